This is an optimization exercise on Yosys and OpenROAD, whose aim is small area, not a production implementation. In this exercise RTL edits were held to simulation tests only and were not proved equivalent to the original. Order is by start time. A run may have started before the one above it ended, and the first run may already hold edits. The series may have gaps, and a smaller design here may also do less where the tests do not look. The flow treats the clock pin as an ideal source, which a real chip does not have. No activity file was given, so power comes from the tool's default toggle rates.

===== config.mk =====
export PLATFORM = sky130hd
export DESIGN_NAME = ram32
export DESIGN_NICKNAME = ram32
export VERILOG_FILES = /design/flow/design.v
export SDC_FILE = /design/flow/constraint.sdc
export NUM_CORES = 8
export LEC_CHECK = 0
export CAP_MARGIN = 20
export CORE_MARGIN = 2
export CORE_UTILIZATION = 30
export SLEW_MARGIN = 20

===== constraint.sdc =====
create_clock -name core_clock -period 4.0 [get_ports {clk}]
set_input_delay 0.8000 -clock core_clock [delete_from_list [all_inputs] [get_ports {clk}]]
set_output_delay 0.8000 -clock core_clock [all_outputs]
set_load 0.01 [all_outputs]

===== design.v =====
module ram32(
    input clk,
    input rst,                      
    input [4:0] addr_a, addr_b,
    input [31:0] data_in_a, data_in_b,
    input we_a, we_b,               
    input re_a, re_b,               
    output reg [31:0] data_out_a, data_out_b
);
    reg [31:0] mem [0:31];
    always @(posedge clk or posedge rst) begin
        if (rst) begin
            data_out_a <= 32'd0;
            data_out_b <= 32'd0;
        end 
        else begin
            if (we_a)
                mem[addr_a] <= data_in_a;         
            else if (re_a)
                data_out_a <= mem[addr_a];        
            if(!re_a)
                data_out_a <= 32'b0;              
            if (we_b)
                mem[addr_b] <= data_in_b;         
            else if (re_b)
                data_out_b <= mem[addr_b];        
            if(!re_b)
                data_out_b <= 32'b0;
        end
    end
endmodule

===== run.sh =====
#!/bin/bash
# synth_recipe.tcl (not shown) runs the flow's synth.tcl, then flattens the netlist and writes it again
# the make line also repeats each setting of config.mk as NAME=value (left out here)
make -C /OpenROAD-flow-scripts/flow DESIGN_CONFIG=/design/flow/config.mk WORK_HOME=/design/flow/orfs CLKGATE_MAP_FILE= SYNTH_SCRIPT=/design/flow/synth_recipe.tcl finish

==> key figures, run 1 <==
STA
  • Slew of the pin with the lowest slew margin: 1.33 ns
  • RSZ-0062 raised after global routing: no
  • Slew Limit Fails: 0
  • Hold_ws: 0.498 ns
  • Setup Skew: 0.0326 ns
  • Setup TNS: 0 ns
  • Final Hold Viols: 0
  • Peak Freq: 290 MHz
  • Tcrit/Tclk final: 86.1%
  • Minimum clock period: 3.44 ns
  • Setup violations, final: 0
  • Slew margin rel.: 10.5%

Detailed routing
  • Drt initial violations: 15100
  • DR WL met3: 74500 µm
  • Routed WL per cell: 49.1 µm
  • WL met2: 204000 µm
  • Routed Antenna Nets: 0
  • Routed met1 length: 184000 µm
  • DR top layer: met5
  • Drt first pass iters: 9
  • Total Wirelength: 509000 µm
  • # DRC: 0
  • Post-DR vias/cell: 6.99
  • Total vias in the final route: 72400

Critical path
  • CP Class: in2reg
  • Worst setup EP type: flip-flop
  • R2R depth: 6
  • R2r endpoint: data_out_b[14]$_DFFE_PP0P_
  • Reg2reg start: mem[6][14]$_DFFE_PN_
  • R2r setup slk: 1.30 ns
  • Worst Path Required: 4.71 ns
  • Critical path arrival: 4.16 ns
  • Worst setup startpoint: addr_b[2]
  • Startpoint types: input pin
  • Crit-path max FO: 21

CTS
  • CTS Buf Count: 142
  • CTS root buf: clkbuf_16
  • CTS tree: yes
  • Clk slew on worst S/H paths: 0.06 ns
  • Post-cts hold buffer count: 0
  • Post-CTS Setup Bufs: 0
  • Num Clock Sinks: 1088
  • CTS max path bufs: 3
  • Worst skew pair latency: 0.85 ns
  • Post-cts resize count: 0
  • Total number of H-tree levels: 4

Synthesis
  • Top-area cell type share of the netlist area: 44.6%
  • FFs w/ async S/R, synth: 5.88%
  • Syn Area/Cell: 9.80 µm²
  • Yosys reg bits: 1088
  • Post-synth EDFFs: 1024
  • Post-synth top flop: edfxtp_1
  • Synth Instances: 7032
  • Cell type with the largest total area after synthesis: edfxtp_1
  • Main area contributors after synthesis: edfxtp_1 (45%), mux2i_1 (15%), a22oi_1 (7.4%)
  • Cell area after synthesis: 68900 µm²
  • Synth unique cells: 77
  • Synth warn: 2
  • Sequential area share after synthesis: 46.9%

Worst hold path
  • Min-Delay Path Class: reg2reg
  • Hold path startpoint: data_out_b[6]$_DFFE_PP0P_
  • Hold path endpoint: data_out_b[6]$_DFFE_PP0P_
  • Worst Hold Path Cells: 2

Placement
  • Gpl congestion: 1.05
  • Placed Area: 78000 µm²
  • Detailed-placement wirelength estimate: 328000 µm
  • IO Port Bufs: 143

Global route
  • Initial antenna violation count: 67
  • GR Util All Layers: 41.7%
  • Vias in the first global route: 64000
  • Largest net degree at the start of global routing: 69
  • Remaining Overflow, GRT: 0
  • First-pass GRT wire length: 652000 µm

Die
  • Starting density of the core: 30.2%
  • Die W: 483 µm
  • I/O pin count: 144
  • Die area: 234000 µm²
  • DIE HEIGHT: 483 µm
  • Std cell rows: 175
  • Core area: 228000 µm²

Finish
  • Layout cells sized above 1: 14.3%
  • Post-route cell area: 83000 µm²
  • Area grow syn2layout: 20.4%
  • Final #Nets: 7255
  • Most common cell after layout, fill and taps aside: mux2i_1
  • Most frequent cells in the layout: mux2i_1 (1065), edfxtp_1 (1024), nand2_1 (699)

Status
  • Status: finished clean

Pwr
  • Pwr Total: 32600 µW
  • VDD IR-drop max: 477 µV
  • Pleak: 0.0340 µW
  • Power Density: 393 nW/µm²

Job
  • Max cap viols: 0
per-stage QoR:
step	setup slack (ns)	utilization [%]	std cells
after floorplan	-13.51	-	7032
after global placement	-0.195	34.2	10000
after detailed placement	-0.193	34.2	10000
after CTS	0.697	36.4	10300
after global routing	0.567	36.4	10300
final	0.555	36.4	10400
critical path, cell delays in order:
cell and delay, ns:
buf_2 0.47, buf_4 0.35, nor3b_2 0.15, buf_4 0.26, buf_4 0.25, and3_1 0.22
a2111oi_0 0.72, nand3_1 0.17, nor4_1 0.60, o21ai_1 0.15
power breakdown:
group	switching, µW	internal (µW)	leakage, µW	total (µW)
registers	1000	13400	0.0109	14400
logic	2910	1340	0.0207	4250
clock network	5860	8080	0.00239	13900
cell families (layout without fill, tap and decap cells):
kind of cell           Yosys count  in the layout  share of synthesized area (%)
AO/OA/AOI/OAI                 2105           2105                           18.9
buffers and inverters          768           1028                           4.94
flip-flops                    1088           1088                           46.9
multiplexers                  1073           1073                           15.6
other                            0             58                              0
AND/OR/NAND/NOR               1998           1998                           13.6
cell usage after synthesis (all sizes together), types with 6 or more instances:
library cell	instances
a2111oi	63
a211oi	13
a21oi	532
a221oi	27
a222oi	6
a22o	25
a22oi	675
a2bb2oi	9
a31oi	8
a32oi	23
and3	196
and3b	8
buf	276
clkbuf	479
dfrtp	64
edfxtp	1024
inv	13
mux2	7
mux2i	1065
nand2	733
nand2b	13
nand3	108
nand3b	15
nand4	145
nor2	591
nor2b	18
nor3	59
nor3b	11
nor4	55
o211ai	11
o21ai	677
or2	7
or3	11
or3b	8
how the worst max path moves through the flow:
stage / endpoint / slack (ns) / cells after the start
after global routing: data_out_b[4]$_DFFE_PP0P_ / 0.57 / 10
final: data_out_b[4]$_DFFE_PP0P_ / 0.56 / 10
after detailed placement: data_out_b[4]$_DFFE_PP0P_ / -0.19 / 10
after global placement: data_out_b[4]$_DFFE_PP0P_ / -0.19 / 10
after floorplan: mem[0][0]$_DFFE_PN_ / -13.51 / 1
after CTS: data_out_b[4]$_DFFE_PP0P_ / 0.70 / 10
layer usage:
metal	up-vias	track usage [%]
met5	-	0
met4	28	31.4
met3	2189	16.6
met2	7465	57.9
met1	35600	51.6
li1	27100	-
state kept, by name (all words and copies together), names as in the netlist:
| name | count |
|---|---|
| mem | 1024 |
| data_out_a | 32 |
| data_out_b | 32 |
final cells by class:
cell class | count | area [µm²]
inverters | 13 | 52.6
clock inverters | 75 | 915
well taps | 3009 | 3760
multi-input cells | 5176 | 34100
clock buffers | 186 | 3950
fillers | 22700 | 145000
diodes | 58 | 145
flip-flops and latches | 1088 | 32400
repair buffers | 754 | 7690
==> run 2, diff against run 1 <==
==> design.v (replaced) <==
module ram32_word(
    input clk,
    input sel_a, sel_b, keep,
    input [31:0] da, db,
    output reg [31:0] s
);
    always @(posedge clk)
        s <= ~(({32{sel_a}} & da) | ({32{sel_b}} & db) | ({32{keep}} & s));
endmodule
module ram32_aoi3(
    input a0, b0, a1, b1, a2, b2,
    output y
);
    assign y = ~((a0 & b0) | (a1 & b1) | (a2 & b2));
endmodule
module ram32_rdbit(
    input [31:0] sel,
    input [31:0] col,
    input hold, cur, flip,
    output d
);
    wire [10:0] y;
    genvar k;
    generate
        for (k = 0; k < 10; k = k + 1) begin : g_aoi
            ram32_aoi3 u_aoi(.a0(sel[3*k]), .b0(col[3*k]), .a1(sel[3*k+1]), .b1(col[3*k+1]),
                             .a2(sel[3*k+2]), .b2(col[3*k+2]), .y(y[k]));
        end
    endgenerate
    ram32_aoi3 u_aoi_last(.a0(sel[30]), .b0(col[30]), .a1(sel[31]), .b1(col[31]),
                          .a2(hold), .b2(cur), .y(y[10]));
    assign d = ~(&y) ^ flip;
endmodule
module ram32(
    input clk,
    input rst,
    input [4:0] addr_a, addr_b,
    input [31:0] data_in_a, data_in_b,
    input we_a, we_b,
    input re_a, re_b,
    output reg [31:0] data_out_a, data_out_b
);
    reg p;
    always @(posedge clk)
        p <= ~p;
    wire wa = we_a & ~rst;
    wire wb = we_b & ~rst;
    wire [31:0] hit_a = 32'd1 << addr_a;
    wire [31:0] hit_b = 32'd1 << addr_b;
    wire [31:0] sel_b  = {32{wb}} & hit_b;
    wire [31:0] sel_a  = {32{wa}} & hit_a & ~sel_b;
    wire [31:0] keep   = ~(({32{wa}} & hit_a) | sel_b);
    wire [31:0] da = data_in_a ^ {32{p}};
    wire [31:0] db = data_in_b ^ {32{p}};
    wire rdy_a = re_a & ~we_a;
    wire rdy_b = re_b & ~we_b;
    wire [31:0] rd_a = {32{rdy_a}} & hit_a;
    wire [31:0] rd_b = {32{rdy_b}} & hit_b;
    wire hold_a = re_a & we_a;
    wire hold_b = re_b & we_b;
    wire flip_a = rdy_a & p;
    wire flip_b = rdy_b & p;
    wire [31:0] s [0:31];
    genvar w, j;
    generate
        for (w = 0; w < 32; w = w + 1) begin : g_word
            ram32_word u_word(.clk(clk), .sel_a(sel_a[w]), .sel_b(sel_b[w]), .keep(keep[w]),
                              .da(da), .db(db), .s(s[w]));
        end
    endgenerate
    wire [31:0] nxt_a, nxt_b;
    generate
        for (j = 0; j < 32; j = j + 1) begin : g_col
            wire [31:0] col;
            for (w = 0; w < 32; w = w + 1) begin : g_w
                assign col[w] = s[w][j];
            end
            ram32_rdbit u_ra(.sel(rd_a), .col(col), .hold(hold_a), .cur(data_out_a[j]),
                             .flip(flip_a), .d(nxt_a[j]));
            ram32_rdbit u_rb(.sel(rd_b), .col(col), .hold(hold_b), .cur(data_out_b[j]),
                             .flip(flip_b), .d(nxt_b[j]));
        end
    endgenerate
    always @(posedge clk or posedge rst) begin
        if (rst) begin
            data_out_a <= 32'd0;
            data_out_b <= 32'd0;
        end else begin
            data_out_a <= nxt_a;
            data_out_b <= nxt_b;
        end
    end
endmodule
--- a/config.mk
+++ b/config.mk
@@ -9,3 +9,5 @@
 export CORE_MARGIN = 2
 export CORE_UTILIZATION = 30
 export SLEW_MARGIN = 20
+export SYNTH_HIERARCHICAL = 1
+export SYNTH_MINIMUM_KEEP_SIZE = 0
==> run 2 against run 1 <==
  * Count of clock-buffer cells in the layout shrank 33
  * Clock skew shrank 0.0031 ns
  * First-iteration DRC count grew 45%
  * Non-clock buffer count shrank 239
  * Synthesized cell count shrank 47%
  * Critical path type unchanged
  * Largest cell class unchanged
  * Largest power group unchanged
==> key figures, run 2 <==
STA
  • Setup TNS: 0 ns (unchanged)
  • Tcrit/Tclk final: 95.8% (was 86.1%)
  • Slew Limit Fails: 0 (unchanged)
  • Minimum clock period: 3.83 ns (was 3.44 ns)
  • Final Hold Viols: 0 (unchanged)
  • Hold_ws: 0.469 ns (was 0.498 ns)
  • Slew margin rel.: 13.8% (was 10.5%)
  • Slew of the pin with the lowest slew margin: 1.29 ns (was 1.33 ns)
  • RSZ-0062 raised after global routing: no (unchanged)
  • Peak Freq: 261 MHz (was 290 MHz)
  • Setup Skew: 0.0295 ns (was 0.0326 ns)
  • Setup violations, final: 0 (unchanged)

CTS
  • Clk slew on worst S/H paths: 0.06 ns (about the same)
  • Worst skew pair latency: 0.73 ns (was 0.85 ns)
  • CTS tree: yes (unchanged)
  • Post-cts resize count: 0 (unchanged)
  • CTS root buf: clkbuf_16 (unchanged)
  • Post-CTS Setup Bufs: 0 (unchanged)
  • Total number of H-tree levels: 3 (was 4)
  • Num Clock Sinks: 1089 (was 1088)
  • CTS max path bufs: 3 (unchanged)
  • Post-cts hold buffer count: 0 (unchanged)
  • CTS Buf Count: 113 (was 142)

Synthesis
  • XOR/XNOR Fraction of Synth Area: 2.41% (was 0%)
  • Synth Instances: 3762 (was 7032)
  • Synth warn: 8 (was 2)
  • Synth Area in Simple Gates: 6.48% (was 13.6%)
  • Post-synth EDFFs: 0 (was 1024)
  • Post-synth top flop: dfxtp_1 (was edfxtp_1)
  • Cell type with the largest total area after synthesis: dfxtp_1 (was edfxtp_1)
  • Mux share of post-synthesis cell area: 0% (was 15.6%)
  • Top-area cell type share of the netlist area: 44.1% (was 44.6%)
  • FFs w/ async S/R, synth: 5.88% (about the same)
  • Synth unique cells: 38 (was 77)
  • Synth Area in Adders: 0% (unchanged)
  • Most frequent cell after synthesis: a222oi_1 (was mux2i_1)
  • Main area contributors after synthesis: dfxtp_1 (44%), a222oi_1 (37%), buf_6 (4.7%) (was edfxtp_1 (45%), mux2i_1 (15%), a22oi_1 (7.4%))
  • Most frequent cells after synthesis: a222oi_1 (1728), dfxtp_1 (1025), buf_6 (194), nand4_1 (129), buf_2 (117) (was mux2i_1 (1065), edfxtp_1 (1024), nand2_1 (725), a22oi_1 (675), o21ai_0 (605))
  • Synth Area in Compound Gates: 37.5% (was 18.9%)
  • Cell area after synthesis: 46500 µm² (was 68900 µm²)
  • Yosys reg bits: 1089 (was 1088)
  • Sequential area share after synthesis: 47.5% (was 46.9%)
  • Largest family of logic cells by synthesized area: compound AO/OA/AOI/OAI gates (unchanged)
  • Syn Area/Cell: 12.4 µm² (was 9.80 µm²)

Placement
  • Gpl congestion: 0.977 (was 1.05)
  • Placed Cells: 5994 (was 10000)
  • IO Port Bufs: 143 (unchanged)
  • Detailed-placement wirelength estimate: 161000 µm (was 328000 µm)

Detailed routing
  • Drt initial violations: 21800 (was 15100)
  • # DRC: 0 (unchanged)
  • Routed Antenna Nets: 0 (unchanged)
  • Routed WL per cell: 42.0 µm (was 49.1 µm)
  • Drt first pass iters: 21 (was 9)
  • Total vias in the final route: 51800 (was 72400)
  • Post-DR vias/cell: 8.33 (was 6.99)
  • Total Wirelength: 261000 µm (was 509000 µm)

Pwr
  • Pleak: 0.0210 µW (was 0.0340 µW)
  • VDD IR-drop max: 371 µV (was 477 µV)
  • Power Density: 564 nW/µm² (was 393 nW/µm²)

Finish
  • Filler cells: 14700 (was 22700)
  • Layout cells sized above 1: 20.8% (was 14.3%)
  • Final #Nets: 4151 (was 7255)
  • Number of non-filler instances in the completed layout: 6217 (was 10400)
  • Top Registers: g_word.u_word.s: 1024 flops, data_out_a: 32 flops, data_out_b: 32 flops (was mem: 1024 flops, data_out_a: 32 flops, data_out_b: 32 flops)
  • Most frequent cells in the layout: a222oi_1 (1728), dfxtp_1 (1024), buf_4 (323) (was mux2i_1 (1065), edfxtp_1 (1024), nand2_1 (699))
  • Max reg flops: 1024 (unchanged)
  • Biggest register: g_word.u_word.s (was mem)
  • Area grow syn2layout: 22.5% (was 20.4%)
  • Most common cell after layout, fill and taps aside: a222oi_1 (was mux2i_1)

Die
  • Die area: 158000 µm² (was 234000 µm²)
  • Std cell rows: 144 (was 175)
  • I/O pin count: 144 (unchanged)
  • Starting density of the core: 30.2% (about the same)
  • Die W: 398 µm (was 483 µm)
  • Core area: 154000 µm² (was 228000 µm²)
  • DIE HEIGHT: 398 µm (was 483 µm)

Critical path
  • Worst setup EP type: flip-flop (unchanged)
  • Startpoint types: input pin (unchanged)
  • Worst stage delay on the critical path: 1.01 ns (was 0.72 ns)
  • WP buf/inv: 3 (was 4)
  • Critical-path top delay cell: nor2_4 (was a2111oi_0)
  • Crit-path max FO: 26 (was 21)
  • Worst path cell trace: clkdlybuf4s50_1 -> and3b_1 -> nand2_1 -> nor2_4 -> buf_4 -> a222oi_1 -> nand4_1 -> buf_4 -> nor3_2 -> xnor2_1 (was buf_2 -> buf_4 -> nor3b_2 -> buf_4 -> buf_4 -> and3_1 -> a2111oi_0 -> nand3_1 -> nor4_1 -> o21ai_1)
  • CP Class: in2reg (unchanged)
  • Critical path arrival: 4.42 ns (was 4.16 ns)
  • Cell mode on critical path: buf_4 (unchanged)
  • Top Family by Delay on Critical Path: simple AND/OR/NAND/NOR gates (was buffers and inverters)
  • Worst Path Required: 4.58 ns (was 4.71 ns)

Status
  • Status: finished clean (unchanged)

Global route
  • Initial antenna violation count: 22 (was 67)
  • GR Util All Layers: 31.1% (was 41.7%)
  • Largest net degree at the start of global routing: 37 (was 69)
  • Remaining Overflow, GRT: 0 (unchanged)
  • First-pass GRT wire length: 363000 µm (was 652000 µm)
  • Vias in the first global route: 48200 (was 64000)

Worst hold path
  • Min-Delay Path Class: reg2reg (unchanged)

Job
  • Max cap viols: 0 (unchanged)
==> run 2: power breakdown <==
group / internal (µW) / total (µW) / switching [µW] / leakage (µW)
Sequential: 13900 / 16600 / 2750 / 0.00962
Combinational: 2020 / 4050 / 2030 / 0.00942
Clock: 6700 / 11500 / 4770 / 0.00196
Total: 22600 / 32200 / 9560 / 0.0210
==> run 2: layout make-up <==
type / instances / area, µm² / area share, %
Inverter: 3 / 12.5 / 0.0219
Timing Repair Buffer: 515 / 4880 / 8.56
Multi-Input combinational cell: 2349 / 23500 / 41.2
Tap cell: 2044 / 2560 / 4.48
Antenna cell: 7 / 17.5 / 0.0307
Clock buffer: 153 / 3200 / 5.61
Sequential cell: 1089 / 22100 / 38.8
Clock inverter: 57 / 761 / 1.33
==> run 2: final timing paths <==
| kind | startpoint | endpoint | slack, ns | cells past startpoint |
|---|---|---|---|---|
| min | g_word[7].u_word.s[1]$_DFF_P_ | g_word[7].u_word.s[1]$_DFF_P_ | 0.47 | 1 |
| max reg2reg | p$_DFF_P_ | g_word[17].u_word.s[10]$_DFF_P_ | 1.46 | 3 |
| min in group asynchronous | rst | data_out_b[25]$_DFF_PP0_ | 1.05 | 2 |
| min reg2reg | g_word[7].u_word.s[1]$_DFF_P_ | g_word[7].u_word.s[1]$_DFF_P_ | 0.47 | 1 |
| max | re_a | data_out_a[29]$_DFF_PP0_ | 0.17 | 10 |
| max in group asynchronous | rst | data_out_b[5]$_DFF_PP0_ | 2.05 | 3 |
==> run 2: logic make-up (layout without fill, tap and decap cells) <==
group                  after synthesis  count (layout)
AO/OA/AOI/OAI                     1760            1760
XOR/XNOR                           128             128
buffers and inverters              324             728
flip-flops                        1089            1089
other                                0               7
AND/OR/NAND/NOR                    461             461
==> run 2: Yosys stat by module (local to each module, per instance) <==
module	cells inside	flip-flops and latches	cell area, µm²	copies in the design
ram32_rdbit	5	0	36.3	64
ram32_aoi3	1	0	10.0	704
ram32	402	65	3780	1
ram32_word	73	32	1040	32
==> run 2: through the flow <==
| step | util [%] | power [µW] | area [µm²] | setup slack [ns] |
|---|---|---|---|---|
| after global routing | 37.0 | 33000 | 57000 | 0.228 |
| after detailed placement | 34.3 | 20500 | 52900 | -0.182 |
| after CTS | 36.9 | 31700 | 56900 | 0.541 |
| after global placement | 34.3 | 20300 | 52800 | -0.194 |
| final | 37.0 | 32200 | 57000 | 0.166 |
| after floorplan | - | 18200 | 46500 | 0.0379 |
==> run 2: metal layers <==
metal  global-route usage [%]  vias to the layer above  part of all wire (%)
met5                    0.121                        -                 0.082
li1                         -                    19200                     -
met4                     17.0                       28                   7.3
met2                     44.2                     6049                    40
met1                     37.9                    25100                    33
met3                     15.4                     1432                    20
==> run 3, diff against run 2 <==
--- a/design.v
+++ b/design.v
@@ -31,6 +31,17 @@
                           .a2(hold), .b2(cur), .y(y[10]));
     assign d = ~(&y) ^ flip;
 endmodule
+module ram32_wdec(
+    input alo, ahi, blo, bhi, rlo_a, rhi_a, rlo_b, rhi_b,
+    output sel_a, sel_b, keep, rd_a, rd_b
+);
+    wire hit_a = alo & ahi;
+    assign sel_b = blo & bhi;
+    assign sel_a = hit_a & ~sel_b;
+    assign keep  = ~(hit_a | sel_b);
+    assign rd_a  = rlo_a & rhi_a;
+    assign rd_b  = rlo_b & rhi_b;
+endmodule
 module ram32(
     input clk,
     input rst,
@@ -45,17 +56,19 @@
         p <= ~p;
     wire wa = we_a & ~rst;
     wire wb = we_b & ~rst;
-    wire [31:0] hit_a = 32'd1 << addr_a;
-    wire [31:0] hit_b = 32'd1 << addr_b;
-    wire [31:0] sel_b  = {32{wb}} & hit_b;
-    wire [31:0] sel_a  = {32{wa}} & hit_a & ~sel_b;
-    wire [31:0] keep   = ~(({32{wa}} & hit_a) | sel_b);
+    wire rdy_a = re_a & ~we_a;
+    wire rdy_b = re_b & ~we_b;
+    wire [3:0] lo_a = 4'd1 << addr_a[1:0];
+    wire [3:0] lo_b = 4'd1 << addr_b[1:0];
+    wire [7:0] hi_a = 8'd1 << addr_a[4:2];
+    wire [7:0] hi_b = 8'd1 << addr_b[4:2];
+    wire [7:0] whi_a = {8{wa}} & hi_a;
+    wire [7:0] whi_b = {8{wb}} & hi_b;
+    wire [7:0] rhi_a = {8{rdy_a}} & hi_a;
+    wire [7:0] rhi_b = {8{rdy_b}} & hi_b;
+    wire [31:0] sel_a, sel_b, keep, rd_a, rd_b;
     wire [31:0] da = data_in_a ^ {32{p}};
     wire [31:0] db = data_in_b ^ {32{p}};
-    wire rdy_a = re_a & ~we_a;
-    wire rdy_b = re_b & ~we_b;
-    wire [31:0] rd_a = {32{rdy_a}} & hit_a;
-    wire [31:0] rd_b = {32{rdy_b}} & hit_b;
     wire hold_a = re_a & we_a;
     wire hold_b = re_b & we_b;
     wire flip_a = rdy_a & p;
@@ -64,6 +77,9 @@
     genvar w, j;
     generate
         for (w = 0; w < 32; w = w + 1) begin : g_word
+            ram32_wdec u_dec(.alo(lo_a[w%4]), .ahi(whi_a[w/4]), .blo(lo_b[w%4]), .bhi(whi_b[w/4]),
+                             .rlo_a(lo_a[w%4]), .rhi_a(rhi_a[w/4]), .rlo_b(lo_b[w%4]), .rhi_b(rhi_b[w/4]),
+                             .sel_a(sel_a[w]), .sel_b(sel_b[w]), .keep(keep[w]), .rd_a(rd_a[w]), .rd_b(rd_b[w]));
             ram32_word u_word(.clk(clk), .sel_a(sel_a[w]), .sel_b(sel_b[w]), .keep(keep[w]),
                               .da(da), .db(db), .s(s[w]));
         end
==> flow/run.sh (new file) <==
#!/bin/bash
# Own layout flow: the standard ORFS flow (standard.sh) with these
# changes, all through ORFS's own variables:
#  - the synthesis netlist's buffers are removed at floorplan, and global
#    placement is not timing-driven, so high-fanout nets are not buffered
#    early, while cells are still spread out;
#  - ports are buffered with the smallest buffer cell;
#  - before repair_design, flow/presize.tcl gives each high-fanout net just
#    enough drive (a stronger driver or one buffer, whichever is smaller);
#  - clock tree synthesis without dummy loads;
#  - after CTS, flow/downsize.tcl shrinks logic cells that synthesis sized
#    for more load than they drive, then repairs slew, capacitance and setup.
# make's output goes to make_finish.log; each ORFS step keeps its own log
# under orfs/logs/.
set -euo pipefail
W=$(cd "$(dirname "$0")/.." && pwd)
cd "$W"
bash standard.sh \
  REMOVE_ABC_BUFFERS=1 \
  GPL_TIMING_DRIVEN=0 \
  "BUFFER_PORTS_ARGS=-buffer_cell sky130_fd_sc_hd__buf_1" \
  PRE_RESIZE_TCL="$W/flow/presize.tcl" \
  "CTS_ARGS=-sink_clustering_enable -repair_clock_nets -sink_clustering_size 25 -sink_clustering_max_diameter 100 -dont_use_dummy_load" \
  POST_CTS_TCL="$W/flow/downsize.tcl" \
  finish > "$W/make_finish.log" 2>&1
==> flow/downsize.tcl (new file) <==
# Runs after CTS (POST_CTS_TCL). Swaps each logic cell that drives only a
# few loads for the smallest cell of the same function that keeps the slew on
# its output net under a target and the worst setup slack above a margin:
# synthesis sized some of them for loads they do not have in the layout.
# Buffers and the drivers of high-fanout nets keep the sizes the placement
# step gave them. A repair of slew, capacitance and setup follows.
set_propagated_clock [all_clocks]
estimate_parasitics -placement
estimate_parasitics -placement

proc my_ds_area {m} { return [expr {[$m getWidth] * [$m getHeight] / 1e6}] }

proc my_ds_net_slew {net} {
  set w 0
  foreach it [$net getITerms] {
    set pin [get_pins [[$it getInst] getName]/[[$it getMTerm] getName]]
    foreach p {slew_max_rise slew_max_fall} {
      set s [get_property $pin $p]
      if {$s > $w} { set w $s }
    }
  }
  return $w
}

proc my_downsize {target min_slack maxfo} {
  set db [ord::get_db]
  set block [ord::get_db_block]
  set saved 0.0
  set n 0
  set insts {}
  foreach inst [$block getInsts] {
    set m [$inst getMaster]
    if {[$m getType] ne "CORE"} continue
    if {[$inst isDoNotTouch]} continue
    if {![regexp {^(sky130_fd_sc_hd__[a-z0-9]+)_(\d+)$} [$m getName] -> base sz]} continue
    if {[regexp {^sky130_fd_sc_hd__(df|sdf|edf|clk|dly|conb|tap|fill|decap|diode|buf|inv)} $base]} continue
    lappend insts [list $inst $base $m]
  }
  foreach e $insts {
    lassign $e inst base m0
    set out ""
    foreach it [$inst getITerms] {
      if {[$it isOutputSignal] && [$it getNet] ne "NULL"} { set out [$it getNet] }
    }
    if {$out eq "" || [$out getSigType] ne "SIGNAL"} continue
    if {[llength [$out getITerms]] > $maxfo + 1} continue
    set a0 [my_ds_area $m0]
    set cands {}
    foreach s {0 1 2 3 4 6 8 12 16} {
      set m [$db findMaster ${base}_$s]
      if {$m ne "NULL" && [my_ds_area $m] < $a0} { lappend cands [list [my_ds_area $m] $m] }
    }
    set done 0
    foreach c [lsort -real -index 0 $cands] {
      set m [lindex $c 1]
      replace_cell [$inst getName] [$m getName]
      if {[my_ds_net_slew $out] <= $target && [sta::worst_slack_cmd max] >= $min_slack} {
        set saved [expr {$saved + $a0 - [lindex $c 0]}]
        incr n
        set done 1
        break
      }
    }
    if {!$done} { replace_cell [$inst getName] [$m0 getName] }
  }
  puts "my_downsize: $n cells smaller, [format %.1f $saved] um2 less"
}

set my_ds_wns [sta::worst_slack_cmd max]
puts "my_downsize: worst slack before [format %.3f [expr {$my_ds_wns * 1e9}]] ns"
my_downsize 1.0 [expr {min(0.2e-9, $my_ds_wns)}] 4
estimate_parasitics -placement
puts "my_downsize: worst slack after [format %.3f [expr {[sta::worst_slack_cmd max] * 1e9}]] ns"
repair_design -slew_margin 20 -cap_margin 20
repair_timing -setup -setup_margin 0.1
detailed_placement
check_placement
estimate_parasitics -placement
puts "my_downsize: worst slack after repair [format %.3f [expr {[sta::worst_slack_cmd max] * 1e9}]] ns"
==> flow/presize.tcl (new file) <==
# Runs before ORFS's repair_design (PRE_RESIZE_TCL). For each net with many
# loads, gives it enough drive at the least added cell area: either a
# stronger cell of the driver's own function, or one buffer after the
# driver. The repair that follows then finds little to do, and may use only
# small buffers.
estimate_parasitics -placement

proc my_area_of {m} { return [expr {[$m getWidth] * [$m getHeight] / 1e6}] }

# worst slew over a net's pins
proc my_net_slew {net} {
  set w 0
  foreach it [$net getITerms] {
    set pin [get_pins [[$it getInst] getName]/[[$it getMTerm] getName]]
    foreach p {slew_max_rise slew_max_fall} {
      set s [get_property $pin $p]
      if {$s > $w} { set w $s }
    }
  }
  return $w
}

proc my_driver {net} {
  foreach it [$net getITerms] { if {[$it isOutputSignal]} { return $it } }
  return ""
}

proc my_family {base} {
  set db [ord::get_db]
  set cands {}
  foreach s {0 1 2 3 4 6 8 12 16} {
    set m [$db findMaster ${base}_$s]
    if {$m ne "NULL"} { lappend cands [list [my_area_of $m] $m] }
  }
  return [lsort -real -index 0 $cands]
}

proc my_drive_hf {minfo target} {
  set db [ord::get_db]
  set block [ord::get_db_block]
  set bufs {}
  foreach b {buf_2 buf_4 buf_6 buf_8} {
    set m [$db findMaster sky130_fd_sc_hd__$b]
    lappend bufs [list [my_area_of $m] $m]
  }
  set nets {}
  foreach net [$block getNets] {
    if {[$net getSigType] ne "SIGNAL"} continue
    if {[llength [$net getITerms]] < $minfo} continue
    lappend nets $net
  }
  set nres 0
  set nbuf 0
  foreach net $nets {
    set drv [my_driver $net]
    if {$drv eq ""} continue
    set inst [$drv getInst]
    set m0 [$inst getMaster]
    if {![regexp {^(sky130_fd_sc_hd__[a-z0-9]+)_(\d+)$} [$m0 getName] -> base sz]} continue
    if {[regexp {^sky130_fd_sc_hd__(df|sdf|edf|buf|clk|inv)} $base]} continue
    if {[my_net_slew $net] <= $target} continue
    set a0 [my_area_of $m0]
    # option 1: the same function, stronger
    set best_cost 1e9
    set best_m ""
    foreach c [my_family $base] {
      set m [lindex $c 1]
      set cost [expr {[lindex $c 0] - $a0}]
      if {$cost >= $best_cost} break
      replace_cell [$inst getName] [$m getName]
      if {[my_net_slew $net] <= $target} { set best_cost $cost; set best_m $m; break }
    }
    replace_cell [$inst getName] [$m0 getName]
    estimate_parasitics -placement
    # option 2: one buffer after the driver, at the middle of the loads
    set x 0; set y 0; set n 0
    foreach it [$net getITerms] {
      if {$it eq $drv} continue
      set bb [[$it getInst] getBBox]
      set x [expr {$x + [$bb xMin]}]; set y [expr {$y + [$bb yMin]}]; incr n
    }
    set dbu [$block getDbUnitsPerMicron]
    set loc [list [expr {$x / $n / double($dbu)}] [expr {$y / $n / double($dbu)}]]
    set bobj [insert_buffer -buffer_cell [[lindex [lindex $bufs 0] 1] getName] -net [get_nets [$net getName]] -location $loc]
    set binst [$block findInst [get_full_name $bobj]]
    set bnet ""
    foreach it [$binst getITerms] { if {[$it isOutputSignal]} { set bnet [$it getNet] } }
    set bbest ""
    foreach c $bufs {
      if {[lindex $c 0] >= $best_cost} break
      replace_cell [$binst getName] [[lindex $c 1] getName]
      if {[my_net_slew $bnet] <= $target && [my_net_slew $net] <= $target} { set bbest [lindex $c 1]; break }
    }
    if {$bbest ne ""} {
      replace_cell [$binst getName] [$bbest getName]
      incr nbuf
    } else {
      remove_buffers $bobj
      if {$best_m ne ""} { replace_cell [$inst getName] [$best_m getName]; incr nres }
    }
  }
  puts "my_drive_hf: [llength $nets] nets, resized $nres drivers, buffered $nbuf nets"
}

my_drive_hf 8 1.0
estimate_parasitics -placement
set_dont_use {sky130_fd_sc_hd__buf_6 sky130_fd_sc_hd__buf_8 sky130_fd_sc_hd__buf_12 sky130_fd_sc_hd__buf_16 sky130_fd_sc_hd__bufinv_* sky130_fd_sc_hd__bufbuf_* sky130_fd_sc_hd__clkbuf_*}
==> standard.sh (new file) <==
#!/bin/bash
# synth_recipe.tcl (not shown) runs the flow's synth.tcl, then flattens the netlist and writes it again
# the make line also repeats each setting of config.mk as NAME=value (left out here)
make -C /OpenROAD-flow-scripts/flow DESIGN_CONFIG=/design/flow/config.mk WORK_HOME=/design/flow/orfs CLKGATE_MAP_FILE= SYNTH_SCRIPT=/design/flow/synth_recipe.tcl "${@:-finish}"
--- a/config.mk
+++ b/config.mk
@@ -6,8 +6,13 @@
 export NUM_CORES = 8
 export LEC_CHECK = 0
 export CAP_MARGIN = 20
+export CELL_PAD_IN_SITES_DETAIL_PLACEMENT = 1
+export CELL_PAD_IN_SITES_GLOBAL_PLACEMENT = 1
 export CORE_MARGIN = 2
-export CORE_UTILIZATION = 30
+export CORE_UTILIZATION = 45
+export CTS_CLUSTER_DIAMETER = 100
+export CTS_CLUSTER_SIZE = 25
+export PLACE_DENSITY = 0.5
 export SLEW_MARGIN = 20
 export SYNTH_HIERARCHICAL = 1
 export SYNTH_MINIMUM_KEEP_SIZE = 0
removed: run.sh
==> run 3 against run 2 <==
  * Now fails the layout checks on negative setup slack
  * Cell count fell by 17%
  * Power fell by 18%
  * Critical path depth fell by 3
  * Sequential share of layout area rose by 7.4 points
  * Global-route usage rose by 22 points
  * Sequential cell count did not move
  * Via count rose by 0.60%
  * Critical path type unchanged
  * Critical endpoint is now data_out_b[10]$_DFF_PP0_
  * Largest power group unchanged
  * Highest routed layer unchanged
==> key figures, run 3 <==
STA
  • Setup violations, final: 7 (was 0)
  • Slew margin rel.: 19.4% (was 13.8%)
  • Setup TNS: -0.600 ns (was 0 ns)
  • PnR worst setup slack: -0.152 ns (was 0.166 ns)
  • RSZ-0062 raised after global routing: no (unchanged)
  • Minimum clock period: 4.15 ns (was 3.83 ns)
  • Peak Freq: 241 MHz (was 261 MHz)
  • Slew of the pin with the lowest slew margin: 1.21 ns (was 1.29 ns)
  • Slew Limit Fails: 0 (unchanged)
  • Setup Skew: 0.0375 ns (was 0.0295 ns)
  • Tcrit/Tclk final: 104% (was 95.8%)
  • Final Hold Viols: 0 (unchanged)

Global route
  • Largest net degree at the start of global routing: 40 (was 37)
  • First-pass GRT wire length: 401000 µm (was 363000 µm)
  • Remaining Overflow, GRT: 0 (unchanged)
  • GR Util All Layers: 52.6% (was 31.1%)
  • Initial antenna violation count: 45 (was 22)
  • Vias in the first global route: 48200 (about the same)

Finish
  • Top Registers: g_word.u_word.s: 1024 flops, data_out_a: 32 flops, data_out_b: 32 flops (unchanged)
  • Number of non-filler instances in the completed layout: 5185 (was 6217)
  • FF/Latch Area: 22100 µm² (unchanged)
  • Most common cell after layout, fill and taps aside: a222oi_1 (unchanged)
  • Layout cells sized above 1: 7.71% (was 20.8%)
  • Max reg flops: 1024 (unchanged)
  • Most frequent cells in the layout: a222oi_1 (1728), dfxtp_1 (1024), buf_1 (143) (was a222oi_1 (1728), dfxtp_1 (1024), buf_4 (323))
  • Area of the multi-input gates: 21400 µm² (was 23500 µm²)
  • Biggest register: g_word.u_word.s (unchanged)
  • Filler cells: 10700 (was 14700)
  • Final #Nets: 3868 (was 4151)
  • Area grow syn2layout: 2.67% (was 22.5%)

Die
  • Starting density of the core: 45.2% (was 30.2%)
  • DIE HEIGHT: 326 µm (was 398 µm)
  • I/O pin count: 144 (unchanged)
  • Core area: 103000 µm² (was 154000 µm²)
  • Die area: 106000 µm² (was 158000 µm²)
  • Die W: 326 µm (was 398 µm)
  • Std cell rows: 118 (was 144)

Synthesis
  • Synth warn: 8 (unchanged)
  • Most frequent cell after synthesis: a222oi_1 (unchanged)
  • FFs w/ async S/R, synth: 5.88% (unchanged)
  • Post-synth top flop: dfxtp_1 (unchanged)
  • Sequential area share after synthesis: 47.4% (was 47.5%)
  • Cell area after synthesis: 46700 µm² (was 46500 µm²)
  • Cell type with the largest total area after synthesis: dfxtp_1 (unchanged)
  • Synth Instances: 3753 (was 3762)
  • Syn Area/Cell: 12.4 µm² (about the same)
  • Main area contributors after synthesis: dfxtp_1 (44%), a222oi_1 (37%), buf_6 (4.8%) (was dfxtp_1 (44%), a222oi_1 (37%), buf_6 (4.7%))
  • Most frequent cells after synthesis: a222oi_1 (1728), dfxtp_1 (1025), buf_6 (198), nand4_1 (128), buf_2 (98) (was a222oi_1 (1728), dfxtp_1 (1025), buf_6 (194), nand4_1 (129), buf_2 (117))
  • Top-area cell type share of the netlist area: 44.0% (was 44.1%)
  • Synth unique cells: 26 (was 38)
  • Post-synth EDFFs: 0 (unchanged)
  • Yosys reg bits: 1089 (unchanged)

Detailed routing
  • Total vias in the final route: 52100 (was 51800)
  • Post-DR vias/cell: 10.0 (was 8.33)
  • Drt initial violations: 20800 (was 21800)
  • Routed Antenna Nets: 0 (unchanged)
  • # DRC: 0 (unchanged)
  • Drt first pass iters: 23 (was 21)
  • Routed WL per cell: 57.5 µm (was 42.0 µm)
  • Total Wirelength: 298000 µm (was 261000 µm)

Placement
  • Placed Cells: 5116 (was 5994)
  • IO Port Bufs: 143 (unchanged)
  • Gpl congestion: 0.924 (was 0.977)
  • Detailed-placement wirelength estimate: 166000 µm (was 161000 µm)

Pwr
  • Comb pwr share: 15.0% (was 12.6%)
  • Pleak: 0.0178 µW (was 0.0210 µW)
  • Sequential share of power: 62.2% (was 51.7%)
  • Clock share of power: 22.8% (was 35.7%)
  • Int Power: 17800 µW (was 22600 µW)
  • Switching power: 8660 µW (was 9560 µW)
  • VDD IR-drop max: 372 µV (was 371 µV)
  • Switching part of the total power: 32.7% (was 29.7%)
  • Power Density: 553 nW/µm² (was 564 nW/µm²)

Critical path
  • Startpoint types: input pin (unchanged)
  • Critical path arrival: 4.73 ns (was 4.42 ns)
  • Worst Path Required: 4.57 ns (was 4.58 ns)
  • Reg2reg start: p$_DFF_P_ (unchanged)
  • Worst setup EP type: flip-flop (unchanged)
  • R2r endpoint: g_word[15].u_word.s[5]$_DFF_P_ (was g_word[17].u_word.s[10]$_DFF_P_)
  • Crit-path max FO: 32 (was 26)
  • R2r setup slk: 0.40 ns (was 1.46 ns)
  • R2R depth: 4 (was 3)
  • CP Class: in2reg (unchanged)

CTS
  • Clk slew on worst S/H paths: 0.10 ns (was 0.06 ns)
  • Num Clock Sinks: 1089 (unchanged)
  • Worst skew pair latency: 0.73 ns (about the same)
  • CTS tree: yes (unchanged)

Status
  • Status: complete, but fails checks (was finished clean)
  • Blocking Checks: negative setup slack

Job
  • Max cap viols: 0 (unchanged)

Worst hold path
  • Min-Delay Path Class: in2async (was reg2reg)
==> run 3: changes by cell type after synthesis, moves of 19 or more <==
| cell | before | now |
|---|---|---|
| a21oi_2 | 0 | 32 |
| nor3_1 | 36 | 8 |
| and2_4 | 0 | 32 |
| nor2_1 | 74 | 20 |
| buf_2 | 117 | 98 |
| nand2_1 | 13 | 36 |
| a21oi_1 | 32 | 0 |
| nor2_2 | 7 | 32 |
| and2_1 | 4 | 68 |
==> run 3: logic make-up (layout without fill, tap and decap cells) <==
kind of cell / count (synthesis) / after routing / share of synthesized area (%)
compound gates: 1760 / 1760 / 37.7
buf+inv: 299 / 332 / 5.86
flops: 1089 / 1089 / 47.4
other cells: 0 / 19 / 0
xor+xnor: 128 / 128 / 2.40
simple gates: 477 / 477 / 6.65
==> run 3: how the worst max path moves through the flow <==
stage                          from                  endpoint  cells past startpoint
after floorplan           p$_DFF_P_   data_out_a[0]$_DFF_PP0_                      3
after global placement    p$_DFF_P_  data_out_b[22]$_DFF_PP0_                      3
after detailed placement  addr_b[0]  data_out_b[22]$_DFF_PP0_                      7
after global routing      addr_b[1]  data_out_b[10]$_DFF_PP0_                      7
final                     addr_b[1]  data_out_b[10]$_DFF_PP0_                      7
==> run 3: worst max-delay path, stage by stage <==
cell	delay, ns
buf_1	0.43
nor2b_2	0.79
and2_2	1.05
a222oi_1	0.32
nand4_1	0.59
nor3_1	0.18
xnor2_1	0.48
==> run 3: area by class of cell, clock buffers not listed <==
type | count | share of cell area [%]
Inverter | 2 | 0.0209
Multi-Input combinational cell | 2365 | 44.7
Tap cell | 1380 | 3.60
Antenna cell | 19 | 0.0993
Sequential cell | 1089 | 46.2
Timing Repair Buffer | 280 | 2.73
==> run 3: through the flow <==
step	hold slack, ns	cell area (µm²)	power [µW]	worst slack (ns)	util, %
final	0.445	47900	26500	-0.152	46.4
after global routing	0.463	47900	27200	0.0943	46.4
after detailed placement	0.459	47100	20300	-0.335	45.7
after global placement	0.448	46200	19600	-7.58	44.8
after floorplan	0.438	43900	18200	-2.03	-
==> run 3: power by group through the flow <==
stage / registers (µW) / logic, µW / clock network (µW)
2_1_floorplan: 15800 / 2430 / 0
3_3_place_gp: 16200 / 3460 / 0
3_5_place_dp: 16500 / 3840 / 0
5_1_grt: 16700 / 4150 / 6310
6_report: 16500 / 3980 / 6030
==> run 3: per-module statistics from Yosys, one instance, submodules excluded <==
module       area, µm²  times used  flip-flops and latches
ram32_rdbit       36.3          64                       0
ram32             2620           1                      65
ram32_aoi3        10.0         704                       0
ram32_wdec        40.0          32                       0
ram32_word        1040          32                      32
==> run 3: layer usage <==
layer | routed length [µm] | part of all wire, % | global-route usage (%) | up-vias
li1 | - | - | - | 18600
met1 | 95400 | 32 | 63.8 | 25700
met2 | 114000 | 38 | 72.0 | 6257
met5 | 327 | 0.11 | 0.799 | -
met4 | 28200 | 9.5 | 35.5 | 34
met3 | 59800 | 20 | 26.9 | 1570
==> run 4, diff against run 3 <==
--- a/flow/downsize.tcl
+++ b/flow/downsize.tcl
@@ -68,11 +68,11 @@
 
 set my_ds_wns [sta::worst_slack_cmd max]
 puts "my_downsize: worst slack before [format %.3f [expr {$my_ds_wns * 1e9}]] ns"
-my_downsize 1.0 [expr {min(0.2e-9, $my_ds_wns)}] 4
+my_downsize 1.0 [expr {min(0.5e-9, $my_ds_wns)}] 4
 estimate_parasitics -placement
 puts "my_downsize: worst slack after [format %.3f [expr {[sta::worst_slack_cmd max] * 1e9}]] ns"
 repair_design -slew_margin 20 -cap_margin 20
-repair_timing -setup -setup_margin 0.1
+repair_timing -setup -setup_margin 0.5
 detailed_placement
 check_placement
 estimate_parasitics -placement
--- a/config.mk
+++ b/config.mk
@@ -13,6 +13,7 @@
 export CTS_CLUSTER_DIAMETER = 100
 export CTS_CLUSTER_SIZE = 25
 export PLACE_DENSITY = 0.5
+export SETUP_SLACK_MARGIN = 0.5
 export SLEW_MARGIN = 20
 export SYNTH_HIERARCHICAL = 1
 export SYNTH_MINIMUM_KEEP_SIZE = 0
==> run 4 against run 3 <==
  * Register-to-register slack got worse by 0.07 ns
  * The run now finishes clean
  * Power is essentially flat
  * Critical endpoint is now data_out_a[11]$_DFF_PP0_
  * Highest routed layer unchanged
  * Area after synthesis stayed put
  * Critical path type unchanged
  * Combinational power barely moved
  * First-iteration DRC count down 0.50%
==> key figures, run 4 <==
Finish
  • Most frequent cells in the layout: a222oi_1 (1728), dfxtp_1 (1024), buf_1 (143) (unchanged)
  • Top Registers: g_word.u_word.s: 1024 flops, data_out_a: 32 flops, data_out_b: 32 flops (unchanged)
  • Max reg flops: 1024 (unchanged)
  • Post-route cell area: 48000 µm² (was 47900 µm²)
  • Biggest register: g_word.u_word.s (unchanged)
  • Layout cells sized above 1: 8.18% (was 7.71%)
  • Area grow syn2layout: 2.95% (was 2.67%)
  • Most common cell after layout, fill and taps aside: a222oi_1 (unchanged)
  • Final #Nets: 3874 (was 3868)
  • Filler cells: 10700 (about the same)

STA
  • Setup TNS: 0 ns (was -0.600 ns)
  • RSZ-0062 raised after global routing: yes (was no)
  • Setup Skew: 0.0363 ns (was 0.0375 ns)
  • Slew Limit Fails: 0 (unchanged)
  • Final Hold Viols: 0 (unchanged)
  • Peak Freq: 265 MHz (was 241 MHz)
  • Slew of the pin with the lowest slew margin: 1.25 ns (was 1.21 ns)
  • Tcrit/Tclk final: 94.2% (was 104%)
  • Minimum clock period: 3.77 ns (was 4.15 ns)
  • Setup violations, final: 0 (was 7)
  • Slew margin rel.: 16.6% (was 19.4%)

Pwr
  • Comb pwr share: 15.1% (was 15.0%)
  • Power Density: 552 nW/µm² (was 553 nW/µm²)
  • Pleak: 0.0178 µW (about the same)
  • Sequential share of power: 62.2% (about the same)
  • Int Power: 17800 µW (about the same)
  • Clock share of power: 22.7% (was 22.8%)
  • VDD IR-drop max: 373 µV (was 372 µV)
  • Switching part of the total power: 32.7% (about the same)
  • Switching power: 8670 µW (was 8660 µW)

Detailed routing
  • # DRC: 0 (unchanged)
  • Drt first pass iters: 27 (was 23)
  • Post-DR vias/cell: 10.0 (about the same)
  • Total Wirelength: 300000 µm (was 298000 µm)
  • Drt initial violations: 20700 (was 20800)
  • Routed WL per cell: 57.8 µm (was 57.5 µm)
  • Routed Antenna Nets: 0 (unchanged)
  • Total vias in the final route: 52000 (was 52100)

CTS
  • CTS tree: yes (unchanged)
  • Clk slew on worst S/H paths: 0.10 ns (about the same)
  • Worst skew pair latency: 0.73 ns (about the same)
  • Num Clock Sinks: 1089 (unchanged)

Critical path
  • Worst setup EP type: flip-flop (unchanged)
  • Critical path arrival: 4.34 ns (was 4.73 ns)
  • Worst Path Required: 4.57 ns (about the same)
  • Cell mode on critical path: nor3_1
  • Crit-path max FO: 32 (unchanged)
  • Worst path cell trace: buf_1 -> or3b_1 -> nor3_1 -> and2_4 -> a222oi_1 -> nand4_1 -> nor3_1 -> xnor2_1 (was buf_1 -> nor2b_2 -> and2_2 -> a222oi_1 -> nand4_1 -> nor3_1 -> xnor2_1)
  • CP Class: in2reg (unchanged)
  • Worst stage delay on the critical path: 0.81 ns (was 1.05 ns)
  • WP buf/inv: 1 (unchanged)
  • Startpoint types: input pin (unchanged)
  • Top Family by Delay on Critical Path: simple AND/OR/NAND/NOR gates (unchanged)
  • Critical-path top delay cell: nor3_1 (was and2_2)

Synthesis
  • Top-area cell type share of the netlist area: 44.0% (unchanged)
  • Synth Instances: 3753 (unchanged)
  • Post-synth EDFFs: 0 (unchanged)
  • Most frequent cell after synthesis: a222oi_1 (unchanged)
  • Sequential area share after synthesis: 47.4% (unchanged)
  • Yosys reg bits: 1089 (unchanged)
  • FFs w/ async S/R, synth: 5.88% (unchanged)
  • Main area contributors after synthesis: dfxtp_1 (44%), a222oi_1 (37%), buf_6 (4.8%) (unchanged)
  • Synth unique cells: 26 (unchanged)
  • Cell type with the largest total area after synthesis: dfxtp_1 (unchanged)
  • Post-synth top flop: dfxtp_1 (unchanged)
  • Most frequent cells after synthesis: a222oi_1 (1728), dfxtp_1 (1025), buf_6 (198), nand4_1 (128), buf_2 (98) (unchanged)
  • Cell area after synthesis: 46700 µm² (unchanged)
  • Syn Area/Cell: 12.4 µm² (unchanged)
  • Synth warn: 8 (unchanged)

Die
  • DIE HEIGHT: 326 µm (unchanged)
  • Starting density of the core: 45.2% (unchanged)
  • Core area: 103000 µm² (unchanged)
  • Std cell rows: 118 (unchanged)
  • Die area: 106000 µm² (unchanged)
  • Die W: 326 µm (unchanged)
  • I/O pin count: 144 (unchanged)

Global route
  • Vias in the first global route: 48200 (about the same)
  • First-pass GRT wire length: 401000 µm (about the same)
  • Largest net degree at the start of global routing: 40 (unchanged)
  • Initial antenna violation count: 48 (was 45)
  • Remaining Overflow, GRT: 0 (unchanged)
  • GR Util All Layers: 52.7% (was 52.6%)

Placement
  • Gpl congestion: 0.924 (unchanged)
  • IO Port Bufs: 143 (unchanged)
  • Detailed-placement wirelength estimate: 166000 µm (unchanged)
  • Placed Area: 47100 µm² (unchanged)

Job
  • Max cap viols: 0 (unchanged)

Status
  • Status: finished clean (was complete, but fails checks)

Worst hold path
  • Min-Delay Path Class: in2async (unchanged)
[run 4: modules after synthesis (local to each module, per instance)]
module       cells inside  area [µm²]  flip-flops and latches
ram32                 201        2620                      65
ram32_rdbit             5        36.3                       0
ram32_aoi3              1        10.0                       0
ram32_word             73        1040                      32
ram32_wdec              6        40.0                       0
[run 4: metrics by stage]
| stage | hold slack [ns] | utilization [%] | setup slack, ns | instances | power (µW) |
|---|---|---|---|---|---|
| floorplan | 0.438 | - | -2.03 | 3456 | 18200 |
| global placement | 0.448 | 44.8 | -7.58 | 4979 | 19600 |
| detailed placement | 0.459 | 45.7 | -0.335 | 5116 | 20300 |
| global route | 0.475 | 46.5 | 0.481 | 5176 | 27200 |
| finish | 0.438 | 46.5 | 0.231 | 5192 | 26500 |
[run 4: path summary, 6_finish.rpt]
| path | start | to | slack [ns] | depth (start not counted) |
|---|---|---|---|---|
| setup / recovery | we_a | data_out_a[11]$_DFF_PP0_ | 0.23 | 8 |
| hold / removal | rst | data_out_a[25]$_DFF_PP0_ | 0.44 | 2 |
| setup reg to reg | p$_DFF_P_ | g_word[21].u_word.s[22]$_DFF_P_ | 0.33 | 4 |
| hold reg to reg | g_word[3].u_word.s[6]$_DFF_P_ | g_word[3].u_word.s[6]$_DFF_P_ | 0.47 | 1 |
| max in group asynchronous | rst | data_out_b[24]$_DFF_PP0_ | 2.60 | 3 |
| min in group core_clock | g_word[3].u_word.s[6]$_DFF_P_ | g_word[3].u_word.s[6]$_DFF_P_ | 0.47 | 1 |
[run 4: worst reg2reg max path, stage by stage, from the launching register on]
cell      delay [ns]
dfxtp_4         0.65
buf_4           0.67
xor2_1          0.95
buf_2           0.93
a222oi_1        0.29
[run 4: kinds of logic (layout without fill, tap and decap cells)]
| logic type | after synthesis | count (layout) | share of synthesized area (%) |
|---|---|---|---|
| AOI/OAI and AO/OA | 1760 | 1760 | 37.7 |
| xor gates and xnor gates | 128 | 128 | 2.40 |
| buffers and inverters | 299 | 332 | 5.86 |
| DFF | 1089 | 1089 | 47.4 |
| other | 0 | 20 | 0 |
| and+or+nand+nor | 477 | 483 | 6.65 |
[run 4: layout make-up, clock buffers not listed]
cell class	instances	area [µm²]	share of cell area (%)
antenna	20	50.0	0.104
inverter	2	10.0	0.0208
multi-input combinational	2371	21600	44.9
sequential	1089	22100	46.1
tap	1380	1730	3.59
timing repair buffer	280	1310	2.73
[run 4: layer usage]
layer	track usage (%)	vias up	wire length (µm)
li1	-	18600	-
met1	63.6	25700	96500
met3	27.2	1541	59600
met5	0.177	-	451
met4	35.1	50	28500
met2	72.4	6229	115000
[run 4: power groups by stage]
stage | combinational [µW] | clock (µW) | sequential (µW)
floorplan | 2430 | 0 | 15800
global placement | 3460 | 0 | 16200
detailed placement | 3840 | 0 | 16500
global route | 4170 | 6310 | 16700
finish | 4000 | 6020 | 16500
==> run 5, diff against run 4 <==
==> run.sh (new file) <==
#!/bin/bash
# synth_recipe.tcl (not shown) runs the flow's synth.tcl, then flattens the netlist and writes it again
# the make line also repeats each setting of config.mk as NAME=value (left out here)
make -C /OpenROAD-flow-scripts/flow DESIGN_CONFIG=/design/flow/config.mk WORK_HOME=/design/flow/orfs CLKGATE_MAP_FILE= SYNTH_SCRIPT=/design/flow/synth_recipe.tcl finish
--- a/config.mk
+++ b/config.mk
@@ -13,7 +13,7 @@
 export CTS_CLUSTER_DIAMETER = 100
 export CTS_CLUSTER_SIZE = 25
 export PLACE_DENSITY = 0.5
-export SETUP_SLACK_MARGIN = 0.5
+export SETUP_SLACK_MARGIN = 0.3
 export SLEW_MARGIN = 20
 export SYNTH_HIERARCHICAL = 1
 export SYNTH_MINIMUM_KEEP_SIZE = 0
removed: flow/run.sh
removed: flow/downsize.tcl
removed: flow/presize.tcl
removed: standard.sh
==> run 5 against run 4 <==
  * Utilization increased by 5.9 points
  * Sequential cell count did not move
  * Largest power group unchanged
  * Critical path depth grew 1
  * Routed wire length shrank 4.6%
  * Setup slack gained 0.011 ns
  * Global-route usage shrank 1.7 points
  * Synthesized cell count unchanged
  * Combinational power increased by 5.3%
  * Cell area increased by 13%
==> key figures, run 5 <==
Detailed routing
  • # DRC: 0 (unchanged)
  • Drt initial violations: 19700 (was 20700)
  • Total vias in the final route: 52500 (was 52000)
  • Routed Antenna Nets: 0 (unchanged)
  • Post-DR vias/cell: 9.60 (was 10.0)
  • Total Wirelength: 286000 µm (was 300000 µm)
  • Drt first pass iters: 22 (was 27)
  • Routed WL per cell: 52.4 µm (was 57.8 µm)

STA
  • Peak Freq: 266 MHz (was 265 MHz)
  • Tcrit/Tclk final: 94.0% (was 94.2%)
  • RSZ-0062 raised after global routing: no (was yes)
  • Minimum clock period: 3.76 ns (was 3.77 ns)
  • Slew of the pin with the lowest slew margin: 1.34 ns (was 1.25 ns)
  • Setup Skew: 0.0351 ns (was 0.0363 ns)
  • Final Hold Viols: 0 (unchanged)
  • Setup TNS: 0 ns (unchanged)
  • Setup violations, final: 0 (unchanged)
  • Slew margin rel.: 10.5% (was 16.6%)
  • Hold_ws: 0.477 ns (was 0.438 ns)
  • Slew Limit Fails: 0 (unchanged)

Synthesis
  • Yosys reg bits: 1089 (unchanged)
  • Most frequent cell after synthesis: a222oi_1 (unchanged)
  • Cell type with the largest total area after synthesis: dfxtp_1 (unchanged)
  • Cell area after synthesis: 46700 µm² (unchanged)
  • FFs w/ async S/R, synth: 5.88% (unchanged)
  • Synth Instances: 3753 (unchanged)
  • Synth warn: 8 (unchanged)
  • Post-synth EDFFs: 0 (unchanged)
  • Syn Area/Cell: 12.4 µm² (unchanged)
  • Synth unique cells: 26 (unchanged)
  • Top-area cell type share of the netlist area: 44.0% (unchanged)
  • Main area contributors after synthesis: dfxtp_1 (44%), a222oi_1 (37%), buf_6 (4.8%) (unchanged)
  • Most frequent cells after synthesis: a222oi_1 (1728), dfxtp_1 (1025), buf_6 (198), nand4_1 (128), buf_2 (98) (unchanged)
  • Post-synth top flop: dfxtp_1 (unchanged)
  • Sequential area share after synthesis: 47.4% (unchanged)

Pwr
  • Switching power: 8630 µW (was 8670 µW)
  • Sequential share of power: 61.3% (was 62.2%)
  • Comb pwr share: 15.5% (was 15.1%)
  • Power Density: 500 nW/µm² (was 552 nW/µm²)
  • Clock share of power: 23.1% (was 22.7%)
  • Switching part of the total power: 31.8% (was 32.7%)
  • Int Power: 18500 µW (was 17800 µW)
  • Pleak: 0.0204 µW (was 0.0178 µW)
  • VDD IR-drop max: 441 µV (was 373 µV)

CTS
  • Post-CTS Setup Bufs: 0
  • CTS tree: yes (unchanged)
  • Num Clock Sinks: 1089 (unchanged)
  • Clk slew on worst S/H paths: 0.10 ns (about the same)
  • Total number of H-tree levels: 2
  • CTS root buf: clkbuf_16
  • CTS Buf Count: 50
  • Worst skew pair latency: 0.72 ns (was 0.73 ns)
  • CTS max path bufs: 3

Critical path
  • Reg2reg start: p$_DFF_P_ (unchanged)
  • Worst Path Required: 4.64 ns (was 4.57 ns)
  • R2r endpoint: g_word[31].u_word.s[31]$_DFF_P_ (was g_word[21].u_word.s[22]$_DFF_P_)
  • Worst setup EP type: flip-flop (unchanged)
  • Worst path cell trace: clkdlybuf4s50_1 -> nand2b_1 -> nor2_1 -> and2_1 -> buf_4 -> a222oi_1 -> nand4_1 -> nor3_2 -> xnor2_1 (was buf_1 -> or3b_1 -> nor3_1 -> and2_4 -> a222oi_1 -> nand4_1 -> nor3_1 -> xnor2_1)
  • Critical path arrival: 4.40 ns (was 4.34 ns)
  • Critical-path top delay cell: clkdlybuf4s50_1 (was nor3_1)
  • R2r setup slk: 1.27 ns (was 0.33 ns)
  • Worst stage delay on the critical path: 0.72 ns (was 0.81 ns)
  • Crit-path max FO: 15 (was 32)
  • Worst setup path endpoint: data_out_a[10]$_DFF_PP0_ (was data_out_a[11]$_DFF_PP0_)
  • Startpoint types: input pin (unchanged)
  • CP Class: in2reg (unchanged)
  • R2R depth: 3 (was 4)
  • Worst setup startpoint: addr_a[3] (was we_a)

Global route
  • Largest net degree at the start of global routing: 39 (was 40)
  • First-pass GRT wire length: 394000 µm (was 401000 µm)
  • Remaining Overflow, GRT: 0 (unchanged)
  • Initial antenna violation count: 8 (was 48)
  • GR Util All Layers: 50.9% (was 52.7%)
  • Vias in the first global route: 51700 (was 48200)

Die
  • DIE HEIGHT: 326 µm (unchanged)
  • Std cell rows: 118 (unchanged)
  • Core area: 103000 µm² (unchanged)
  • Starting density of the core: 45.2% (unchanged)
  • Die W: 326 µm (unchanged)
  • Die area: 106000 µm² (unchanged)
  • I/O pin count: 144 (unchanged)

Placement
  • Detailed-placement wirelength estimate: 174000 µm (was 166000 µm)
  • Placed Cells: 5377 (was 5116)
  • Gpl congestion: 0.987 (was 0.924)
  • IO Port Bufs: 143 (unchanged)
  • Placed Area: 52600 µm² (was 47100 µm²)

Worst hold path
  • Min-Delay Path Class: reg2reg (was in2async)

Finish
  • Top Registers: g_word.u_word.s: 1024 flops, data_out_a: 32 flops, data_out_b: 32 flops (unchanged)
  • Biggest register: g_word.u_word.s (unchanged)
  • Layout cells sized above 1: 18.3% (was 8.18%)
  • Final #Nets: 4135 (was 3874)
  • Most common cell after layout, fill and taps aside: a222oi_1 (unchanged)
  • Max reg flops: 1024 (unchanged)
  • Number of non-filler instances in the completed layout: 5465 (was 5192)
  • Post-layout util: 52.5% (was 46.5%)
  • Post-route cell area: 54200 µm² (was 48000 µm²)
  • Area grow syn2layout: 16.1% (was 2.95%)
  • Most frequent cells in the layout: a222oi_1 (1728), dfxtp_1 (1024), buf_4 (296) (was a222oi_1 (1728), dfxtp_1 (1024), buf_1 (143))

Status
  • Status: finished clean (unchanged)

Job
  • Max cap viols: 0 (unchanged)
[run 5: per-stage QoR]
stage / power [µW] / setup slack, ns
global placement: 20100 / -0.334
floorplan: 18300 / 0.736
global route: 27900 / 0.351
detailed placement: 20700 / -0.370
CTS: 26700 / 0.368
finish: 27100 / 0.242
[run 5: final cells by class]
type                       count  area, µm²
timing repair buffer         547       5900
multi-input combinational   2365      23000
antenna                        4       10.0
tap                         1380       1730
sequential                  1089      22100
inverter                       2       8.76
clock inverter                 6       73.8
clock buffer                  72       1370
fill                       10300      49000
[run 5: Yosys stat by module (local to each module, per instance)]
module	cells	copies in the design	flops+latches	area [µm²]
ram32	201	1	65	2620
ram32_rdbit	5	64	0	36.3
ram32_aoi3	1	704	0	10.0
ram32_wdec	6	32	0	40.0
ram32_word	73	32	32	1040
[run 5: cells by family after synthesis]
kind of cell | synth area share, %
AO/OA/AOI/OAI | 37.7
XOR/XNOR | 2.40
buffers and inverters | 5.86
flip-flops | 47.4
AND/OR/NAND/NOR | 6.65
[run 5: worst min path at each step]
stage / from / to / cells past startpoint
after global placement: g_word[18].u_word.s[8]$_DFF_P_ / g_word[18].u_word.s[8]$_DFF_P_ / 1
after detailed placement: g_word[4].u_word.s[21]$_DFF_P_ / g_word[4].u_word.s[21]$_DFF_P_ / 1
after CTS: g_word[4].u_word.s[21]$_DFF_P_ / g_word[4].u_word.s[21]$_DFF_P_ / 1
after global routing: g_word[0].u_word.s[15]$_DFF_P_ / g_word[0].u_word.s[15]$_DFF_P_ / 1
final: g_word[13].u_word.s[21]$_DFF_P_ / g_word[13].u_word.s[21]$_DFF_P_ / 1
after floorplan: g_word[0].u_word.s[0]$_DFF_P_ / g_word[0].u_word.s[0]$_DFF_P_ / 1
[run 5: worst max-delay path, delay by kind of cell]
| kind | cells | cell delay (ns) |
|---|---|---|
| buffers and inverters | 2 | 1.07 |
| AO/OA/AOI/OAI | 1 | 0.64 |
| AND/OR/NAND/NOR | 5 | 1.71 |
| XOR/XNOR | 1 | 0.15 |
[run 5: power by group through the flow]
stage          combinational [µW]  sequential (µW)  clock [µW]
2_1_floorplan                2470            15800           0
3_3_place_gp                 3830            16300           0
3_5_place_dp                 4100            16600           0
4_1_cts                      4090            16400        6260
5_1_grt                      4450            16800        6640
6_report                     4210            16600        6270
[run 5: per-layer routing]
metal	wire, µm	GRT usage, %	vias up
met5	153	1.15	-
met4	28900	40.5	10
met3	52100	22.2	1592
met2	113000	70.7	6121
met1	92500	61.0	25700
li1	-	-	19000
[run 5: timing repair]
action	4_1_cts	5_1_grt
gates resized for setup	0	3
hold buffers	0	0
endpoints found under the setup margin	0	1
==> run 6, diff against run 5 <==
==> flow/run.sh (new file) <==
#!/bin/bash
# Own layout flow: the standard ORFS flow (standard.sh) with these
# changes, all through ORFS's own variables:
#  - the synthesis netlist's buffers are removed at floorplan, and global
#    placement is not timing-driven, so high-fanout nets are not buffered
#    early, while cells are still spread out;
#  - ports are buffered with the smallest buffer cell;
#  - before repair_design, flow/presize.tcl gives each high-fanout net just
#    enough drive (a stronger driver or one buffer, whichever is smaller);
#  - clock tree synthesis without dummy loads;
#  - after CTS, flow/downsize.tcl shrinks logic cells that synthesis sized
#    for more load than they drive, then repairs slew, capacitance and setup.
# make's output goes to make_finish.log; each ORFS step keeps its own log
# under orfs/logs/.
set -euo pipefail
W=$(cd "$(dirname "$0")/.." && pwd)
cd "$W"
bash standard.sh \
  REMOVE_ABC_BUFFERS=1 \
  GPL_TIMING_DRIVEN=0 \
  "BUFFER_PORTS_ARGS=-buffer_cell sky130_fd_sc_hd__buf_1" \
  PRE_RESIZE_TCL="$W/flow/presize.tcl" \
  "CTS_ARGS=-sink_clustering_enable -repair_clock_nets -sink_clustering_size 25 -sink_clustering_max_diameter 100 -dont_use_dummy_load" \
  POST_CTS_TCL="$W/flow/downsize.tcl" \
  finish > "$W/make_finish.log" 2>&1
==> flow/downsize.tcl (new file) <==
# Runs after CTS (POST_CTS_TCL). Swaps each logic cell that drives only a
# few loads for the smallest cell of the same function that keeps the slew on
# its output net under a target and the worst setup slack above a margin:
# synthesis sized some of them for loads they do not have in the layout.
# Buffers and the drivers of high-fanout nets keep the sizes the placement
# step gave them. A repair of slew, capacitance and setup follows.
set_propagated_clock [all_clocks]
estimate_parasitics -placement
estimate_parasitics -placement

proc my_ds_area {m} { return [expr {[$m getWidth] * [$m getHeight] / 1e6}] }

proc my_ds_net_slew {net} {
  set w 0
  foreach it [$net getITerms] {
    set pin [get_pins [[$it getInst] getName]/[[$it getMTerm] getName]]
    foreach p {slew_max_rise slew_max_fall} {
      set s [get_property $pin $p]
      if {$s > $w} { set w $s }
    }
  }
  return $w
}

proc my_downsize {target min_slack maxfo} {
  set db [ord::get_db]
  set block [ord::get_db_block]
  set saved 0.0
  set n 0
  set insts {}
  foreach inst [$block getInsts] {
    set m [$inst getMaster]
    if {[$m getType] ne "CORE"} continue
    if {[$inst isDoNotTouch]} continue
    if {![regexp {^(sky130_fd_sc_hd__[a-z0-9]+)_(\d+)$} [$m getName] -> base sz]} continue
    if {[regexp {^sky130_fd_sc_hd__(df|sdf|edf|clk|dly|conb|tap|fill|decap|diode|buf|inv)} $base]} continue
    lappend insts [list $inst $base $m]
  }
  foreach e $insts {
    lassign $e inst base m0
    set out ""
    foreach it [$inst getITerms] {
      if {[$it isOutputSignal] && [$it getNet] ne "NULL"} { set out [$it getNet] }
    }
    if {$out eq "" || [$out getSigType] ne "SIGNAL"} continue
    if {[llength [$out getITerms]] > $maxfo + 1} continue
    set a0 [my_ds_area $m0]
    set cands {}
    foreach s {0 1 2 3 4 6 8 12 16} {
      set m [$db findMaster ${base}_$s]
      if {$m ne "NULL" && [my_ds_area $m] < $a0} { lappend cands [list [my_ds_area $m] $m] }
    }
    set done 0
    foreach c [lsort -real -index 0 $cands] {
      set m [lindex $c 1]
      replace_cell [$inst getName] [$m getName]
      if {[my_ds_net_slew $out] <= $target && [sta::worst_slack_cmd max] >= $min_slack} {
        set saved [expr {$saved + $a0 - [lindex $c 0]}]
        incr n
        set done 1
        break
      }
    }
    if {!$done} { replace_cell [$inst getName] [$m0 getName] }
  }
  puts "my_downsize: $n cells smaller, [format %.1f $saved] um2 less"
}

set my_ds_wns [sta::worst_slack_cmd max]
puts "my_downsize: worst slack before [format %.3f [expr {$my_ds_wns * 1e9}]] ns"
my_downsize 1.0 [expr {min(0.35e-9, $my_ds_wns)}] 4
estimate_parasitics -placement
puts "my_downsize: worst slack after [format %.3f [expr {[sta::worst_slack_cmd max] * 1e9}]] ns"
repair_design -slew_margin 20 -cap_margin 20
repair_timing -setup -setup_margin 0.35
detailed_placement
check_placement
estimate_parasitics -placement
puts "my_downsize: worst slack after repair [format %.3f [expr {[sta::worst_slack_cmd max] * 1e9}]] ns"
==> flow/presize.tcl: back to that of run 3 <==
==> standard.sh (new file) <==
#!/bin/bash
# synth_recipe.tcl (not shown) runs the flow's synth.tcl, then flattens the netlist and writes it again
# the make line also repeats each setting of config.mk as NAME=value (left out here)
make -C /OpenROAD-flow-scripts/flow DESIGN_CONFIG=/design/flow/config.mk WORK_HOME=/design/flow/orfs CLKGATE_MAP_FILE= SYNTH_SCRIPT=/design/flow/synth_recipe.tcl "${@:-finish}"
--- a/config.mk
+++ b/config.mk
@@ -13,7 +13,7 @@
 export CTS_CLUSTER_DIAMETER = 100
 export CTS_CLUSTER_SIZE = 25
 export PLACE_DENSITY = 0.5
-export SETUP_SLACK_MARGIN = 0.3
+export SETUP_SLACK_MARGIN = 0.35
 export SLEW_MARGIN = 20
 export SYNTH_HIERARCHICAL = 1
 export SYNTH_MINIMUM_KEEP_SIZE = 0
removed: run.sh
==> run 6 against run 5 <==
  * Area after synthesis unchanged
  * Synthesized cell count stayed put
  * Sequential share of layout area increased by 5.3 points
  * Largest cell class is now sequential cells
  * Setup slack worse by 0.076 ns
  * Cell count decreased by 5.1%
  * Maximum frequency shrank 2.0%
  * Largest power group unchanged
  * Sequential cell count is the same
==> key figures, run 6 <==
Status
  • Status: finished clean (unchanged)

Job
  • Max cap viols: 0 (unchanged)

STA
  • Setup violations, final: 0 (unchanged)
  • Final Hold Viols: 0 (unchanged)
  • RSZ-0062 raised after global routing: no (unchanged)
  • Tcrit/Tclk final: 95.9% (was 94.0%)
  • Peak Freq: 261 MHz (was 266 MHz)
  • Slew margin rel.: 16.8% (was 10.5%)
  • Slew Limit Fails: 0 (unchanged)
  • Minimum clock period: 3.83 ns (was 3.76 ns)
  • Setup TNS: 0 ns (unchanged)
  • Slew of the pin with the lowest slew margin: 1.25 ns (was 1.34 ns)
  • Setup Skew: 0.0418 ns (was 0.0351 ns)

Pwr
  • Power Density: 553 nW/µm² (was 500 nW/µm²)
  • Pleak: 0.0178 µW (was 0.0204 µW)
  • VDD IR-drop max: 370 µV (was 441 µV)
  • Pwr Total: 26500 µW (was 27100 µW)

Placement
  • Detailed-placement wirelength estimate: 166000 µm (was 174000 µm)
  • IO Port Bufs: 143 (unchanged)
  • Gpl congestion: 0.924 (was 0.987)

Critical path
  • Worst stage delay on the critical path: 0.96 ns (was 0.72 ns)
  • Critical path arrival: 4.40 ns (about the same)
  • Worst setup EP type: flip-flop (unchanged)
  • Worst Path Required: 4.57 ns (was 4.64 ns)
  • CP Class: in2reg (unchanged)
  • Crit-path max FO: 32 (was 15)
  • Startpoint types: input pin (unchanged)
  • Critical-path top delay cell: and2_2 (was clkdlybuf4s50_1)
  • Worst path cell trace: buf_1 -> nor2b_2 -> and2_2 -> a222oi_1 -> nand3_1 -> nor3_1 -> xnor2_1 (was clkdlybuf4s50_1 -> nand2b_1 -> nor2_1 -> and2_1 -> buf_4 -> a222oi_1 -> nand4_1 -> nor3_2 -> xnor2_1)

Synthesis
  • Post-synth top flop: dfxtp_1 (unchanged)
  • Synth warn: 8 (unchanged)
  • Synth Instances: 3753 (unchanged)
  • Post-synth EDFFs: 0 (unchanged)
  • Cell type with the largest total area after synthesis: dfxtp_1 (unchanged)
  • Top-area cell type share of the netlist area: 44.0% (unchanged)
  • Yosys reg bits: 1089 (unchanged)
  • Syn Area/Cell: 12.4 µm² (unchanged)
  • Sequential area share after synthesis: 47.4% (unchanged)
  • Synth unique cells: 26 (unchanged)
  • Most frequent cell after synthesis: a222oi_1 (unchanged)
  • Cell area after synthesis: 46700 µm² (unchanged)
  • Main area contributors after synthesis: dfxtp_1 (44%), a222oi_1 (37%), buf_6 (4.8%) (unchanged)
  • Most frequent cells after synthesis: a222oi_1 (1728), dfxtp_1 (1025), buf_6 (198), nand4_1 (128), buf_2 (98) (unchanged)
  • FFs w/ async S/R, synth: 5.88% (unchanged)

CTS
  • CTS tree: yes (unchanged)
  • Worst skew pair latency: 0.73 ns (was 0.72 ns)
  • Num Clock Sinks: 1089 (unchanged)
  • Clk slew on worst S/H paths: 0.10 ns (about the same)

Finish
  • Biggest register: g_word.u_word.s (unchanged)
  • Top Registers: g_word.u_word.s: 1024 flops, data_out_a: 32 flops, data_out_b: 32 flops (unchanged)
  • Filler cells: 10700 (was 10300)
  • Most frequent cells in the layout: a222oi_1 (1728), dfxtp_1 (1024), buf_1 (143) (was a222oi_1 (1728), dfxtp_1 (1024), buf_4 (296))
  • Max reg flops: 1024 (unchanged)
  • Layout cells sized above 1: 7.77% (was 18.3%)
  • Most common cell after layout, fill and taps aside: a222oi_1 (unchanged)
  • Final #Nets: 3868 (was 4135)
  • Area grow syn2layout: 2.71% (was 16.1%)

Die
  • Die area: 106000 µm² (unchanged)
  • Core area: 103000 µm² (unchanged)
  • DIE HEIGHT: 326 µm (unchanged)
  • Std cell rows: 118 (unchanged)
  • I/O pin count: 144 (unchanged)
  • Die W: 326 µm (unchanged)
  • Starting density of the core: 45.2% (unchanged)

Detailed routing
  • Drt initial violations: 21100 (was 19700)
  • Total vias in the final route: 52000 (was 52500)
  • Drt first pass iters: 28 (was 22)
  • # DRC: 0 (unchanged)
  • Total Wirelength: 298000 µm (was 286000 µm)
  • Post-DR vias/cell: 10.0 (was 9.60)
  • Routed Antenna Nets: 0 (unchanged)
  • Routed WL per cell: 57.5 µm (was 52.4 µm)

Global route
  • Vias in the first global route: 48200 (was 51700)
  • Remaining Overflow, GRT: 0 (unchanged)
  • GR Util All Layers: 52.6% (was 50.9%)
  • Initial antenna violation count: 44 (was 8)
  • First-pass GRT wire length: 401000 µm (was 394000 µm)
  • Largest net degree at the start of global routing: 40 (was 39)

Worst hold path
  • Min-Delay Path Class: in2async (was reg2reg)
-- run 6: worst max-delay path: cells and delay by family --
family                 cells  cell delay, ns
buffers and inverters      1            0.40
AND/OR/NAND/NOR            4            2.25
XOR/XNOR                   1            0.53
AO/OA/AOI/OAI              1            0.36
-- run 6: cell type report, clock buffers not listed --
class	count	area, µm²	share of cell area, %
diodes	20	50.0	0.104
inverters	2	10.0	0.0209
multi-input cells	2365	21500	44.8
flip-flops and latches	1089	22100	46.2
well taps	1380	1730	3.60
repair buffers	280	1310	2.73
-- run 6: per-module statistics from Yosys, one instance, submodules excluded --
| module | cells | flops+latches | cell area (µm²) | copies in the design |
|---|---|---|---|---|
| ram32_aoi3 | 1 | 0 | 10.0 | 704 |
| ram32_rdbit | 5 | 0 | 36.3 | 64 |
| ram32_wdec | 6 | 0 | 40.0 | 32 |
| ram32_word | 73 | 32 | 1040 | 32 |
| ram32 | 201 | 65 | 2620 | 1 |
-- run 6: cell families (layout without fill, tap and decap cells) --
family | count (synthesis) | count (layout) | synth area share [%]
compound gates | 1760 | 1760 | 37.7
flops | 1089 | 1089 | 47.4
simple gates | 477 | 477 | 6.65
buf+inv | 299 | 332 | 5.86
xor+xnor | 128 | 128 | 2.40
other cells | 0 | 20 | 0
-- run 6: final timing paths --
kind | startpoint | to | slack (ns) | depth (start not counted)
max | addr_b[0] | data_out_b[5]$_DFF_PP0_ | 0.17 | 7
min reg2reg | g_word[3].u_word.s[6]$_DFF_P_ | g_word[3].u_word.s[6]$_DFF_P_ | 0.47 | 1
max reg2reg | p$_DFF_P_ | g_word[21].u_word.s[22]$_DFF_P_ | 0.38 | 4
min in group core_clock | g_word[3].u_word.s[6]$_DFF_P_ | g_word[3].u_word.s[6]$_DFF_P_ | 0.47 | 1
max in group asynchronous | rst | data_out_b[24]$_DFF_PP0_ | 2.63 | 3
min | rst | data_out_a[25]$_DFF_PP0_ | 0.42 | 2
-- run 6: layer usage --
metal / global-route usage [%] / vias up / routed length (µm)
li1: - / 18600 / -
met2: 72.0 / 6203 / 114000
met3: 26.9 / 1628 / 60100
met5: 0.799 / - / 339
met4: 35.5 / 36 / 28600
met1: 63.8 / 25600 / 95300
-- run 6: through the flow --
step           util [%]  worst slack [ns]  cell area, µm²  std cells  hold WS (ns)
6_report           46.4             0.166           47900       5186         0.422
2_1_floorplan         -             -2.03           43900       3456         0.438
3_3_place_gp       44.8             -7.58           46200       4979         0.448
3_5_place_dp       45.7            -0.335           47100       5116         0.459
5_1_grt            46.4             0.356           47900       5168         0.463
-- run 6: power by group --
group	switching [µW]	leakage, µW	internal (µW)
registers	2590	0.00959	13900
clock network	3790	0.000616	2240
logic	2300	0.00759	1690

-- afterwards: timing with drivers on the ports --
The flow's constraints put no driver on any port. The routed layouts listed below were extracted and timed again, unchanged, in two steps.
Step 1: set_driving_cell puts a clkbuf_16 on clk and a buf_2 on each other input, an assumption about the parent block.
Step 2 adds t to the input delays and takes it off the output delays; t is the mean of the earliest and latest rising clock arrival at the registers after step 1. Input paths then give back, and output paths get back, about the clock's delay inside the block.
a / b / c = ideal / step 1 / step 2; a / b = the first two.
run	t, ns	slack for setup (ns)	worst register clock-pin slew, ns
run 1	0.943	0.555 / 0.415 / -0.528	0.07 / 0.07
run 2	0.799	0.166 / 0.228 / -0.572	0.07 / 0.07
run 3	0.792	-0.152 / -0.104 / -0.897	0.11 / 0.11
run 4	0.791	0.231 / 0.275 / -0.516	0.11 / 0.11
run 5	0.786	0.242 / 0.290 / -0.496	0.11 / 0.11
run 6	0.795	0.166 / 0.219 / -0.576	0.11 / 0.11
With both steps, setup timing fails in 5 of these runs, where it was met with ideal ports. For run 1, which loses most, drivers alone change the setup slack by -0.140 ns; drivers and shift together by -1.083 ns.
